This design comes from an exercise in tuning for small area on the open sky130 flow, not from production work. RTL that was checked went through simulation tests only; none was proved equivalent to the original. Runs are listed by start time; runs that overlapped did not see each other's results, and the first one shown may already differ from the original design. Not every run is shown, and edits may drop behaviour that the tests do not exercise. No functional check of the RTL was part of run 3. The clock cells of runs 10 and 11 come from the design's own scripts or RTL, not from TritonCTS. The flow treats the clock pin as an ideal source. Dropping or thinning the clock tree relies on that and would not hold on a real chip.

### flow/config.mk
export PLATFORM = sky130hd
export DESIGN_NAME = bt656_tx
export DESIGN_NICKNAME = bt656_tx
export VERILOG_FILES = /design/flow/design.v
export SDC_FILE = /design/flow/constraint.sdc
export NUM_CORES = 8
export LEC_CHECK = 0
export CAP_MARGIN = 20
export CORE_MARGIN = 2
export CORE_UTILIZATION = 40
export SLEW_MARGIN = 20
### flow/run.sh
#!/bin/bash
# synth_recipe.tcl (not shown) runs the flow's synth.tcl, then flattens the netlist and writes it again
# the make line also repeats each setting of config.mk as NAME=value (left out here)
make -C /OpenROAD-flow-scripts/flow DESIGN_CONFIG=/design/flow/config.mk WORK_HOME=/design/flow/orfs CLKGATE_MAP_FILE= SYNTH_SCRIPT=/design/flow/synth_recipe.tcl finish
### flow/design.v
`timescale 1 ns / 1 ps
`default_nettype none
module bt656_tx
    #(
    parameter SYS_CLOCK         = 50000000,
    parameter PIXEL_CLOCK       = 12500000,
    parameter HACT_PIXELS       = 720*2,
    parameter HBLK_PIXELS       = (19+62+57)*2, 
    parameter VACT_LINES_F1     = 240, 
    parameter VBLK_LINES_F1_TOP = 18,
    parameter VBLK_LINES_F1_BOT = 4,
    parameter VACT_LINES_F2     = 240, 
    parameter VBLK_LINES_F2_TOP = 18,
    parameter VBLK_LINES_F2_BOT = 5
    )(
    input wire i_ResetN,
    input wire i_SysClock,
    input wire i_TxValid,
    input wire i_InterlaceMode,
    input wire i_FirstField,
    input wire [15:0] i_FirstLine,
    output wire [7:0] o_Data,
    output wire o_PixelClock,
    output wire o_Vsignal,
    output wire o_Hsignal,
    output wire o_Fsignal
    );
    localparam s_MSB4BIT_VBLK_EAV     = 4'b1011;  
    localparam s_MSB4BIT_VBLK_EAV2SAV = 4'b0011;  
    localparam s_MSB4BIT_VBLK_SAV     = 4'b0111;  
    localparam s_MSB4BIT_VBLK_HACT    = 4'b0001;  
    localparam s_MSB4BIT_VACT_EAV     = 4'b1010;  
    localparam s_MSB4BIT_VACT_EAV2SAV = 4'b0010;  
    localparam s_MSB4BIT_VACT_SAV     = 4'b0110;  
    localparam s_MSB4BIT_VACT_HACT    = 4'b0000;  
    localparam s_LSB1BIT_F1           = 1'b0;
    localparam s_LSB1BIT_F2           = 1'b1;
    reg [4:0] status, next_status;  
    reg [$clog2(SYS_CLOCK / PIXEL_CLOCK) - 1:0] prescaler_count;
    reg [$clog2(HACT_PIXELS + HBLK_PIXELS):0] pixel_count;
    wire [$clog2(HACT_PIXELS + HBLK_PIXELS):0] pixel_count_max;
    reg [$clog2(VACT_LINES_F2 + VBLK_LINES_F2_TOP + VBLK_LINES_F2_BOT):0] line_count;
    wire [$clog2(VACT_LINES_F2 + VBLK_LINES_F2_TOP + VBLK_LINES_F2_BOT):0] line_count_max;
    reg Vsignal;
    reg Hsignal;
    reg Fsignal;
    reg EAVsignal;
    reg SAVsignal;
    reg [31:0] Dout;
    reg [3:0] byte_count;
    reg InterlaceMode;
    reg displaying;
    reg field_id;
    wire PixelClock;
    wire PixelEnable;
    wire [7:0] EmbbedSync;
    wire bitP3,bitP2,bitP1,bitP0;
    wire VBLK_HACT_to_VACT_EAV_Cond;
    wire VACT_HACT_to_VBLK_EAV_Cond;
    wire DISPLAYER_OUT_Cond;
    wire TRIG_DISPLAYER_Cond;
    assign DISPLAYER_OUT_Cond = (displaying == 1 && i_ResetN);
    assign TRIG_DISPLAYER_Cond = (i_TxValid && displaying == 0);
    assign o_Vsignal = DISPLAYER_OUT_Cond ? Vsignal : 1;
    assign o_Hsignal = DISPLAYER_OUT_Cond ? Hsignal : 1;
    assign o_Fsignal = DISPLAYER_OUT_Cond ? Fsignal : 0;
    assign o_Data = DISPLAYER_OUT_Cond ? Dout[31:24] : 0;
    assign o_PixelClock = DISPLAYER_OUT_Cond ? ~PixelClock : 0;
    assign PixelClock = prescaler_count[$clog2(SYS_CLOCK / PIXEL_CLOCK) - 1];
    assign PixelEnable = (prescaler_count == {1'b0, {($clog2(SYS_CLOCK / PIXEL_CLOCK) - 1){1'b1}}});
    always @(posedge i_SysClock, negedge i_ResetN) begin : FreqDivisor
        if (!i_ResetN) begin
            prescaler_count <= 0;
        end else begin
            prescaler_count <= prescaler_count + 1;
        end
    end
    assign pixel_count_max = (HACT_PIXELS + HBLK_PIXELS - 1);
    always @(posedge i_SysClock, negedge i_ResetN) begin : PixelCounter
        if (!i_ResetN) begin
            pixel_count <= 0;
        end else if (PixelEnable) begin
            if (TRIG_DISPLAYER_Cond) begin
                pixel_count <= 0;
            end else if (displaying == 1) begin
                if (pixel_count == pixel_count_max) begin
                    pixel_count <= 0;
                end else begin
                    pixel_count <= pixel_count + 1;
                end
            end
        end
    end
    assign line_count_max = next_status[0] == s_LSB1BIT_F1 ? (VACT_LINES_F1 + VBLK_LINES_F1_TOP + VBLK_LINES_F1_BOT - 1) : (VACT_LINES_F2 + VBLK_LINES_F2_TOP + VBLK_LINES_F2_BOT - 1);
    always @(posedge i_SysClock, negedge i_ResetN) begin : LineCounter
        if (!i_ResetN) begin
            line_count <= 0;
            field_id <= s_LSB1BIT_F1;
        end else if (PixelEnable) begin
            if (TRIG_DISPLAYER_Cond) begin
                line_count <= i_FirstLine;
                field_id <= i_FirstField;
            end else if (displaying == 1) begin
                if (pixel_count == pixel_count_max) begin
                    if (line_count == line_count_max) begin
                        line_count <= 0;
                        field_id <= ~field_id;
                    end else begin
                        line_count <= line_count + 1;
                    end
                end
            end
        end
    end
    always @(posedge i_SysClock, negedge i_ResetN) begin : UpdateStatusMachine
        if (!i_ResetN) begin
            status <= {s_MSB4BIT_VBLK_EAV, s_LSB1BIT_F1};
            displaying <= 0;
        end else if (PixelEnable) begin
            if (TRIG_DISPLAYER_Cond) begin
                displaying <= 1;
            end else if (displaying == 1) begin
                status <= next_status;
            end
        end
    end
    always @(posedge i_SysClock, negedge i_ResetN) begin : InterlaceModeSelector
        if (!i_ResetN) begin
            InterlaceMode <= 0;
        end else if (PixelEnable && TRIG_DISPLAYER_Cond) begin
            InterlaceMode <= i_InterlaceMode;
        end
    end
    always @(posedge i_SysClock) begin : SyncGen
        if (PixelEnable) begin
            EAVsignal <= next_status[4];
            SAVsignal <= next_status[3];
            Hsignal <= next_status[2];
            Vsignal <= next_status[1];
            Fsignal <= next_status[0];
        end
    end
    assign bitP3 = next_status[1] ^ (~next_status[3]);
    assign bitP2 = next_status[0] ^ (~next_status[3]);
    assign bitP1 = next_status[0] ^ next_status[1];
    assign bitP0 = (next_status[0] ^ next_status[1]) ^ (~next_status[3]);
    assign EmbbedSync = {1'b1,next_status[0],next_status[1],(~next_status[3]),bitP3,bitP2,bitP1,bitP0};
    always @(posedge i_SysClock, negedge i_ResetN) begin : DataOut
        if (!i_ResetN) begin
            byte_count <= 0;
            Dout <= 0;
        end else if (PixelEnable) begin
            if (displaying == 0) begin
                Dout <= 0;
            end else if (next_status[4] || next_status[3]) begin
                Dout <= byte_count == 0 ? {24'hFF0000,EmbbedSync} : {Dout[23:0],Dout[31:24]};
            end else if (next_status[2]) begin
                Dout <= byte_count == 0 ? 32'h80108010 : {Dout[23:0],Dout[31:24]};
            end else begin
                Dout <= byte_count == 0 ? {8'h25,8'hAA,8'h5A,8'h55} : {Dout[23:0],Dout[31:24]};  
            end
            if (displaying == 0) begin
                byte_count <= 0;
            end else begin
                byte_count <= byte_count != 3 ? byte_count + 1 : 0;
            end
        end
    end
    assign VBLK_HACT_to_VACT_EAV_Cond = next_status[0] == s_LSB1BIT_F1 ? (line_count == VBLK_LINES_F1_TOP) : (line_count == VBLK_LINES_F2_TOP);
    assign VACT_HACT_to_VBLK_EAV_Cond = next_status[0] == s_LSB1BIT_F1 ? (line_count == (VACT_LINES_F1 + VBLK_LINES_F1_TOP)) : (line_count == (VACT_LINES_F2 + VBLK_LINES_F2_TOP));
    always @(*) begin : NextStatusMachine
        next_status[0] = InterlaceMode == 0 ? s_LSB1BIT_F1 : field_id;
        case (status[4:1])
            s_MSB4BIT_VBLK_EAV: begin
                if (pixel_count == 4)
                    next_status[4:1] = s_MSB4BIT_VBLK_EAV2SAV;
                else
                    next_status[4:1] = s_MSB4BIT_VBLK_EAV;
            end
            s_MSB4BIT_VBLK_EAV2SAV: begin
                if (pixel_count == (HBLK_PIXELS - 4))
                    next_status[4:1] = s_MSB4BIT_VBLK_SAV;
                else
                    next_status[4:1] = s_MSB4BIT_VBLK_EAV2SAV;
            end
            s_MSB4BIT_VBLK_SAV: begin
                 if (pixel_count == HBLK_PIXELS)
                    next_status[4:1] = s_MSB4BIT_VBLK_HACT;
                 else
                    next_status[4:1] = s_MSB4BIT_VBLK_SAV;
            end
            s_MSB4BIT_VBLK_HACT: begin
                if (pixel_count == 0 && VBLK_HACT_to_VACT_EAV_Cond)
                    next_status[4:1] = s_MSB4BIT_VACT_EAV;
                else if (pixel_count == 0)
                    next_status[4:1] = s_MSB4BIT_VBLK_EAV;
                else
                    next_status[4:1] = s_MSB4BIT_VBLK_HACT;
            end
            s_MSB4BIT_VACT_EAV: begin
                if (pixel_count == 4)
                    next_status[4:1] = s_MSB4BIT_VACT_EAV2SAV;
                else
                    next_status[4:1] = s_MSB4BIT_VACT_EAV;
            end
            s_MSB4BIT_VACT_EAV2SAV: begin
                if (pixel_count == (HBLK_PIXELS - 4))
                    next_status[4:1] = s_MSB4BIT_VACT_SAV;
                else
                    next_status[4:1] = s_MSB4BIT_VACT_EAV2SAV;
            end
            s_MSB4BIT_VACT_SAV: begin
                if (pixel_count == HBLK_PIXELS)
                    next_status[4:1] = s_MSB4BIT_VACT_HACT;
                else
                    next_status[4:1] = s_MSB4BIT_VACT_SAV;
            end
            s_MSB4BIT_VACT_HACT: begin
                if (pixel_count == 0 && (line_count == 0 || VACT_HACT_to_VBLK_EAV_Cond)) begin
                    next_status[4:1] = s_MSB4BIT_VBLK_EAV;
                end else if (pixel_count == 0) begin
                    next_status[4:1] = s_MSB4BIT_VACT_EAV;
                end else begin
                    next_status[4:1] = s_MSB4BIT_VACT_HACT;
                end
            end
            default: begin
                next_status[4:1] = s_MSB4BIT_VBLK_EAV;
            end
        endcase
    end
endmodule
`resetall
### flow/constraint.sdc
create_clock -name core_clock -period 20.0 [get_ports {i_SysClock}]
set_input_delay 4.0000 -clock core_clock [delete_from_list [all_inputs] [get_ports {i_SysClock}]]
set_output_delay 4.0000 -clock core_clock [all_outputs]
set_load 0.01 [all_outputs]
==> results of run 1 <==
[worst paths after layout]
path / start / endpoint / slack, ps / depth (start not counted)
hold reg to reg: prescaler_count[0] / prescaler_count[0] / 430 / 1
setup reg to reg: pixel_count[3] / line_count[3] / 17050 / 6
min in group asynchronous: i_ResetN / prescaler_count[0] / 3770 / 1
max in group asynchronous: i_ResetN / Dout[7] / 15260 / 2
setup / recovery: i_ResetN / o_Vsignal / 9860 / 5
hold / removal: prescaler_count[0] / prescaler_count[0] / 430 / 1
[registers in the layout (all words and copies together), names as in the netlist, 2 cells and up]
| register | count |
|---|---|
| line_count | 10 |
| pixel_count | 12 |
| Dout | 32 |
| status | 4 |
| prescaler_count | 2 |
| byte_count | 4 |
[placed cells by master (no fill, tap or decap), types with 3 or more instances in the layout]
master,netlist,layout
a21oi_1,12,12
a221o_1,9,9
a22o_1,7,7
a22oi_1,4,4
a31oi_1,4,4
and2_1,4,4
and3_1,13,13
buf_4,0,3
clkbuf_8,0,9
clkdlybuf4s50_1,0,25
dfrtp_1,64,64
dfstp_2,3,3
edfxtp_1,3,3
ha_1,8,8
inv_1,16,16
inv_6,0,4
mux2_2,3,3
nand2_1,48,48
nand2b_1,3,3
nand3_1,14,14
nand4_1,5,5
nor2_1,26,25
nor2b_1,9,9
nor3_1,3,3
nor3b_1,3,3
nor4_1,6,6
o21ai_0,34,34
o2bb2ai_1,15,15
o31ai_1,3,3
o41ai_1,3,3
or2_2,3,3
or4_1,4,4
xnor2_1,4,4
xor2_1,3,3
[cells by family after synthesis]
kind of cell / after synthesis
mux: 6
flops: 70
compound gates: 104
xor+xnor: 7
simple gates: 151
fa+ha+maj: 8
buf+inv: 39
[per-stage QoR]
step | instance area (sq um) | instances
6_report | 4250 | 519
5_1_grt | 4250 | 519
4_1_cts | 4250 | 519
3_5_place_dp | 4020 | 503
3_3_place_gp | 4020 | 503
2_1_floorplan | 3690 | 385
[layout make-up]
class                   count  area, sq um  area share
flip-flops and latches     70         1770       0.416
clock inverters             7          104      0.0244
repair buffers             29          278      0.0653
well taps                 111          139      0.0327
clock buffers               9          124      0.0291
inverters                  17         63.8      0.0150
multi-input cells         276         1770       0.417
[per-layer routing]
layer,up-vias,wire [um],GRT usage
li1,1441,-,-
met3,7,320,0.0258
met2,59,3820,0.274
met1,1442,3980,0.260
met4,0,95,0.0717
met5,-,0,0
==> summary.md, run 1 <==
| Metric | Value |
|---|---|
| Hold slack | 431 ps |
| Synth Area per Inst | 9.59 sq um |
| Most common library cells after synthesis | dfrtp_1 (64), nand2_1 (48), o21ai_0 (34) |
| NumNets Final | 432 |
| Hold Path Class | reg -> reg |
| EDFF count, synth | 3 |
| # fillers | 871 |
| Worst Skew | 8.21 ps |
| Layout area overhead | 15.2% |
| I/O pin count | 33 |
| Max_cap viols | 0 |
| DR WL/cell | 15.8 um |
| Clk sinks | 70 |
| Crit. End Element | output port |
| Num CTS Buffers | 9 |
| CORE AREA | 0.00911 sq mm |
| RSZ-0062 raised after global routing | no |
| Drt first pass iters | 4 |
| Post-cts sizing count | 0 |
| Final setup viols | 0 |
| Crit Path Max Fanout | 39 |
| Syn nets | 414 |
| CTS tree | done |
| Fin Setup TNS | 0 ps |
| Largest net degree at the start of global routing | 40 |
| Synth Area in XOR/XNOR | 0.0166 |
| Gr usage total | 0.180 |
| Critical Path Max Stage Delay | 680 ps |
| Worst Path Required | 16000 ps |
| Worst-Margin Slew | 1040 ps |
| Top post-synthesis cells by area | dfrtp_1 (43%), nand2_1 (4.9%), o21ai_0 (4.6%) |
| Synth Warn # | 1 |
| DR iter-0 viols | 139 |
| Layout Utilization | 0.467 |
| Worst path buffer plus inverter count | 3 |
| CTS Buffer Depth | 2 |
| Period utilisation layout | 0.507 |
| Post-DP HPWL | 5440 um |
| Netlist cell types | 53 |
| Vias in the first global route | 2800 |
| Gr ovfl total | 0 |
| Cell Chain, Critical Path | buf_2 > buf_4 > nand2_1 > or2_2 > clkdlybuf4s50_1 |
| PortBufs | 26 |
| Antenna violations before repair | 0 |
| Post-CTS setup buffer count | 0 |
| Antenna Cells | 0 |
| Cell taking the most area after synthesis | dfrtp_1 |
| Critical path's slowest cell | buf_2 |
| Die height | 100 um |
| Via count | 2949 |
| Final period demand of the worst path | 10140 ps |
| Synth Flop Type | dfrtp_1 |
| Setup slack after layout | 9860 ps |
| Die area | 0.0100 sq mm |
| Worst path top cell family by delay | buffers and inverters |
| Clk slew on worst S/H paths | 80 ps |
| Asr flop ratio synth | 0.957 |
| Startpoint types | input pin |
| Top cell type's share of synthesized area | 0.434 |
| CP Data Arrival Time | 6140 ps |
| Final number of max-transition violations | 0 |
| Layout cell share with drive strength beyond 1 | 0.0907 |
| Outcome | finished clean |
| Post-Synth Adder-Cell Area | 0.0271 |
| Instance count of the mapped netlist | 385 |
| Final wirelength | 8220 um |
| Most common cell in the netlist | dfrtp_1 |
| Final hold violations | 0 |
| Hold buffers post-CTS | 0 |
| Placer congestion estimate | 0.898 |
| Synth Cell Area | 0.00369 sq mm |
| First-pass GRT wire length | 14200 um |
| Post-synthesis mux area share | 0.0183 |
| Setup Crit Path Kind | in -> out |
| Sequential-to-total area share from yosys stat | 0.479 |
| Site row count | 35 |
| Root Driver | clkbuf_8 |
| Routed vias/inst | 5.68 |
| Chip width | 100 um |
| Highest Clock Rate | 0.0986 GHz |
| Clock latency on the worst-skew pair | 350 ps |
| DRT antenna net count | 0 |
| Synth Area in Compound Gates | 0.202 |
| Main combinational cell family by area after synthesis | simple AND/OR/NAND/NOR gates |
| #FFs+latches synth | 70 |
| DP Worst Slack | 9740 ps |
| Starting density of the core | 0.405 |
| Synth Area in Simple Gates | 0.216 |
| Slew margin rel. | 0.303 |
| Residual DRC | 0 |
| H-tree Lvls | 3 |
Power of run 1 is not shown: the default activity estimate is doubtful for this run.
==> run 2: changes to the inputs <==
==> flow/design.v (replaced) <==
`timescale 1 ns / 1 ps
`default_nettype none
module bt656_tx
    #(
    parameter SYS_CLOCK         = 50000000,
    parameter PIXEL_CLOCK       = 12500000,
    parameter HACT_PIXELS       = 720*2,
    parameter HBLK_PIXELS       = (19+62+57)*2,
    parameter VACT_LINES_F1     = 240,
    parameter VBLK_LINES_F1_TOP = 18,
    parameter VBLK_LINES_F1_BOT = 4,
    parameter VACT_LINES_F2     = 240,
    parameter VBLK_LINES_F2_TOP = 18,
    parameter VBLK_LINES_F2_BOT = 5
    )(
    input wire i_ResetN,
    input wire i_SysClock,
    input wire i_TxValid,
    input wire i_InterlaceMode,
    input wire i_FirstField,
    input wire [15:0] i_FirstLine,
    output wire [7:0] o_Data,
    output wire o_PixelClock,
    output wire o_Vsignal,
    output wire o_Hsignal,
    output wire o_Fsignal
    );
    reg [1:0]  presc;      
    reg        disp;       
    reg        im;         
    reg        fld;        
    reg        vb;         
    reg [8:0]  line;       
    reg [10:0] pos;        
    wire [8:0] w = pos[10:2];
    wire [1:0] b = pos[1:0];
    wire tick = ~presc[1] & presc[0];
    wire adv  = tick & disp;
    wire eol  = pos[10] & pos[9] & pos[7] & pos[5] & pos[4] & pos[1] & pos[0];
    wire pre  = pos[10] & pos[9] & pos[8];
    wire nxl  = adv & eol & ~pos[8];
    wire eof  = line[8] & line[2] & (fld ? line[1] : line[0]);
    always @(posedge i_SysClock, negedge i_ResetN) begin
        if (!i_ResetN) begin
            presc <= 2'd0;
            disp  <= 1'b0;
            pos   <= {11{1'b1}};
            vb    <= 1'b1;
        end else begin
            presc <= presc + 2'd1;
            if (tick & i_TxValid)
                disp <= 1'b1;
            if (adv)
                pos <= eol ? 11'd0 : pos + 11'd1;
            if (nxl & (vb ? (line == 9'd17) : (line[8] & line[0])))
                vb <= ~vb;
        end
    end
    always @(posedge i_SysClock) begin
        if (!disp) begin
            im   <= i_InterlaceMode;
            fld  <= i_InterlaceMode & i_FirstField;
            line <= i_FirstLine[8:0];
        end else if (nxl) begin
            if (eof) begin
                line <= 9'd0;
                fld  <= im & ~fld;
            end else begin
                line <= line + 9'd1;
            end
        end
    end
    wire sync = (w == 9'd0) | (w == 9'd68);
    wire hact = (w >= 9'd69) & ~pre;
    wire hx   = ~w[2];                 
    wire [7:0] xy = {1'b1, fld, vb, hx, vb ^ hx, fld ^ hx, fld ^ vb, fld ^ vb ^ hx};
    reg [7:0] data;
    always @(*) begin
        if (pre)
            data = 8'h00;
        else if (sync)
            case (b)
                2'd0: data = 8'hFF;
                2'd3: data = xy;
                default: data = 8'h00;
            endcase
        else if (!hact)
            data = b[0] ? 8'h10 : 8'h80;
        else
            case (b)
                2'd0: data = 8'h25;
                2'd1: data = 8'hAA;
                2'd2: data = 8'h5A;
                default: data = 8'h55;
            endcase
    end
    assign o_Data       = data;
    assign o_PixelClock = disp & ~presc[1];
    assign o_Vsignal    = vb;
    assign o_Hsignal    = ~hact;
    assign o_Fsignal    = fld & ~pre;
endmodule
`resetall
==> run 2 against run 1 <==
  * Design area decreased by 52%
  * Still clean on timing, DRC and antenna
  * Wire length decreased by 57%
  * First-iteration DRC count decreased by 61%
  * Final cell count decreased by 50%
  * Synthesized area decreased by 54%
==> summary.md, run 2 <==
| Metric | Value |
|---|---|
| Outcome | finished clean |
| Post-cts sizing count | 0 |
| Starting density of the core | 0.421 |
| #FFs+latches synth | 26 |
| Synth Warn # | 1 |
| Synth Flop Type | dfstp_2 |
| Worst Skew | 7.62 ps |
| Sequential-to-total area share from yosys stat | 0.422 |
| Largest registers | pos x11, line x9, presc x2 |
| Cell Chain, Critical Path | or4_4 > or4_4 > or2_4 > o32ai_1 > clkdlybuf4s50_1 |
| Asr flop ratio synth | 0.577 |
| Critical Path Max Stage Delay | 590 ps |
| Instance count of the mapped netlist | 186 |
| Slew margin rel. | 0.492 |
| Drt first pass iters | 4 |
| Gr ovfl total | 0 |
| H-tree Lvls | 1 |
| I/O pin count | 33 |
| Period utilisation layout | 0.339 |
| Hold buffers post-CTS | 0 |
| Clock latency on the worst-skew pair | 260 ps |
| CTS Buffer Depth | 2 |
| PortBufs | 25 |
| First-pass GRT wire length | 6330 um |
| Num CTS Buffers | 3 |
| Storage cell area | 721 sq um |
| Netlist cell types | 38 |
| Most common cell in the netlist | nand2_1 |
| DR WL/cell | 13.6 um |
| Top post-synthesis cells by area | edfxtp_1 (19%), dfstp_2 (18%), ha_1 (5.1%) |
| Most common cell after layout, fill and taps aside | clkdlybuf4s50_1 |
| EDFF count, synth | 11 |
| Cell mode on critical path | or4_4 |
| Clk sinks | 26 |
| Largest net degree at the start of global routing | 16 |
| Setup Crit Path Kind | reg -> out |
| Routed vias/inst | 5.42 |
| Multi-input logic area | 915 sq um |
| Gr usage total | 0.157 |
| Residual DRC | 0 |
| Startpoint types | flop |
| Layout area overhead | 19.2% |
| Highest Clock Rate | 0.147 GHz |
| Critical path's slowest cell | or4_4 |
| Area after DPL | 0.00199 sq mm |
| Hold Path Class | reg -> reg |
| Worst Path Required | 16000 ps |
| DR iter-0 viols | 54 |
| Post-DP HPWL | 2620 um |
| CP Data Arrival Time | 2780 ps |
| Syn nets | 214 |
| Fin area | 0.00203 sq mm |
| CTS tree | done |
| CORE AREA | 0.00406 sq mm |
| Placer congestion estimate | 0.854 |
| Max_cap viols | 0 |
| Die area | 0.00481 sq mm |
| DRT antenna net count | 0 |
| Hold slack | 427 ps |
| Final hold violations | 0 |
| Vias in the first global route | 1414 |
| Antenna violations before repair | 0 |
| Die height | 69.3 um |
| Final setup viols | 0 |
| Crit Path Max Fanout | 9 |
| Antenna Cells | 0 |
| Fin Setup TNS | 0 ps |
| Synth Cell Area | 0.00171 sq mm |
| Top cell type's share of synthesized area | 0.194 |
| Chip width | 69.3 um |
| # fillers | 392 |
| Largest register FFs | 11 |
| Most common library cells after synthesis | nand2_1 (22), nor2_1 (16), nand3_1 (13) |
| Crit. End Element | output port |
| Final period demand of the worst path | 6780 ps |
| Most frequent cells in the layout | clkdlybuf4s50_1 (25), nand2_1 (22), nor2_1 (16) |
| Root Driver | clkbuf_8 |
| RSZ-0062 raised after global routing | no |
| Worst-Margin Slew | 756 ps |
| Clk slew on worst S/H paths | 80 ps |
| Layout cell share with drive strength beyond 1 | 0.101 |
| Cell taking the most area after synthesis | edfxtp_1 |
| Site row count | 23 |
| Post-CTS setup buffer count | 0 |
| NumNets Final | 237 |
| Synth Area per Inst | 9.18 sq um |
| Final wirelength | 3500 um |
| Largest Register | pos |
| Final number of max-transition violations | 0 |
| Via count | 1398 |
## run 2: critical path, delay by kind of cell (launching register included)
family	cells	cell delay (ps)
buffers and inverters	1	580
AO/OA/AOI/OAI	1	120
flip-flops	1	400
AND/OR/NAND/NOR	3	1420
## run 2: final cells by class
cell class / instances / area share
multi-input cells: 143 / 0.450
clock buffers: 4 / 0.0221
inverters: 9 / 0.0166
flip-flops and latches: 26 / 0.354
repair buffers: 26 / 0.127
well taps: 50 / 0.0308
## run 2: final timing paths
check                         start        end  slack, ps  cells after the start
hold reg to reg            presc[0]   presc[0]        430                      1
setup reg to reg           presc[1]        fld      18000                      7
setup / recovery             pos[9]  o_Data[5]      13220                      5
max in group asynchronous  i_ResetN       disp      15460                      1
hold / removal             presc[0]   presc[0]        430                      1
min in group asynchronous  i_ResetN   presc[0]       4130                      1
## run 2: logic make-up after synthesis
logic type / Yosys count / synth area share
simple gates: 76 / 0.220
flops: 26 / 0.422
mux: 1 / 0.00587
buf+inv: 17 / 0.0418
xor+xnor: 18 / 0.0924
compound gates: 41 / 0.166
fa+ha+maj: 7 / 0.0513
## run 2: per-layer routing
layer / up-vias / GRT usage / part of all wire
met3: 2 / 0.0233 / 0.027
li1: 713 / - / -
met2: 25 / 0.256 / 0.46
met4: 0 / 0.0305 / 0.0034
met5: - / 0 / 0
met1: 658 / 0.224 / 0.51
## run 2: metrics by stage
stage          utilization  cells  setup slack, ps
6_report             0.501    258            13220
5_1_grt              0.501    258            13140
4_1_cts              0.501    258            13220
3_5_place_dp         0.490    254            13520
3_3_place_gp         0.490    254            13540
2_1_floorplan            -    186            14000
Power of run 2 is not shown: the default activity estimate is doubtful for this run.
==> run 3: changes to the inputs <==
--- a/flow/design.v
+++ b/flow/design.v
@@ -31,28 +31,35 @@
     reg        fld;        
     reg        vb;         
     reg [8:0]  line;       
+    reg        cy;         
     reg [10:0] pos;        
     wire [8:0] w = pos[10:2];
     wire [1:0] b = pos[1:0];
     wire tick = ~presc[1] & presc[0];
     wire adv  = tick & disp;
-    wire eol  = pos[10] & pos[9] & pos[7] & pos[5] & pos[4] & pos[1] & pos[0];
-    wire pre  = pos[10] & pos[9] & pos[8];
-    wire nxl  = adv & eol & ~pos[8];
-    wire eof  = line[8] & line[2] & (fld ? line[1] : line[0]);
+    wire [11:0] inc = {1'b0, pos} + 12'd1;
+    wire eol  = inc[11];                
+    wire pre  = ~w[8] & ~w[7] & ~w[5] & ~w[3] & ~w[2] & ~w[0];                  
+    wire eav  = ~w[8] & ~w[7] & ~w[5] & ~w[3] & ~w[2] & w[0];                   
+    wire sav  = ~w[8] & ~w[6] & ~w[5] & w[4] & ~w[3] & w[2] & w[1] & w[0];      
+    wire nxl  = adv & eol;
+    wire hact = w[8] | (w[7] & (w[6] | w[5] | (w[4] & w[3])));               
+    wire shift = adv & hact;
+    wire [8:0] ln = {line[0], line[8:1]};
+    wire eof  = ln[8] & ln[2] & (fld ? ln[1] : ln[0]);
     always @(posedge i_SysClock, negedge i_ResetN) begin
         if (!i_ResetN) begin
             presc <= 2'd0;
             disp  <= 1'b0;
-            pos   <= {11{1'b1}};
+            pos   <= 11'd331;
             vb    <= 1'b1;
         end else begin
             presc <= presc + 2'd1;
             if (tick & i_TxValid)
                 disp <= 1'b1;
             if (adv)
-                pos <= eol ? 11'd0 : pos + 11'd1;
-            if (nxl & (vb ? (line == 9'd17) : (line[8] & line[0])))
+                pos <= inc[10:0] | {2'b00, eol, 1'b0, eol, 2'b00, eol, eol, 2'b00};
+            if (nxl & (vb ? (ln == 9'd17) : (ln[8] & ln[0])))
                 vb <= ~vb;
         end
     end
@@ -61,18 +68,18 @@
             im   <= i_InterlaceMode;
             fld  <= i_InterlaceMode & i_FirstField;
             line <= i_FirstLine[8:0];
-        end else if (nxl) begin
-            if (eof) begin
-                line <= 9'd0;
-                fld  <= im & ~fld;
-            end else begin
-                line <= line + 9'd1;
-            end
+            cy   <= 1'b0;
+        end else if (nxl & eof) begin
+            line <= 9'd0;
+            fld  <= im & ~fld;
+            cy   <= 1'b0;
+        end else if (shift) begin
+            line <= {line[0] ^ cy, line[8:1]};
+            cy   <= nxl | (cy & line[0]);
         end
     end
-    wire sync = (w == 9'd0) | (w == 9'd68);
-    wire hact = (w >= 9'd69) & ~pre;
-    wire hx   = ~w[2];                 
+    wire sync = eav | sav;
+    wire hx   = ~w[7];                 
     wire [7:0] xy = {1'b1, fld, vb, hx, vb ^ hx, fld ^ hx, fld ^ vb, fld ^ vb ^ hx};
     reg [7:0] data;
     always @(*) begin
==> flow/flow/run.sh (new file) <==
#!/bin/bash
# The standard ORFS layout (standard.sh, standard synthesis unchanged) with three
# changes that only touch buffering:
#  - the port buffers are the smallest buffer, buf_1;
#  - CTS builds its tree from clkbuf_8 without dummy loads;
#  - after CTS the root clock buffer, which drives only the leaf buffers, is shrunk to clkbuf_1.
# ORFS writes each step's log under orfs/logs; make's own output goes to flow_make.log here.
set -euo pipefail
HERE=$(pwd)
export BUFFER_PORTS_ARGS="-buffer_cell sky130_fd_sc_hd__buf_1"
export CTS_ARGS="-sink_clustering_enable -repair_clock_nets -dont_use_dummy_load -buf_list sky130_fd_sc_hd__clkbuf_8 -root_buf sky130_fd_sc_hd__clkbuf_8"
export POST_CTS_TCL="$HERE/flow/post_cts.tcl"
bash standard.sh finish > "$HERE/flow_make.log" 2>&1
==> flow/flow/post_cts.tcl (new file) <==
# Shrink the clock buffers that the clock port drives directly (the root of the tree,
# which drives only the leaf buffers) to clkbuf_1.
set net [[ord::get_db_block] findNet i_SysClock]
foreach it [$net getITerms] {
  set inst [$it getInst]
  if {[string match "*clkbuf*" [[$inst getMaster] getName]]} {
    puts "post_cts: [$inst getName] [[$inst getMaster] getName] -> sky130_fd_sc_hd__clkbuf_1"
    replace_cell [$inst getName] sky130_fd_sc_hd__clkbuf_1
  }
}
==> flow/standard.sh (new file) <==
#!/bin/bash
# synth_recipe.tcl (not shown) runs the flow's synth.tcl, then flattens the netlist and writes it again
# the make line also repeats each setting of config.mk as NAME=value (left out here)
make -C /OpenROAD-flow-scripts/flow DESIGN_CONFIG=/design/flow/config.mk WORK_HOME=/design/flow/orfs CLKGATE_MAP_FILE= SYNTH_SCRIPT=/design/flow/synth_recipe.tcl "${@:-finish}"
removed: flow/run.sh
==> run 3 against run 2 <==
  * Die area is 7.4% lower
  * Count of clock-buffer cells in the layout is 1 lower
  * Core utilization is 3.6 points lower
  * Global-route usage is 0.43 points lower
  * Critical path type unchanged
  * Sequential share of layout area is 6.9 points higher
  * First-iteration DRC count is 57% lower
  * Clock skew is 9.9 ps higher
  * Final cell count is 16% lower
==> summary.md, run 3 <==
| Metric | Value |
|---|---|
| Setup Crit Path Kind | reg -> out |
| RSZ-0062 raised after global routing | no |
| Final setup viols | 0 |
| Startpoint types | flop |
| GR peak layer | met2 |
| Die area | 0.00445 sq mm |
| Placer congestion estimate | 0.809 |
| Clk sinks | 27 |
| GRT met3 Usage | 0.0169 |
| Worst-Margin Slew | 830 ps |
| Crit Path Max Fanout | 6 |
| Worst reg2reg setup slack | 17440 ps |
| RR Endpoint | line[8] |
| Site row count | 22 |
| Largest Register | pos |
| CP Data Arrival Time | 2120 ps |
| I/O pin count | 33 |
| NumNets Final | 198 |
| Cell taking the most area after synthesis | edfxtp_1 |
| Post-DP HPWL | 2320 um |
| Synth Area per Inst | 10.8 sq um |
| Residual DRC | 0 |
| Layout cell share with drive strength beyond 1 | 0.130 |
| Crit. End Element | output port |
| Top post-synthesis cells by area | edfxtp_1 (21%), dfrtp_1 (14%), dfstp_2 (10%) |
| Gr usage total | 0.153 |
| RR Startpoint | presc[1] |
| DR iter-0 viols | 23 |
| Instance count of the mapped netlist | 146 |
| Clock latency on the worst-skew pair | 340 ps |
| EDFF count, synth | 11 |
| CORE AREA | 0.00372 sq mm |
| Most frequent cells in the layout | buf_1 (25), nand2_1 (13), edfxtp_1 (11) |
| Worst Skew | 17.6 ps |
| Die height | 66.7 um |
| Worst Path Required | 16000 ps |
| Fin cells | 217 |
| Largest net degree at the start of global routing | 17 |
| Period utilisation layout | 0.306 |
| Synth Cell Area | 0.00157 sq mm |
| Most common cell after layout, fill and taps aside | buf_1 |
| PortBufs | 25 |
| Outcome | finished clean |
| DRT antenna net count | 0 |
| Syn nets | 173 |
| Layout area overhead | 10.0% |
| Synth Warn # | 1 |
| CP Capture Point | o_Data[3] |
| DR WL/cell | 14.3 um |
| Asr flop ratio synth | 0.556 |
| Gr ovfl total | 0 |
| Slew margin rel. | 0.447 |
| Sequential-to-total area share from yosys stat | 0.466 |
| Top cell type's share of synthesized area | 0.210 |
| Via count | 1190 |
| Largest registers | pos x11, line x9, presc x2 |
| Routed vias/inst | 5.48 |
| R2R depth | 6 |
| GR Util met2 | 0.250 |
| Vias in the first global route | 1094 |
| DP Worst Slack | 14260 ps |
| Antenna Cells | 0 |
| Hold Path Class | reg -> reg |
| Final hold violations | 0 |
| Fin Setup TNS | 0 ps |
| Starting density of the core | 0.423 |
| Antenna violations before repair | 0 |
| Final wirelength | 3090 um |
| GR Util met1 | 0.213 |
| Setup slack after layout | 13880 ps |
| Final number of max-transition violations | 0 |
| Largest register FFs | 11 |
| Critical Path Start | pos[0] |
| Final period demand of the worst path | 6120 ps |
| Most common cell in the netlist | nand2_1 |
| Max_cap viols | 0 |
| Highest Clock Rate | 0.163 GHz |
| Clk slew on worst S/H paths | 100 ps |
| Most common library cells after synthesis | nand2_1 (13), edfxtp_1 (11), xnor2_1 (10) |
| First-pass GRT wire length | 5260 um |
| Inst Count DP | 214 |
| Drt first pass iters | 4 |
| #FFs+latches synth | 27 |
| CTS tree | done |
| Synth Flop Type | edfxtp_1 |
| Chip width | 66.7 um |
| Netlist cell types | 50 |
-- run 3: how the worst min path moves through the flow --
| stage | from | end | slack (ps) | cells past startpoint |
|---|---|---|---|---|
| 6_report | presc[0] | presc[0] | 430 | 1 |
| 5_1_grt | presc[0] | presc[0] | 450 | 1 |
| 3_3_place_gp | presc[0] | presc[0] | 410 | 1 |
| 2_1_floorplan | presc[0] | presc[0] | 400 | 1 |
| 3_5_place_dp | presc[0] | presc[0] | 420 | 1 |
-- run 3: logic make-up (layout without fill, tap and decap cells) --
group           Yosys count  count (layout)  synth area share
xor+xnor                 12              12            0.0668
flops                    27              27             0.466
simple gates             49              49             0.194
mux                       2               2            0.0143
buf+inv                  13              36            0.0366
fa+ha+maj                 6               6            0.0477
compound gates           37              37             0.174
-- run 3: routing by layer --
| metal | routed length [um] | up-vias |
|---|---|---|
| li1 | - | 591 |
| met1 | 1530 | 570 |
| met2 | 1430 | 27 |
| met3 | 119 | 2 |
| met4 | 20 | 0 |
| met5 | 0 | - |
-- run 3: metrics by stage --
step	hold slack [ps]	utilization	instance area, sq um
global placement	411	0.457	1700
detailed placement	421	0.457	1700
floorplan	401	-	1570
finish	429	0.466	1730
global route	451	0.466	1730
-- run 3: area by class of cell --
| cell class | count | area, sq um |
|---|---|---|
| inverters | 8 | 30.0 |
| fillers | 356 | 1990 |
| well taps | 48 | 60.1 |
| flip-flops and latches | 27 | 733 |
| multi-input cells | 106 | 782 |
| repair buffers | 25 | 93.8 |
| clock buffers | 3 | 31.3 |
-- run 3: worst max-delay path, stage by stage, from the launching register on --
cell and delay (ps):
dfstp_2 610, inv_1 80, ha_1 380, a211oi_2 300, a21oi_1 100, a21oi_1 150, buf_1 170
Power of run 3 is not shown: the default activity estimate is doubtful for this run.
==> run 4: changes to the inputs <==
--- a/flow/design.v
+++ b/flow/design.v
@@ -27,11 +27,10 @@
     );
     reg [1:0]  presc;      
     reg        disp;       
-    reg        im;         
     reg        fld;        
     reg        vb;         
-    reg [8:0]  line;       
-    reg        cy;         
+    reg [10:0] ring;
+    reg        cy;
     reg [10:0] pos;        
     wire [8:0] w = pos[10:2];
     wire [1:0] b = pos[1:0];
@@ -44,8 +43,8 @@
     wire sav  = ~w[8] & ~w[6] & ~w[5] & w[4] & ~w[3] & w[2] & w[1] & w[0];      
     wire nxl  = adv & eol;
     wire hact = w[8] | (w[7] & (w[6] | w[5] | (w[4] & w[3])));               
-    wire shift = adv & hact;
-    wire [8:0] ln = {line[0], line[8:1]};
+    wire [8:0] ln = {ring[5:0], ring[10:8]};     
+    wire im = ring[6];                            
     wire eof  = ln[8] & ln[2] & (fld ? ln[1] : ln[0]);
     always @(posedge i_SysClock, negedge i_ResetN) begin
         if (!i_ResetN) begin
@@ -65,17 +64,18 @@
     end
     always @(posedge i_SysClock) begin
         if (!disp) begin
-            im   <= i_InterlaceMode;
             fld  <= i_InterlaceMode & i_FirstField;
-            line <= i_FirstLine[8:0];
+            ring <= {1'b0, i_InterlaceMode, i_FirstLine[8:0]};
             cy   <= 1'b0;
-        end else if (nxl & eof) begin
-            line <= 9'd0;
-            fld  <= im & ~fld;
-            cy   <= 1'b0;
-        end else if (shift) begin
-            line <= {line[0] ^ cy, line[8:1]};
-            cy   <= nxl | (cy & line[0]);
+        end else begin
+            if (nxl & eof) begin
+                fld  <= im & ~fld;
+                ring <= {5'd0, ring[6], 5'd0};
+                cy   <= 1'b0;
+            end else begin
+                ring <= {ring[0], ring[10:8], ring[7] ^ cy, ring[6:1]};
+                cy   <= nxl | (cy & ring[7]);
+            end
         end
     end
     wire sync = eav | sav;
==> run 4 against run 3 <==
  * Sequential share of layout area fell by 2.9 points
  * Synthesized cell count increased by 1.4%
  * Wire length decreased by 7.7%
  * Non-clock buffer count unchanged
  * Final cell count unchanged
  * Worst setup slack improved by 4.9 ps
  * Die area shrank 3.7%
  * Via count shrank 7.2%
  * Critical path type unchanged
  * Global-route usage grew 0.26 points
  * Critical endpoint is now o_Data[1]
  * Still clean on timing, DRC and antenna
==> summary.md, run 4 <==
| Metric | Value |
|---|---|
| First-pass GRT wire length | 5180 um |
| Synth Flop Type | dfxtp_1 |
| RSZ-0062 raised after global routing | no |
| Residual DRC | 0 |
| CTS tree | done |
| R2R depth | 4 |
| Outcome | finished clean |
| Post-DP HPWL | 2170 um |
| Instance count of the mapped netlist | 148 |
| Worst Path Required | 16000 ps |
| Layout cell share with drive strength beyond 1 | 0.124 |
| Antenna Cells | 0 |
| CP Data Arrival Time | 2110 ps |
| I/O pin count | 33 |
| Synth Cell Area | 0.00151 sq mm |
| Sequential-to-total area share from yosys stat | 0.432 |
| Gr usage total | 0.156 |
| Critical Path Start | pos[0] |
| PortBufs | 25 |
| RR Startpoint | pos[1] |
| Syn nets | 175 |
| Layout area overhead | 9.53% |
| RR Endpoint | fld |
| Die height | 65.4 um |
| Worst Skew | 11.9 ps |
| Worst reg2reg setup slack | 18030 ps |
| Final setup viols | 0 |
| Routed vias/inst | 5.09 |
| Clk sinks | 28 |
| Setup Crit Path Kind | reg -> out |
| # fillers | 375 |
| Via count | 1104 |
| CORE AREA | 0.00363 sq mm |
| Placer congestion estimate | 0.850 |
| Largest registers | pos x11, ring x11, presc x2 |
| Asr flop ratio synth | 0.536 |
| Final period demand of the worst path | 6110 ps |
| Period utilisation layout | 0.306 |
| Worst Hold End | presc[0] |
| Clock latency on the worst-skew pair | 330 ps |
| Gr ovfl total | 0 |
| Starting density of the core | 0.416 |
| Netlist cell types | 43 |
| Crit. End Element | output port |
| Worst-Margin Slew | 788 ps |
| #FFs+latches synth | 28 |
| EDFF count, synth | 1 |
| Antenna violations before repair | 0 |
| DR iter-0 viols | 33 |
| Final wirelength | 2850 um |
| Final hold violations | 0 |
| Synth Area per Inst | 10.2 sq um |
| Most frequent cells in the layout | buf_1 (25), nand2_1 (15), dfxtp_1 (12) |
| Hold Path Stages | 1 |
| Hold Path Class | reg -> reg |
| Fin Setup TNS | 0 ps |
| Cell taking the most area after synthesis | dfxtp_1 |
| Top post-synthesis cells by area | dfxtp_1 (16%), dfrtp_1 (15%), dfstp_2 (10%) |
| Largest net degree at the start of global routing | 17 |
| Hold Path Origin | presc[0] |
| Clk slew on worst S/H paths | 90 ps |
| Die area | 0.00428 sq mm |
| Most common library cells after synthesis | nand2_1 (15), dfxtp_1 (12), a22o_1 (9), dfrtp_1 (9), nor2_1 (9) |
| Highest Clock Rate | 0.164 GHz |
| Crit Path Max Fanout | 7 |
| Site row count | 22 |
| Top cell type's share of synthesized area | 0.159 |
| Most common cell after layout, fill and taps aside | buf_1 |
| Max_cap viols | 0 |
| Chip width | 65.4 um |
| DR WL/cell | 13.2 um |
| Vias in the first global route | 1102 |
| Most common cell in the netlist | nand2_1 |
| Layout Utilization | 0.455 |
| Final number of max-transition violations | 0 |
| Synth Warn # | 1 |
| Drt first pass iters | 4 |
| NumNets Final | 198 |
| Slew margin rel. | 0.475 |
| DRT antenna net count | 0 |
| Startpoint types | flop |
run 4: critical path, cell delays in order (launching register included):
cell	delay, ps
dfstp_2	620
inv_1	110
ha_1	390
mux2_2	370
a21oi_1	130
buf_1	160
run 4: metrics by stage:
step                      hold WS (ps)  area, sq um  cells  worst slack [ps]
after global placement             412         1620    214             14310
after floorplan                    401         1510    148             14460
final                              424         1650    217             13890
after detailed placement           418         1620    214             14250
after global routing               465         1650    217             13670
run 4: metal layers:
metal	GRT usage	up-vias	wire (um)
li1	-	566	-
met1	0.215	511	1410
met2	0.251	25	1330
met5	0	-	0
met3	0.0188	2	86
met4	0.0547	0	23
run 4: area by class of cell:
class | count | area, sq um | area share
Timing Repair Buffer | 25 | 93.8 | 0.0567
Clock buffer | 3 | 31.3 | 0.0189
Tap cell | 48 | 60.1 | 0.0363
Inverter | 7 | 26.3 | 0.0159
Multi-Input combinational cell | 106 | 790 | 0.477
Sequential cell | 28 | 653 | 0.395
run 4: kinds of logic after synthesis:
| family | Yosys count | share of synthesized area |
|---|---|---|
| AO/OA/AOI/OAI | 29 | 0.157 |
| XOR/XNOR | 14 | 0.0812 |
| adder cells (fa/ha/maj) | 6 | 0.0497 |
| buffers and inverters | 14 | 0.0447 |
| flip-flops | 28 | 0.432 |
| multiplexers | 6 | 0.0431 |
| AND/OR/NAND/NOR | 51 | 0.191 |
run 4: how the worst max path moves through the flow:
stage	slack, ps	cells after the start	endpoint
final	13890	5	o_Data[1]
after global routing	13670	6	o_Data[4]
after global placement	14310	5	o_Data[3]
after detailed placement	14250	5	o_Data[1]
after floorplan	14460	4	o_Data[1]
Power of run 4 is not shown: the default activity estimate is doubtful for this run.
==> run 5: changes to the inputs <==
==> flow/flow/run.sh (replaced) <==
#!/bin/bash
# The standard ORFS layout (standard.sh) with changes that touch only how the
# combinational logic is mapped and how ports and the clock are buffered:
#  - synthesis is ORFS's own (synth_recipe.tcl, same registers and names), with ABC's
#    area script replaced by flow/abc_area.script (ABC_AREA=1, from a copy of the
#    ORFS scripts folder that differs only in that file);
#  - the port buffers are the smallest buffer, buf_1;
#  - CTS builds its tree from clkbuf_8 without dummy loads, and after CTS the root
#    clock buffer, which drives only the leaf buffers, is shrunk to clkbuf_1.
# ORFS writes each step's log under orfs/logs; make's output goes to flow_*.log here.
set -euo pipefail
HERE=$(pwd)
rm -rf "$HERE/scripts_abc"
cp -r "$FLOW_HOME/scripts" "$HERE/scripts_abc"
cp "$HERE/flow/abc_area.script" "$HERE/scripts_abc/abc_area.script"
bash standard.sh SCRIPTS_DIR="$HERE/scripts_abc" ABC_AREA=1 synth > "$HERE/flow_synth.log" 2>&1
export BUFFER_PORTS_ARGS="-buffer_cell sky130_fd_sc_hd__buf_1"
export CTS_ARGS="-sink_clustering_enable -repair_clock_nets -dont_use_dummy_load -buf_list sky130_fd_sc_hd__clkbuf_8 -root_buf sky130_fd_sc_hd__clkbuf_8"
export POST_CTS_TCL="$HERE/flow/post_cts.tcl"
bash standard.sh finish > "$HERE/flow_make.log" 2>&1
==> flow/flow/abc_area.script (new file) <==
&get -n
&deepsyn -J 100 -T 300
&put
dch -f
amap
topo
stime -c
==> run 5 against run 4 <==
  * Critical path depth increased by 5
  * Via count increased by 4.4%
  * Final cell count increased by 4.1%
  * Synthesized cell count increased by 4.1%
  * Non-clock buffer count unchanged
  * Count of clock-buffer cells in the layout unchanged
  * Synthesized area decreased by 12%
  * Wire length decreased by 7.0%
  * Core utilization increased by 3.2 points
  * Critical path type unchanged
  * Largest cell class is now registers
==> summary.md, run 5 <==
| Metric | Value |
|---|---|
| Synth Warn # | 1 |
| Post-DP HPWL | 2140 um |
| Most common cell in the netlist | clkinv_1 |
| # fillers | 335 |
| Top post-synthesis cells by area | dfxtp_1 (18%), dfrtp_1 (17%), dfstp_2 (12%) |
| Placer congestion estimate | 0.824 |
| Worst Path Required | 16000 ps |
| Final number of max-transition violations | 0 |
| Cell Chain, Critical Path | or2_0 > or3_1 > nor3_1 > o21ai_0 > clkinv_1 > nand3_1 > nor2_1 > a21oi_1 > o21ai_0 > buf_1 |
| Clock latency on the worst-skew pair | 370 ps |
| Critical Path Max Stage Delay | 430 ps |
| Drt first pass iters | 4 |
| DRT antenna net count | 0 |
| CTS tree | done |
| #FFs+latches synth | 28 |
| Worst Skew | 14.1 ps |
| Gr usage total | 0.161 |
| Main combinational cell family by area after synthesis | compound AO/OA/AOI/OAI gates |
| Crit. End Element | output port |
| Most common library cells after synthesis | clkinv_1 (26), nor2_1 (20), nand2_1 (14), o21ai_0 (14), dfxtp_1 (12) |
| Top cell type's share of synthesized area | 0.180 |
| Critical path's slowest cell | dfrtp_1 |
| Chip width | 61.7 um |
| Synth Area in Compound Gates | 0.208 |
| Asr flop ratio synth | 0.536 |
| Via count | 1153 |
| Vias in the first global route | 1070 |
| Period utilisation layout | 0.325 |
| Residual DRC | 0 |
| Layout area overhead | 13.5% |
| Instance count of the mapped netlist | 154 |
| Multi-input logic area | 582 sq um |
| Post-Synth Adder-Cell Area | 0.0563 |
| NumNets Final | 211 |
| Startpoint types | flop |
| Worst-Margin Slew | 800 ps |
| Max_cap viols | 0 |
| Clk slew on worst S/H paths | 90 ps |
| Syn nets | 181 |
| I/O pin count | 33 |
| Cell mode on critical path | o21ai_0 |
| Slew margin rel. | 0.467 |
| Site row count | 20 |
| Netlist cell types | 28 |
| EDFF count, synth | 1 |
| Fin Setup TNS | 0 ps |
| DR iter-0 viols | 59 |
| Synth Area in XOR/XNOR | 0 |
| Final wirelength | 2650 um |
| Gr ovfl total | 0 |
| Starting density of the core | 0.429 |
| Antenna violations before repair | 0 |
| Die area | 0.00381 sq mm |
| Final setup viols | 0 |
| Storage cell area | 653 sq um |
| CP Data Arrival Time | 2490 ps |
| Cell taking the most area after synthesis | dfxtp_1 |
| Die height | 61.7 um |
| Layout cell share with drive strength beyond 1 | 0.0440 |
| Highest Clock Rate | 0.154 GHz |
| Post-synthesis mux area share | 0 |
| First-pass GRT wire length | 4460 um |
| Synth Area per Inst | 8.65 sq um |
| DR WL/cell | 11.7 um |
| Synth Flop Type | dfxtp_1 |
| Largest net degree at the start of global routing | 17 |
| Outcome | finished clean |
| Worst path buffer plus inverter count | 2 |
| RSZ-0062 raised after global routing | no |
| Most common cell after layout, fill and taps aside | clkinv_1 |
| Synth Area in Simple Gates | 0.172 |
| Setup Crit Path Kind | reg -> out |
| Final period demand of the worst path | 6490 ps |
| Hold Path Class | reg -> reg |
| Synth Cell Area | 0.00133 sq mm |
| Routed vias/inst | 5.10 |
| Final hold violations | 0 |
| Sequential-to-total area share from yosys stat | 0.490 |
| Antenna Cells | 0 |
| Worst path top cell family by delay | simple AND/OR/NAND/NOR gates |
| Largest registers | pos x11, ring x11, presc x2 |
| CORE AREA | 0.00310 sq mm |
| Crit Path Max Fanout | 5 |
| Most frequent cells in the layout | clkinv_1 (26), buf_1 (25), nor2_1 (20) |
| PortBufs | 25 |
| Clk sinks | 28 |
-- run 5: changes by cell type after synthesis, moves of 5 or more --
cell	change
xor2_1	-7
clkinv_1	+26
nor2_1	+11
o21ai_0	+13
xnor2_1	-7
o22ai_1	+5
inv_1	-7
-- run 5: final timing paths --
| kind | slack, ps | to | from | depth (start not counted) |
|---|---|---|---|---|
| worst max-delay path | 13510 | o_Data[1] | pos[10] | 10 |
| worst min-delay path | 450 | presc[0] | presc[0] | 1 |
| worst max register to register | 17020 | fld | presc[1] | 14 |
| worst min register to register | 450 | presc[0] | presc[0] | 1 |
| max in group asynchronous | 15800 | pos[9] | i_ResetN | 1 |
| min in group asynchronous | 3690 | presc[1] | i_ResetN | 1 |
-- run 5: cell families (layout without fill, tap and decap cells) --
logic type / Yosys count / after routing
adder cells (fa/ha/maj): 6 / 6
flip-flops: 28 / 28
AO/OA/AOI/OAI: 43 / 43
buffers and inverters: 26 / 54
AND/OR/NAND/NOR: 51 / 51
-- run 5: metal layers --
layer,vias up,GRT usage,part of all wire
li1,600,-,-
met1,518,0.214,0.51
met2,31,0.254,0.43
met3,4,0.0311,0.047
met4,0,0.0729,0.015
met5,-,0,0
-- run 5: stage by stage --
| stage | setup WS, ps | hold WS [ps] | util | instances | area, sq um |
|---|---|---|---|---|---|
| 2_1_floorplan | 14180 | 424 | - | 154 | 1330 |
| 3_3_place_gp | 13940 | 440 | 0.477 | 223 | 1480 |
| 3_5_place_dp | 13910 | 446 | 0.477 | 223 | 1480 |
| 5_1_grt | 13270 | 473 | 0.488 | 226 | 1510 |
| 6_report | 13510 | 449 | 0.488 | 226 | 1510 |
-- run 5: final cells by class --
class,count,share of cell area
clock buffers,3,0.0207
inverters,26,0.0645
multi-input cells,100,0.385
flip-flops and latches,28,0.432
well taps,44,0.0364
repair buffers,25,0.0620
-- run 5: worst register-to-register path: cells and delay by family, from the launching register on --
kind / cells / cell delay, ps
adder cells (fa/ha/maj): 1 / 190
AND/OR/NAND/NOR: 8 / 1350
flip-flops: 1 / 390
AO/OA/AOI/OAI: 1 / 250
buffers and inverters: 4 / 520
Power of run 5 is not shown: the default activity estimate is doubtful for this run.
==> run 6: changes to the inputs <==
--- a/flow/design.v
+++ b/flow/design.v
@@ -34,7 +34,7 @@
     reg [10:0] pos;        
     wire [8:0] w = pos[10:2];
     wire [1:0] b = pos[1:0];
-    wire tick = ~presc[1] & presc[0];
+    wire tick = ~presc[1] & presc[0];     
     wire adv  = tick & disp;
     wire [11:0] inc = {1'b0, pos} + 12'd1;
     wire eol  = inc[11];                
@@ -53,7 +53,7 @@
             pos   <= 11'd331;
             vb    <= 1'b1;
         end else begin
-            presc <= presc + 2'd1;
+            presc <= {presc[0], ~presc[1]};
             if (tick & i_TxValid)
                 disp <= 1'b1;
             if (adv)
==> run 6 against run 5 <==
  * Wire length grew 0.72%
  * Via count decreased by 1.9%
  * Clock skew decreased by 5.9 ps
  * Count of clock-buffer cells in the layout unchanged
  * Critical path depth up 1
  * Final cell count fell by 2.7%
  * Register-to-register slack lost 1000 ps
  * Sequential share of layout area is 0.25 points higher
  * Critical path type unchanged
  * Largest cell class unchanged
==> summary.md, run 6 <==
| Metric | Value |
|---|---|
| RR Endpoint | fld |
| Antenna violations before repair | 0 |
| First-pass GRT wire length | 4420 um |
| Highest Clock Rate | 0.150 GHz |
| # fillers | 339 |
| Main combinational cell family by area after synthesis | compound AO/OA/AOI/OAI gates |
| Slew margin rel. | 0.404 |
| EDFF count, synth | 1 |
| Synth Area in XOR/XNOR | 0 |
| Layout area overhead | 13.6% |
| DR iter-0 viols | 47 |
| Worst Hold End | presc[1] |
| Largest registers | pos x11, ring x11, presc x2 |
| Clk slew on worst S/H paths | 80 ps |
| Syn nets | 174 |
| Critical Path Max Stage Delay | 370 ps |
| R2R depth | 12 |
| Outcome | finished clean |
| Via count | 1131 |
| Setup Crit Path Kind | reg -> out |
| Crit Path Max Fanout | 5 |
| Instance count of the mapped netlist | 148 |
| Placer congestion estimate | 0.794 |
| Top cell type's share of synthesized area | 0.181 |
| Synth Area in Simple Gates | 0.181 |
| Final period demand of the worst path | 6640 ps |
| Crit. End Element | output port |
| CTS tree | done |
| Synth Warn # | 1 |
| Max_cap viols | 0 |
| Starting density of the core | 0.427 |
| Vias in the first global route | 1026 |
| Layout Utilization | 0.485 |
| Netlist cell types | 30 |
| RR Startpoint | disp |
| Post-DP HPWL | 2120 um |
| Synth Cell Area | 0.00132 sq mm |
| Layout cell share with drive strength beyond 1 | 0.0455 |
| Chip width | 61.5 um |
| Critical path's slowest cell | dfrtp_1 |
| Cell Chain, Critical Path | clkinv_1 > nor2_1 > nor4_1 > nand4_1 > o21ai_0 > and3_1 > nand2_1 > nor2_1 > nor2_1 > a32oi_1 > buf_1 |
| Synth Area in Compound Gates | 0.207 |
| Post-synthesis mux area share | 0 |
| Final setup viols | 0 |
| Hold Path Stages | 0 |
| CORE AREA | 0.00310 sq mm |
| DR WL/cell | 12.1 um |
| Clock latency on the worst-skew pair | 330 ps |
| Final hold violations | 0 |
| Worst-Margin Slew | 887 ps |
| PortBufs | 25 |
| Period utilisation layout | 0.332 |
| Gr usage total | 0.155 |
| Antenna Cells | 0 |
| Startpoint types | flop |
| Clk sinks | 28 |
| Most common library cells after synthesis | clkinv_1 (25), nor2_1 (19), dfxtp_1 (12), nand2_1 (12), dfrtp_1 (9) |
| Most common cell in the netlist | clkinv_1 |
| Drt first pass iters | 4 |
| Worst Path Required | 16000 ps |
| Cell mode on critical path | nor2_1 |
| Hold Path Class | reg -> reg |
| RSZ-0062 raised after global routing | no |
| Gr ovfl total | 0 |
| Final number of max-transition violations | 0 |
| Residual DRC | 0 |
| Hold slack | 409 ps |
| Hold Path Origin | presc[0] |
| Routed vias/inst | 5.14 |
| Worst Skew | 8.23 ps |
| Sequential-to-total area share from yosys stat | 0.493 |
| Largest net degree at the start of global routing | 17 |
| Most frequent cells in the layout | clkinv_1 (25), buf_1 (25), nor2_1 (19) |
| Cell taking the most area after synthesis | dfxtp_1 |
| Site row count | 20 |
| #FFs+latches synth | 28 |
| Final wirelength | 2670 um |
| Synth Area per Inst | 8.94 sq um |
| I/O pin count | 33 |
| Synth Flop Type | dfxtp_1 |
| Top post-synthesis cells by area | dfxtp_1 (18%), dfrtp_1 (17%), dfstp_2 (12%) |
| DRT antenna net count | 0 |
| Worst reg2reg setup slack | 16000 ps |
| Asr flop ratio synth | 0.536 |
| Die area | 0.00379 sq mm |
| Fin Setup TNS | 0 ps |
| CP Data Arrival Time | 2640 ps |
| NumNets Final | 204 |
| Post-Synth Adder-Cell Area | 0.0473 |
| Die height | 61.5 um |
[run 6: cell count changes in the layout (fill, tap and decap cells not counted), moves of 2 or more]
cell     before  now
nand4_1       1    3
nand2_1      14   12
o21ai_0      14    7
a22oi_1       1    4
a21oi_1       8    6
or2_0         3    5
nor3_1        2    6
o22ai_1       5    3
[run 6: routing by layer]
metal | part of all wire | vias to the layer above | global-route usage | wire length [um]
met4 | 0.0071 | 0 | 0.0456 | 19
met3 | 0.033 | 2 | 0.0189 | 89
li1 | - | 586 | - | -
met2 | 0.46 | 18 | 0.254 | 1230
met5 | 0 | - | 0 | 0
met1 | 0.50 | 525 | 0.215 | 1330
[run 6: cell type report]
class	instances	area (sq um)	area share
clock buffers	3	31.3	0.0208
inverters	25	93.8	0.0624
multi-input cells	95	577	0.384
flip-flops and latches	28	653	0.434
well taps	44	55.1	0.0366
repair buffers	25	93.8	0.0624
[run 6: how the worst max path moves through the flow]
stage,end,slack (ps),startpoint
after global placement,o_Data[4],13770,pos[5]
final,o_Data[4],13360,pos[5]
after detailed placement,o_Data[4],13710,pos[5]
after floorplan,o_Data[4],14120,pos[5]
after global routing,o_Data[4],13110,pos[5]
[run 6: cell families after synthesis]
logic type	Yosys count
AND/OR/NAND/NOR	52
AO/OA/AOI/OAI	38
flip-flops	28
buffers and inverters	25
adder cells (fa/ha/maj)	5
[run 6: through the flow]
stage / worst slack (ps) / std cells / instance area [sq um]
finish: 13360 / 220 / 1500
global route: 13110 / 220 / 1500
detailed placement: 13710 / 217 / 1470
global placement: 13770 / 217 / 1470
floorplan: 14120 / 148 / 1320
[run 6: critical path, delay by kind of cell (launching register included)]
kind,cells,cell delay (ps)
simple gates,7,1170
compound gates,2,520
flops,1,370
buf+inv,2,250
Power of run 6 is not shown: the default activity estimate is doubtful for this run.
==> run 7: changes to the inputs <==
==> flow/flow/run.sh (replaced) <==
#!/bin/bash
# The standard ORFS layout (standard.sh) with changes that touch only how the
# combinational logic is mapped and how the ports and the clock are buffered.
#
# Synthesis: ORFS's own synthesis script (synth_recipe.tcl: same yosys passes, same
# registers and register names), except that
#  - adders are not pre-mapped to half/full-adder cells (ADDER_MAP_FILE empty), so
#    ABC maps all of the combinational logic, and
#  - ABC runs an area script (ABC_AREA=1) from flow/abc/ instead of ORFS's.
# Each script in flow/abc/ is tried in a scratch ORFS folder (trial_*/), and the
# one with the smallest cell area is then run for real by standard.sh.
#
# Layout: standard.sh finish, with the smallest buffer (buf_1) on the ports, a CTS
# tree of clkbuf_8 without dummy loads, and the root clock buffer (which drives
# only the leaf buffers) shrunk to clkbuf_1 after CTS (flow/post_cts.tcl).
#
# ORFS writes each step's log under orfs/logs (trial_*/orfs/logs for the trials);
# make's own output goes to flow_*.log here.
set -uo pipefail
HERE=$(pwd)

scripts_with() {  # $1: folder to make, $2: ABC script to use as abc_area.script
  rm -rf "$1"
  cp -r "$FLOW_HOME/scripts" "$1"
  cp "$2" "$1/abc_area.script"
}

best=""
best_area=""
for s in "$HERE"/flow/abc/*.script; do
  n=$(basename "$s" .script)
  t="$HERE/trial_$n"
  scripts_with "$t/scripts" "$s"
  if bash standard.sh WORK_HOME="$t/orfs" SCRIPTS_DIR="$t/scripts" ABC_AREA=1 ADDER_MAP_FILE= synth \
      > "$HERE/flow_trial_$n.log" 2>&1; then
    a=$(awk '/Chip area for module/ {print $NF}' "$t"/orfs/reports/*/bt656_tx/base/synth_stat.txt)
    echo "trial $n: area $a" | tee -a "$HERE/flow_trials.log"
    if [[ -n "$a" ]] && { [[ -z "$best_area" ]] || awk -v a="$a" -v b="$best_area" 'BEGIN{exit !(a < b)}'; }; then
      best="$n"; best_area="$a"
    fi
  else
    echo "trial $n: failed" | tee -a "$HERE/flow_trials.log"
  fi
  rm -rf "$t/orfs/objects" "$t/orfs/results"
done
echo "chosen: $best ($best_area)" | tee -a "$HERE/flow_trials.log"

set -e
if [[ -n "$best" ]]; then
  scripts_with "$HERE/scripts_abc" "$HERE/flow/abc/$best.script"
  bash standard.sh SCRIPTS_DIR="$HERE/scripts_abc" ABC_AREA=1 ADDER_MAP_FILE= synth > "$HERE/flow_synth.log" 2>&1
else
  bash standard.sh synth > "$HERE/flow_synth.log" 2>&1
fi
export BUFFER_PORTS_ARGS="-buffer_cell sky130_fd_sc_hd__buf_1"
export CTS_ARGS="-sink_clustering_enable -repair_clock_nets -dont_use_dummy_load -buf_list sky130_fd_sc_hd__clkbuf_8 -root_buf sky130_fd_sc_hd__clkbuf_8"
export POST_CTS_TCL="$HERE/flow/post_cts.tcl"
bash standard.sh finish > "$HERE/flow_make.log" 2>&1
==> flow/flow/abc/dc2.script (new file) <==
strash
dc2
dch -f
amap
topo
stime -c
==> flow/flow/abc/ds0.script (new file) <==
&get -n
&deepsyn -J 200 -T 300 -S 0
&put
dch -f
amap
topo
stime -c
==> flow/flow/abc/ds1.script (new file) <==
&get -n
&deepsyn -J 200 -T 300 -S 1
&put
dch -f
amap
topo
stime -c
==> flow/flow/abc/ds2.script (new file) <==
&get -n
&deepsyn -J 200 -T 300 -S 2
&put
dch -f
amap
topo
stime -c
==> flow/flow/abc/ds3.script (new file) <==
&get -n
&deepsyn -J 200 -T 300 -S 3
&put
dch -f
amap
topo
stime -c
==> flow/flow/abc/ds4.script (new file) <==
&get -n
&deepsyn -J 200 -T 300 -S 4
&put
dch -f
amap
topo
stime -c
==> flow/flow/abc/ds5.script (new file) <==
&get -n
&deepsyn -J 200 -T 300 -S 5
&put
dch -f
amap
topo
stime -c
==> flow/flow/abc/ds6.script (new file) <==
&get -n
&deepsyn -J 200 -T 300 -S 6
&put
dch -f
amap
topo
stime -c
==> flow/flow/abc/ds7.script (new file) <==
&get -n
&deepsyn -J 200 -T 300 -S 7
&put
dch -f
amap
topo
stime -c
removed: flow/flow/abc_area.script
==> run 7 against run 6 <==
  * Still clean on timing, DRC and antenna
  * Global-route usage is 0.76 points lower
  * Critical path depth decreased by 6
  * Core utilization fell by 3.3 points
  * Sequential cell count unchanged
  * Count of clock-buffer cells in the layout did not move
  * Clock skew rose by 6.6 ps
  * Wire length grew 9.4%
  * Sequential share of layout area decreased by 3.6 points
  * Worst setup slack better by 600 ps
  * Final cell count shrank 0.91%
  * Largest cell class is now multi-input gates
  * Highest routed layer unchanged
==> summary.md, run 7 <==
| Metric | Value |
|---|---|
| Setup Crit Path Kind | reg -> out |
| Gr ovfl total | 0 |
| RSZ-0062 raised after global routing | no |
| Worst-Margin Slew | 761 ps |
| Largest net degree at the start of global routing | 17 |
| Startpoint types | flop |
| Top post-synthesis cells by area | dfxtp_1 (16%), dfrtp_1 (15%), dfstp_2 (10%) |
| Residual DRC | 0 |
| Final hold violations | 0 |
| Post-DP HPWL | 2240 um |
| Period utilisation layout | 0.302 |
| DR WL/cell | 13.4 um |
| Highest Clock Rate | 0.165 GHz |
| Most common cell in the netlist | nand2_1 |
| Largest registers | pos x11, ring x11, presc x2 |
| Fin cells | 218 |
| Chip width | 65.3 um |
| Final wirelength | 2920 um |
| Antenna Cells | 0 |
| CTS tree | done |
| DR iter-0 viols | 34 |
| Site row count | 22 |
| Layout cell share with drive strength beyond 1 | 0.0882 |
| Crit Path Max Fanout | 13 |
| Clk slew on worst S/H paths | 90 ps |
| Hold Path Class | reg -> reg |
| Synth Area per Inst | 10.1 sq um |
| Layout area overhead | 9.24% |
| Worst Path Required | 16000 ps |
| NumNets Final | 198 |
| Most common library cells after synthesis | nand2_1 (13), dfxtp_1 (12), a22o_1 (9), dfrtp_1 (9), xnor2_1 (9) |
| Routed vias/inst | 5.25 |
| EDFF count, synth | 1 |
| Die area | 0.00426 sq mm |
| I/O pin count | 33 |
| Netlist cell types | 45 |
| Gr usage total | 0.148 |
| Fin Setup TNS | 0 ps |
| Top cell type's share of synthesized area | 0.160 |
| Instance count of the mapped netlist | 149 |
| Placer congestion estimate | 0.780 |
| Final period demand of the worst path | 6050 ps |
| Clock latency on the worst-skew pair | 320 ps |
| Via count | 1145 |
| Most frequent cells in the layout | buf_1 (25), nand2_1 (13), dfxtp_1 (12) |
| Worst Skew | 14.8 ps |
| Inst Count DP | 215 |
| Die height | 65.3 um |
| Drt first pass iters | 4 |
| Final number of max-transition violations | 0 |
| Slew margin rel. | 0.493 |
| Outcome | finished clean |
| Synth Flop Type | dfxtp_1 |
| Synth Warn # | 1 |
| Sequential-to-total area share from yosys stat | 0.435 |
| Clk sinks | 28 |
| Crit. End Element | output port |
| Synth Cell Area | 0.00150 sq mm |
| CORE AREA | 0.00363 sq mm |
| Antenna violations before repair | 0 |
| Max_cap viols | 0 |
| #FFs+latches synth | 28 |
| DRT antenna net count | 0 |
| Cell taking the most area after synthesis | dfxtp_1 |
| PortBufs | 25 |
| Asr flop ratio synth | 0.536 |
| Syn nets | 175 |
| CP Data Arrival Time | 2050 ps |
| First-pass GRT wire length | 4960 um |
| Vias in the first global route | 1112 |
| Most common cell after layout, fill and taps aside | buf_1 |
| Final setup viols | 0 |
| Starting density of the core | 0.414 |
[run 7: cell types whose count changed after synthesis, moves of 5 or more]
cell / change
clkinv_1: -25
nor2_1: -14
xnor2_1: +9
inv_1: +8
or2_0: -5
[run 7: metal layers]
| metal | GRT usage | wire length [um] | vias to the layer above |
|---|---|---|---|
| met5 | 0 | 0 | - |
| li1 | - | - | 583 |
| met3 | 0.0274 | 102 | 2 |
| met2 | 0.256 | 1350 | 21 |
| met1 | 0.191 | 1450 | 539 |
| met4 | 0.0339 | 22 | 0 |
[run 7: critical path, cell delays in order, from the launching register on]
cell and delay, ps:
dfstp_2 590, ha_1 460, a21oi_1 120, o21a_1 190, a211oi_1 190, buf_1 180
[run 7: cells by family after synthesis]
| logic type | after synthesis | synth area share |
|---|---|---|
| flip-flops | 28 | 0.435 |
| XOR/XNOR | 12 | 0.0699 |
| buffers and inverters | 15 | 0.0508 |
| AO/OA/AOI/OAI | 39 | 0.201 |
| adder cells (fa/ha/maj) | 5 | 0.0416 |
| AND/OR/NAND/NOR | 47 | 0.180 |
| multiplexers | 3 | 0.0225 |
[run 7: layout make-up]
cell class | count | area (sq um)
sequential | 28 | 653
clock buffer | 3 | 31.3
fill | 392 | 1990
inverter | 8 | 30.0
timing repair buffer | 25 | 93.8
tap | 48 | 60.1
multi-input combinational | 106 | 773
[run 7: path summary, 6_finish.rpt]
kind | start | to | slack, ps | cells after the start
setup / recovery | pos[0] | o_Data[4] | 13950 | 5
hold / removal | presc[0] | presc[1] | 410 | 0
setup reg to reg | pos[0] | pos[8] | 18180 | 4
hold reg to reg | presc[0] | presc[1] | 410 | 0
max in group asynchronous | i_ResetN | pos[9] | 15790 | 1
min in group asynchronous | i_ResetN | pos[2] | 3720 | 1
[run 7: per-stage QoR]
| step | cell area (sq um) | worst slack (ps) | hold WS [ps] | util |
|---|---|---|---|---|
| 2_1_floorplan | 1500 | 14420 | 367 | - |
| 3_3_place_gp | 1610 | 14350 | 381 | 0.443 |
| 3_5_place_dp | 1610 | 14300 | 396 | 0.443 |
| 5_1_grt | 1640 | 13800 | 438 | 0.452 |
| 6_report | 1640 | 13950 | 409 | 0.452 |
Power of run 7 is not shown: the default activity estimate is doubtful for this run.
==> run 8: changes to the inputs <==
--- a/flow/flow/run.sh
+++ b/flow/flow/run.sh
@@ -21,6 +21,7 @@
 
 scripts_with() {  # $1: folder to make, $2: ABC script to use as abc_area.script
   rm -rf "$1"
+  mkdir -p "$(dirname "$1")"
   cp -r "$FLOW_HOME/scripts" "$1"
   cp "$2" "$1/abc_area.script"
 }
==> run 8 against run 7 <==
  * Still clean
  * Core utilization increased by 1.5 points
  * Sequential cell count unchanged
  * Maximum frequency decreased by 5.2%
  * Hold slack improved by 13 ps
  * Synthesized area decreased by 19%
  * Global-route usage increased by 0.58 points
  * Worst setup slack got worse by 330 ps
  * Final cell count decreased by 7.8%
  * Clock skew decreased by 3.7 ps
  * Critical path type unchanged
==> summary.md, run 8 <==
| Metric | Value |
|---|---|
| Outcome | finished clean |
| Hold Path Origin | presc[0] |
| Post-DP HPWL | 1950 um |
| Critical Path Max Stage Delay | 540 ps |
| Final setup viols | 0 |
| Final period demand of the worst path | 6380 ps |
| DR WL/cell | 12.2 um |
| Synth Cell Area | 0.00122 sq mm |
| Most common cell after layout, fill and taps aside | clkinv_1 |
| Final hold violations | 0 |
| Cell Chain, Critical Path | or2_0 > a21oi_1 > o21ai_0 > clkinv_1 > o21ai_0 > clkinv_1 > o221ai_1 > buf_1 |
| PortBufs | 25 |
| Largest net degree at the start of global routing | 16 |
| Multi-input logic area | 473 sq um |
| Vias in the first global route | 949 |
| Clock latency on the worst-skew pair | 330 ps |
| Fin Setup TNS | 0 ps |
| CORE AREA | 0.00298 sq mm |
| Slew margin rel. | 0.472 |
| Synth Area per Inst | 8.74 sq um |
| Gr ovfl total | 0 |
| Worst-Margin Slew | 792 ps |
| Die area | 0.00352 sq mm |
| Critical Path Start | pos[8] |
| Synth Area in XOR/XNOR | 0 |
| Final number of max-transition violations | 0 |
| First-pass GRT wire length | 4080 um |
| Via count | 1087 |
| Sequential-to-total area share from yosys stat | 0.534 |
| Cell taking the most area after synthesis | dfxtp_1 |
| R2R depth | 16 |
| Antenna Cells | 0 |
| DRT antenna net count | 0 |
| Worst reg2reg setup slack | 16410 ps |
| RSZ-0062 raised after global routing | no |
| Highest Clock Rate | 0.157 GHz |
| Post-synthesis mux area share | 0 |
| # fillers | 302 |
| Hold Path Stages | 0 |
| Site row count | 20 |
| Gr usage total | 0.153 |
| Routed vias/inst | 5.41 |
| Starting density of the core | 0.411 |
| Residual DRC | 0 |
| Synth Warn # | 1 |
| CP Capture Point | o_Data[7] |
| CP Data Arrival Time | 2380 ps |
| Asr flop ratio synth | 0.536 |
| Synth Area in Simple Gates | 0.162 |
| Most common library cells after synthesis | clkinv_1 (26), nor2_1 (20), o21ai_0 (13) |
| EDFF count, synth | 1 |
| Most frequent cells in the layout | clkinv_1 (26), buf_1 (25), nor2_1 (20) |
| Hold Path Class | reg -> reg |
| Clk sinks | 28 |
| Most common cell in the netlist | clkinv_1 |
| Layout cell share with drive strength beyond 1 | 0.0476 |
| Drt first pass iters | 4 |
| Chip width | 59.3 um |
| Die height | 59.3 um |
| Syn nets | 161 |
| Final wirelength | 2450 um |
| Critical path's slowest cell | dfstp_2 |
| Synth Flop Type | dfxtp_1 |
| RR Startpoint | disp |
| Worst Path Required | 16000 ps |
| Synth Area in Compound Gates | 0.225 |
| Startpoint types | flop |
| Layout area overhead | 13.6% |
| Fin area | 0.00139 sq mm |
| Netlist cell types | 25 |
| Largest registers | pos x11, ring x11, presc x2 |
| Clk slew on worst S/H paths | 90 ps |
| Area after DPL | 0.00136 sq mm |
| Instance count of the mapped netlist | 140 |
| Setup Crit Path Kind | reg -> out |
| Antenna violations before repair | 0 |
| Storage cell area | 653 sq um |
| Max_cap viols | 0 |
| Crit. End Element | output port |
| CTS tree | done |
| RR Endpoint | fld |
| Worst Skew | 11.1 ps |
| NumNets Final | 191 |
| DR iter-0 viols | 63 |
| Period utilisation layout | 0.319 |
| #FFs+latches synth | 28 |
| Post-Synth Adder-Cell Area | 0 |
| Main combinational cell family by area after synthesis | compound AO/OA/AOI/OAI gates |
| I/O pin count | 33 |
| Placer congestion estimate | 0.871 |
| Top post-synthesis cells by area | dfxtp_1 (20%), dfrtp_1 (18%), dfstp_2 (13%) |
| Crit Path Max Fanout | 6 |
| Top cell type's share of synthesized area | 0.196 |
## run 8: cell count changes after synthesis, sizes merged, moves of 8 or more
| cell | before | now |
|---|---|---|
| inv | 8 | 0 |
| nor2 | 5 | 20 |
| o21ai | 5 | 13 |
| xnor2 | 9 | 0 |
| clkinv | 0 | 26 |
## run 8: cells by family (layout without fill, tap and decap cells)
group	count (synthesis)	after routing
AO/OA/AOI/OAI	42	42
buffers and inverters	26	54
AND/OR/NAND/NOR	44	44
flip-flops	28	28
## run 8: cell type report
class,instances,area share
Sequential cell,28,0.470
Multi-Input combinational cell,86,0.340
Inverter,26,0.0702
Timing Repair Buffer,25,0.0675
Tap cell,33,0.0297
Clock buffer,3,0.0225
## run 8: worst min path at each step
| stage | endpoint | slack, ps |
|---|---|---|
| 3_5_place_dp | presc[1] | 400 |
| 6_report | presc[1] | 420 |
| 3_3_place_gp | presc[1] | 390 |
| 5_1_grt | presc[1] | 430 |
| 2_1_floorplan | presc[1] | 370 |
## run 8: routing by layer
layer / GRT usage / part of all wire / up-vias
met2: 0.257 / 0.46 / 34
met3: 0.0197 / 0.044 / 4
met4: 0.0747 / 0.020 / 0
met5: 0 / 0 / -
met1: 0.193 / 0.47 / 504
li1: - / - / 545
## run 8: per-stage QoR
stage	setup WS, ps	hold WS (ps)	utilization	std cells
2_1_floorplan	14250	374	-	140
3_3_place_gp	14050	388	0.456	198
3_5_place_dp	13960	398	0.456	198
5_1_grt	13410	429	0.467	201
6_report	13620	423	0.467	201
## run 8: critical path, delay by kind of cell, from the launching register on
kind                   cells  cell delay (ps)
DFF                        1              540
buffers and inverters      3              500
AOI/OAI and AO/OA          4              860
and+or+nand+nor            1              150
Power of run 8 is not shown: the default activity estimate is doubtful for this run.
==> run 9: changes to the inputs <==
--- a/flow/design.v
+++ b/flow/design.v
@@ -26,8 +26,8 @@
     output wire o_Fsignal
     );
     reg [1:0]  presc;      
-    reg        disp;       
-    reg        fld;        
+    reg        fldn;       
+    wire       fld = ~fldn;
     reg        vb;         
     reg [10:0] ring;
     reg        cy;
@@ -35,10 +35,12 @@
     wire [8:0] w = pos[10:2];
     wire [1:0] b = pos[1:0];
     wire tick = ~presc[1] & presc[0];     
-    wire adv  = tick & disp;
+    wire w82  = ~w[8] & ~w[7] & ~w[5] & ~w[3] & ~w[2] & ~w[0];    
+    wire disp = ~(w82 & ~pos[0]);       
+    wire adv  = tick & (disp | i_TxValid);
     wire [11:0] inc = {1'b0, pos} + 12'd1;
     wire eol  = inc[11];                
-    wire pre  = ~w[8] & ~w[7] & ~w[5] & ~w[3] & ~w[2] & ~w[0];                  
+    wire pre  = w82;                    
     wire eav  = ~w[8] & ~w[7] & ~w[5] & ~w[3] & ~w[2] & w[0];                   
     wire sav  = ~w[8] & ~w[6] & ~w[5] & w[4] & ~w[3] & w[2] & w[1] & w[0];      
     wire nxl  = adv & eol;
@@ -49,13 +51,10 @@
     always @(posedge i_SysClock, negedge i_ResetN) begin
         if (!i_ResetN) begin
             presc <= 2'd0;
-            disp  <= 1'b0;
-            pos   <= 11'd331;
+            pos   <= 11'd330;
             vb    <= 1'b1;
         end else begin
             presc <= {presc[0], ~presc[1]};
-            if (tick & i_TxValid)
-                disp <= 1'b1;
             if (adv)
                 pos <= inc[10:0] | {2'b00, eol, 1'b0, eol, 2'b00, eol, eol, 2'b00};
             if (nxl & (vb ? (ln == 9'd17) : (ln[8] & ln[0])))
@@ -64,12 +63,12 @@
     end
     always @(posedge i_SysClock) begin
         if (!disp) begin
-            fld  <= i_InterlaceMode & i_FirstField;
+            fldn <= ~(i_InterlaceMode & i_FirstField);
             ring <= {1'b0, i_InterlaceMode, i_FirstLine[8:0]};
             cy   <= 1'b0;
         end else begin
             if (nxl & eof) begin
-                fld  <= im & ~fld;
+                fldn <= ~(im & fldn);
                 ring <= {5'd0, ring[6], 5'd0};
                 cy   <= 1'b0;
             end else begin
--- a/flow/config.mk
+++ b/flow/config.mk
@@ -6,6 +6,6 @@
 export NUM_CORES = 8
 export LEC_CHECK = 0
 export CAP_MARGIN = 20
-export CORE_MARGIN = 2
-export CORE_UTILIZATION = 40
+export CORE_AREA = 2.5 2.5 62.5 62.5
+export DIE_AREA = 0 0 65 65
 export SLEW_MARGIN = 20
==> run 9 against run 8 <==
  * Still clean
  * Core utilization fell by 5.9 points
  * Design area shrank 0.54%
  * First-iteration DRC count is 140% higher
  * Synthesized area is 1.9% lower
  * Die area rose by 20%
  * Global-route usage down 2.1 points
  * Worst setup slack got worse by 230 ps
  * Sequential cell count fell by 1
  * Final cell count increased by 5.5%
  * Hold slack got worse by 39 ps
==> summary.md, run 9 <==
| Metric | Value |
|---|---|
| Residual DRC | 0 |
| DR WL/cell | 11.7 um |
| Post-DP HPWL | 2000 um |
| Syn nets | 159 |
| R2R depth | 14 |
| Worst-Margin Slew | 759 ps |
| Outcome | finished clean |
| Cell taking the most area after synthesis | dfxtp_1 |
| Antenna Cells | 0 |
| Fin Setup TNS | 0 ps |
| Period utilisation layout | 0.330 |
| NumNets Final | 189 |
| Crit. End Element | output port |
| Highest Clock Rate | 0.151 GHz |
| Worst Path Required | 16000 ps |
| #FFs+latches synth | 27 |
| RSZ-0062 raised after global routing | no |
| Most frequent cells in the layout | buf_1 (25), nor2_1 (24), clkinv_1 (23) |
| Hold Path Class | reg -> reg |
| Routed vias/inst | 5.01 |
| Startpoint types | flop |
| I/O pin count | 33 |
| PortBufs | 25 |
| Final setup viols | 0 |
| Setup Crit Path Kind | reg -> out |
| Gr ovfl total | 0 |
| Final period demand of the worst path | 6610 ps |
| Synth Area per Inst | 8.69 sq um |
| Via count | 1063 |
| Synth Warn # | 1 |
| Drt first pass iters | 4 |
| First-pass GRT wire length | 4330 um |
| Sequential-to-total area share from yosys stat | 0.522 |
| CP Data Arrival Time | 2610 ps |
| Most common cell in the netlist | nor2_1 |
| Asr flop ratio synth | 0.519 |
| Largest registers | pos x11, ring x11, presc x2 |
| Synth Cell Area | 0.00120 sq mm |
| Placer congestion estimate | 0.830 |
| Slew margin rel. | 0.487 |
| Synth Flop Type | dfxtp_1 |
| Starting density of the core | 0.354 |
| Gr usage total | 0.132 |
| Top cell type's share of synthesized area | 0.200 |
| DR iter-0 viols | 150 |
| Max_cap viols | 0 |
| CORE AREA | 0.00339 sq mm |
| Instance count of the mapped netlist | 138 |
| Most common cell after layout, fill and taps aside | buf_1 |
| Final wirelength | 2490 um |
| Antenna violations before repair | 0 |
| EDFF count, synth | 1 |
| Layout area overhead | 15.2% |
| Clk slew on worst S/H paths | 90 ps |
| Clock latency on the worst-skew pair | 360 ps |
| Layout cell share with drive strength beyond 1 | 0.0422 |
| CTS tree | done |
| Clk sinks | 27 |
| Final hold violations | 0 |
| Top post-synthesis cells by area | dfxtp_1 (20%), dfrtp_1 (19%), dfstp_2 (11%) |
| DRT antenna net count | 0 |
| Die area | 0.00423 sq mm |
| Vias in the first global route | 1007 |
| Die height | 65 um |
| Largest net degree at the start of global routing | 16 |
| Hold Path Stages | 0 |
| # fillers | 363 |
| Netlist cell types | 29 |
| Crit Path Max Fanout | 6 |
| Chip width | 65 um |
| Final number of max-transition violations | 0 |
| Site row count | 21 |
| Most common library cells after synthesis | nor2_1 (24), clkinv_1 (23), dfxtp_1 (12), o21ai_0 (12), nand2_1 (11) |
| Worst Skew | 10.1 ps |
run 9: routing by layer:
| metal | vias to the layer above | global-route usage | share of wire |
|---|---|---|---|
| li1 | 538 | - | - |
| met1 | 484 | 0.172 | 0.48 |
| met2 | 36 | 0.214 | 0.45 |
| met3 | 5 | 0.0208 | 0.052 |
| met4 | 0 | 0.0638 | 0.021 |
| met5 | - | 0 | 0 |
run 9: worst paths after layout:
| kind | start | endpoint | slack, ps |
|---|---|---|---|
| min in group asynchronous | i_ResetN | pos[10] | 3660 |
| setup reg to reg | pos[1] | fldn | 16970 |
| hold reg to reg | presc[0] | presc[1] | 380 |
| hold / removal | presc[0] | presc[1] | 380 |
| setup / recovery | pos[3] | o_Data[7] | 13390 |
| max in group asynchronous | i_ResetN | pos[5] | 15880 |
run 9: cells by family after synthesis:
group,Yosys count,synth area share
compound gates,41,0.235
flops,27,0.522
simple gates,47,0.171
buf+inv,23,0.0719
run 9: final cells by class:
class	count	area [sq um]	area share
Inverter	23	86.3	0.0624
Clock buffer	3	31.3	0.0226
Timing Repair Buffer	25	93.8	0.0679
Sequential cell	27	627	0.453
Tap cell	46	57.6	0.0416
Multi-Input combinational cell	88	487	0.352
run 9: critical path: stages (launching register included):
cell,delay (ps)
dfstp_2,540
clkinv_1,70
nor2_1,120
a32oi_1,110
nor3b_1,540
nand3_1,210
o21ai_0,160
nor2_1,100
a32o_1,270
buf_1,120
run 9: through the flow:
| stage | util | std cells | setup slack, ps | hold slack, ps | area, sq um |
|---|---|---|---|---|---|
| after floorplan | - | 138 | 14160 | 354 | 1200 |
| after global placement | 0.399 | 209 | 13860 | 366 | 1350 |
| after detailed placement | 0.399 | 209 | 13810 | 377 | 1350 |
| after global routing | 0.408 | 212 | 13150 | 422 | 1380 |
| final | 0.408 | 212 | 13390 | 384 | 1380 |
Power of run 9 is not shown: the default activity estimate is doubtful for this run.
==> run 10: changes to the inputs <==
==> flow/design.v (replaced) <==
`timescale 1 ns / 1 ps
`default_nettype none
module bt656_tx
    #(
    parameter SYS_CLOCK         = 50000000,
    parameter PIXEL_CLOCK       = 12500000,
    parameter HACT_PIXELS       = 720*2,
    parameter HBLK_PIXELS       = (19+62+57)*2,
    parameter VACT_LINES_F1     = 240,
    parameter VBLK_LINES_F1_TOP = 18,
    parameter VBLK_LINES_F1_BOT = 4,
    parameter VACT_LINES_F2     = 240,
    parameter VBLK_LINES_F2_TOP = 18,
    parameter VBLK_LINES_F2_BOT = 5
    )(
    input wire i_ResetN,
    input wire i_SysClock,
    input wire i_TxValid,
    input wire i_InterlaceMode,
    input wire i_FirstField,
    input wire [15:0] i_FirstLine,
    output wire [7:0] o_Data,
    output wire o_PixelClock,
    output wire o_Vsignal,
    output wire o_Hsignal,
    output wire o_Fsignal
    );
    localparam [10:0] POS_INV   = 11'd2039;
    localparam [10:0] RING_INV  = 11'd293;
    localparam [1:0]  PRESC_INV = 2'd0;
    localparam        VB_INV    = 1'b0;
    localparam        FLD_INV   = 1'b1;
    localparam        CY_INV    = 1'b0;
    reg  [1:0]  presc_q;
    wire [1:0]  presc = presc_q ^ PRESC_INV;
    reg  [10:0] pos_q;
    wire [10:0] pos = pos_q ^ POS_INV;
    wire [8:0]  w = pos[10:2];
    wire [1:0]  b = pos[1:0];
    reg         vb_q;
    wire        vb = vb_q ^ VB_INV;
    reg         fld_q;
    wire        fld = fld_q ^ FLD_INV;
    reg  [10:0] ring_q;
    wire [10:0] ring = ring_q ^ RING_INV;
    reg         cy_q;
    wire        cy = cy_q ^ CY_INV;
    wire w82  = ~w[8] & ~w[7] & ~w[5] & ~w[3] & ~w[2] & ~w[0];
    wire disp = ~(w82 & ~b[0]);         
    wire pre  = w82;                    
    wire eav  = ~w[8] & ~w[7] & ~w[5] & ~w[3] & ~w[2] & w[0];                   
    wire sav  = ~w[8] & ~w[6] & ~w[5] & w[4] & ~w[3] & w[2] & w[1] & w[0];      
    wire hact = w[8] | (w[7] & (w[6] | w[5] | (w[4] & w[3])));               
    wire tick = ~presc[1] & presc[0];
    wire adv  = tick & (disp | i_TxValid);
    wire [11:0] inc = {1'b0, pos} + 12'd1;
    wire eol  = inc[11];                
    wire nxl  = adv & eol;              
    wire [8:0] ln = {ring[5:0], ring[10:8]};    
    wire im = ring[6];                           
    wire eof  = ln[8] & ln[2] & (fld ? ln[1] : ln[0]);
    always @(posedge i_SysClock, negedge i_ResetN) begin
        if (!i_ResetN) begin
            presc_q <= 2'b00 ^ PRESC_INV;
            pos_q   <= 11'd330 ^ POS_INV;
            vb_q    <= 1'b1 ^ VB_INV;
        end else begin
            presc_q <= {presc[0], ~presc[1]} ^ PRESC_INV;
            if (adv)
                pos_q <= (inc[10:0] | {2'b00, eol, 1'b0, eol, 2'b00, eol, eol, 2'b00}) ^ POS_INV;
            if (nxl & (vb ? (ln == 9'd17) : (ln[8] & ln[0])))
                vb_q <= ~vb ^ VB_INV;
        end
    end
    always @(posedge i_SysClock) begin
        if (!disp) begin
            fld_q  <= (i_InterlaceMode & i_FirstField) ^ FLD_INV;
            ring_q <= {1'b0, i_InterlaceMode, i_FirstLine[8:0]} ^ RING_INV;
            cy_q   <= 1'b0 ^ CY_INV;
        end else if (nxl & eof) begin
            fld_q  <= (im & ~fld) ^ FLD_INV;
            ring_q <= {5'd0, ring[6], 5'd0} ^ RING_INV;
            cy_q   <= 1'b0 ^ CY_INV;
        end else begin
            ring_q <= {ring[0], ring[10:8], ring[7] ^ cy, ring[6:1]} ^ RING_INV;
            cy_q   <= (nxl | (cy & ring[7])) ^ CY_INV;
        end
    end
    wire sync = eav | sav;
    wire hx   = ~w[7];                  
    wire [7:0] xy = {1'b1, fld, vb, hx, vb ^ hx, fld ^ hx, fld ^ vb, fld ^ vb ^ hx};
    reg [7:0] data;
    always @(*) begin
        if (pre)
            data = 8'h00;
        else if (sync)
            case (b)
                2'd0: data = 8'hFF;
                2'd3: data = xy;
                default: data = 8'h00;
            endcase
        else if (!hact)
            data = b[0] ? 8'h10 : 8'h80;
        else
            case (b)
                2'd0: data = 8'h25;
                2'd1: data = 8'hAA;
                2'd2: data = 8'h5A;
                default: data = 8'h55;
            endcase
    end
    assign o_Data       = data;
    assign o_PixelClock = disp & ~presc[1];
    assign o_Vsignal    = vb;
    assign o_Hsignal    = ~hact;
    assign o_Fsignal    = fld & ~pre;
endmodule
`resetall
--- a/flow/flow/run.sh
+++ b/flow/flow/run.sh
@@ -10,9 +10,9 @@
 # Each script in flow/abc/ is tried in a scratch ORFS folder (trial_*/), and the
 # one with the smallest cell area is then run for real by standard.sh.
 #
-# Layout: standard.sh finish, with the smallest buffer (buf_1) on the ports, a CTS
-# tree of clkbuf_8 without dummy loads, and the root clock buffer (which drives
-# only the leaf buffers) shrunk to clkbuf_1 after CTS (flow/post_cts.tcl).
+# Layout: standard.sh finish, with the smallest buffer (buf_1) on the ports, and
+# after CTS the clock tree rebuilt as three clkbuf_4 buffers driven straight from
+# the clock port, each driving a third of the flip-flops (flow/post_cts.tcl).
 #
 # ORFS writes each step's log under orfs/logs (trial_*/orfs/logs for the trials);
 # make's own output goes to flow_*.log here.
==> flow/flow/post_cts.tcl (replaced) <==
# After CTS: replace the clock tree that CTS built (a root buffer driving leaf
# buffers) by three clkbuf_4 leaf buffers driven straight from the clock port. The
# flip-flops are sorted by x and cut into three groups of (nearly) equal size; each
# group gets its own buffer, placed at the group's centre and then legalized. All
# flip-flops see the same one-buffer clock path, so the tree stays balanced.
proc my_flat_clock_tree {nleaf leaf_cell} {
  set block [ord::get_db_block]
  set port_net [$block findNet i_SysClock]
  # the clock sinks, found through the CTS buffers
  set bufs {}
  set sinks {}
  set todo [list $port_net]
  while {[llength $todo]} {
    set net [lindex $todo 0]
    set todo [lrange $todo 1 end]
    foreach it [$net getITerms] {
      if {[$it isOutputSignal]} { continue }
      set inst [$it getInst]
      if {[string match "*clkbuf*" [[$inst getMaster] getName]]} {
        lappend bufs $inst
        lappend todo [[$inst findITerm X] getNet]
      } else {
        lappend sinks $it
      }
    }
  }
  foreach inst $bufs {
    set onet [[$inst findITerm X] getNet]
    foreach it [$onet getITerms] { $it disconnect }
    [$inst findITerm A] disconnect
    puts "post_cts: removed [$inst getName] ([[$inst getMaster] getName])"
    odb::dbInst_destroy $inst
    odb::dbNet_destroy $onet
  }
  set pts {}
  foreach it $sinks {
    set bb [[$it getInst] getBBox]
    lappend pts [list [expr {([$bb xMin] + [$bb xMax]) / 2.0}] [expr {([$bb yMin] + [$bb yMax]) / 2.0}] $it]
  }
  set pts [lsort -real -index 0 $pts]
  set n [llength $pts]
  set master [[ord::get_db] findMaster $leaf_cell]
  for {set g 0} {$g < $nleaf} {incr g} {
    set lo [expr {$g * $n / $nleaf}]
    set hi [expr {($g + 1) * $n / $nleaf}]
    set net [odb::dbNet_create $block "clknet_leaf_$g"]
    $net setSigType CLOCK
    set inst [odb::dbInst_create $block $master "clkbuf_leaf_$g"]
    [$inst findITerm A] connect $port_net
    [$inst findITerm X] connect $net
    set sx 0.0
    set sy 0.0
    for {set k $lo} {$k < $hi} {incr k} {
      set p [lindex $pts $k]
      set it [lindex $p 2]
      $it disconnect
      $it connect $net
      set sx [expr {$sx + [lindex $p 0]}]
      set sy [expr {$sy + [lindex $p 1]}]
    }
    set cnt [expr {$hi - $lo}]
    $inst setLocation [expr {int($sx / $cnt)}] [expr {int($sy / $cnt)}]
    $inst setPlacementStatus PLACED
    puts "post_cts: clkbuf_leaf_$g ($leaf_cell) drives $cnt flip-flops"
  }
  detailed_placement
  check_placement -verbose
}
my_flat_clock_tree 3 sky130_fd_sc_hd__clkbuf_4
==> run 10 against run 9 <==
  * Still clean on timing, DRC and antenna
  * Design area down 3.3%
  * Hold slack gained 2.2 ps
  * Critical path depth decreased by 2
  * Sequential share of layout area up 1.9 points
  * Die area did not move
  * Global-route usage up 0.46 points
  * Critical endpoint unchanged
  * Clock skew grew 0.57 ps
  * Maximum frequency is 5.4% higher
  * Worst setup slack better by 340 ps
==> summary.md, run 10 <==
| Metric | Value |
|---|---|
| Clock latency on the worst-skew pair | 160 ps |
| Via count | 1039 |
| Critical Path Max Stage Delay | 630 ps |
| Period utilisation layout | 0.313 |
| Critical Path Start | pos_q[9] |
| Final wirelength | 2600 um |
| CORE AREA | 0.00339 sq mm |
| DR WL/cell | 12.6 um |
| Worst path buffer plus inverter count | 1 |
| Outcome | finished clean |
| GR Util met2 | 0.263 |
| Max_cap viols | 0 |
| Largest registers | pos_q x11, ring_q x11, presc_q x2 |
| PortBufs | 25 |
| Most common library cells after synthesis | nor2_1 (20), nand2_1 (17), o21ai_0 (16) |
| Hold Path Origin | presc_q[0] |
| GRT met3 Usage | 0.0243 |
| Crit. End Element | output port |
| Site row count | 21 |
| Highest Clock Rate | 0.160 GHz |
| Cell taking the most area after synthesis | dfxtp_1 |
| Synth Cell Area | 0.00116 sq mm |
| Antenna violations before repair | 0 |
| EDFF count, synth | 1 |
| Worst Skew | 10.6 ps |
| Worst-Margin Slew | 888 ps |
| Antenna Cells | 0 |
| Most common cell in the netlist | nor2_1 |
| Startpoint types | flop |
| Routed vias/inst | 5.04 |
| # fillers | 347 |
| Worst path top cell family by delay | simple AND/OR/NAND/NOR gates |
| Post-DP HPWL | 2110 um |
| I/O pin count | 33 |
| Die height | 65 um |
| DRT antenna net count | 0 |
| Layout cell share with drive strength beyond 1 | 0.0750 |
| Clk sinks | 27 |
| Synth Warn # | 1 |
| Synth Flop Type | dfxtp_1 |
| Cell Chain, Critical Path | a32oi_1 > nor3_1 > nor2_1 > a221oi_1 > nand2_1 > a31oi_1 > buf_1 |
| Clk slew on worst S/H paths | 100 ps |
| Layout area overhead | 15.0% |
| Critical path's slowest cell | dfstp_2 |
| Asr flop ratio synth | 0.519 |
| NumNets Final | 183 |
| Placer congestion estimate | 0.748 |
| Final hold violations | 0 |
| Starting density of the core | 0.343 |
| DR iter-0 viols | 63 |
| Netlist cell types | 28 |
| Top cell type's share of synthesized area | 0.207 |
| Worst Path Required | 16000 ps |
| Synth Area per Inst | 8.81 sq um |
| GR Util met1 | 0.152 |
| Residual DRC | 0 |
| RR Startpoint | presc_q[1] |
| Fin Setup TNS | 0 ps |
| Crit Path Max Fanout | 9 |
| Sequential-to-total area share from yosys stat | 0.544 |
| Gr ovfl total | 0 |
| Final setup viols | 0 |
| Instance count of the mapped netlist | 132 |
| Largest net degree at the start of global routing | 15 |
| GR peak layer | met2 |
| Most frequent cells in the layout | buf_1 (25), nor2_1 (20), nand2_1 (17) |
| Hold Path Class | reg -> reg |
| Die area | 0.00423 sq mm |
| First-pass GRT wire length | 4550 um |
| Final period demand of the worst path | 6270 ps |
| Top post-synthesis cells by area | dfxtp_1 (21%), dfstp_2 (20%), dfrtp_1 (11%) |
| #FFs+latches synth | 27 |
| Hold slack | 386 ps |
| Setup Crit Path Kind | reg -> out |
| Syn nets | 153 |
| Slew margin rel. | 0.403 |
| Drt first pass iters | 4 |
| Vias in the first global route | 1037 |
| CP Data Arrival Time | 2270 ps |
| Chip width | 65 um |
| Gr usage total | 0.137 |
| RSZ-0062 raised after global routing | no |
| Most common cell after layout, fill and taps aside | buf_1 |
| Final number of max-transition violations | 0 |
-- run 10: cell count changes after synthesis, sizes merged, moves of 2 or more --
cell,change
clkinv,-9
a22o,-8
nand2,+6
dfrtp,-4
dfstp,+4
nor2,-4
o21ai,+4
a22oi,+3
a21o,+2
a32o,-2
o21a,+2
-- run 10: worst register-to-register path: stages, from the launching register on --
cell	delay [ps]
dfrtp_1	390
clkinv_1	60
nand2_1	70
nor2_1	150
nand2_1	100
nor2_1	170
nand2_1	110
nor2_1	160
nand2_1	100
nor2_1	150
nand2_1	100
nor2_1	150
nand2_1	100
nor2_1	260
clkinv_1	260
o31ai_1	780
clkinv_1	340
a22o_1	300
-- run 10: cell type report --
| class | count | area, sq um | share of cell area |
|---|---|---|---|
| repair buffers | 25 | 93.8 | 0.0702 |
| well taps | 46 | 57.6 | 0.0431 |
| multi-input cells | 91 | 478 | 0.358 |
| plain buffers | 3 | 22.5 | 0.0169 |
| flip-flops and latches | 27 | 632 | 0.473 |
| inverters | 14 | 52.6 | 0.0393 |
-- run 10: cell families after synthesis --
| logic type | Yosys count | share of synthesized area |
|---|---|---|
| AO/OA/AOI/OAI | 45 | 0.249 |
| buffers and inverters | 14 | 0.0452 |
| flip-flops | 27 | 0.544 |
| AND/OR/NAND/NOR | 46 | 0.163 |
-- run 10: stage by stage --
step	setup WS, ps	util	instance area [sq um]	cells
6_report	13730	0.394	1340	206
3_5_place_dp	13970	0.388	1310	203
5_1_grt	13540	0.394	1340	206
3_3_place_gp	14000	0.388	1310	203
2_1_floorplan	14230	-	1160	132
-- run 10: final timing paths --
| path | end | slack [ps] | cells past startpoint |
|---|---|---|---|
| hold reg to reg | presc_q[1] | 390 | 0 |
| min in group asynchronous | pos_q[6] | 3850 | 1 |
| setup / recovery | o_Data[7] | 13730 | 7 |
| hold / removal | presc_q[1] | 390 | 0 |
| setup reg to reg | ring_q[3] | 16120 | 17 |
| max in group asynchronous | presc_q[0] | 15690 | 1 |
-- run 10: layer usage --
layer  share of wire  vias up
met5               0        -
met4          0.0073        0
met3           0.033        2
met2            0.52       21
met1            0.44      487
li1                -      529
Power of run 10 is not shown: the default activity estimate is doubtful for this run.
==> run 11: changes to the inputs <==
--- a/flow/design.v
+++ b/flow/design.v
@@ -25,18 +25,18 @@
     output wire o_Hsignal,
     output wire o_Fsignal
     );
-    localparam [10:0] POS_INV   = 11'd2039;
-    localparam [10:0] RING_INV  = 11'd293;
+    localparam [10:0] POS_INV   = 11'd1889;
+    localparam [10:0] RING_INV  = 11'd301;
     localparam [1:0]  PRESC_INV = 2'd0;
     localparam        VB_INV    = 1'b0;
     localparam        FLD_INV   = 1'b1;
     localparam        CY_INV    = 1'b0;
     reg  [1:0]  presc_q;
     wire [1:0]  presc = presc_q ^ PRESC_INV;
-    reg  [10:0] pos_q;
-    wire [10:0] pos = pos_q ^ POS_INV;
-    wire [8:0]  w = pos[10:2];
-    wire [1:0]  b = pos[1:0];
+    reg  [8:0]  w_q;
+    reg  [1:0]  b_q;
+    wire [8:0]  w = w_q ^ POS_INV[10:2];
+    wire [1:0]  b = b_q ^ POS_INV[1:0];  
     reg         vb_q;
     wire        vb = vb_q ^ VB_INV;
     reg         fld_q;
@@ -46,15 +46,16 @@
     reg         cy_q;
     wire        cy = cy_q ^ CY_INV;
     wire w82  = ~w[8] & ~w[7] & ~w[5] & ~w[3] & ~w[2] & ~w[0];
-    wire disp = ~(w82 & ~b[0]);         
+    wire disp = ~(w82 & b[0]);          
     wire pre  = w82;                    
     wire eav  = ~w[8] & ~w[7] & ~w[5] & ~w[3] & ~w[2] & w[0];                   
     wire sav  = ~w[8] & ~w[6] & ~w[5] & w[4] & ~w[3] & w[2] & w[1] & w[0];      
     wire hact = w[8] | (w[7] & (w[6] | w[5] | (w[4] & w[3])));               
     wire tick = ~presc[1] & presc[0];
     wire adv  = tick & (disp | i_TxValid);
-    wire [11:0] inc = {1'b0, pos} + 12'd1;
-    wire eol  = inc[11];                
+    wire b3   = b[1] & ~b[0];           
+    wire [9:0] winc = {1'b0, w} + 10'd1;
+    wire eol  = b3 & winc[9];           
     wire nxl  = adv & eol;              
     wire [8:0] ln = {ring[5:0], ring[10:8]};    
     wire im = ring[6];                           
@@ -62,12 +63,15 @@
     always @(posedge i_SysClock, negedge i_ResetN) begin
         if (!i_ResetN) begin
             presc_q <= 2'b00 ^ PRESC_INV;
-            pos_q   <= 11'd330 ^ POS_INV;
+            w_q     <= 9'd82 ^ POS_INV[10:2];
+            b_q     <= 2'b11 ^ POS_INV[1:0];
             vb_q    <= 1'b1 ^ VB_INV;
         end else begin
             presc_q <= {presc[0], ~presc[1]} ^ PRESC_INV;
             if (adv)
-                pos_q <= (inc[10:0] | {2'b00, eol, 1'b0, eol, 2'b00, eol, eol, 2'b00}) ^ POS_INV;
+                b_q <= {b[0], ~b[1]} ^ POS_INV[1:0];
+            if (adv & b3)
+                w_q <= (winc[8:0] | {2'b00, winc[9], 1'b0, winc[9], 2'b00, winc[9], winc[9]}) ^ POS_INV[10:2];
             if (nxl & (vb ? (ln == 9'd17) : (ln[8] & ln[0])))
                 vb_q <= ~vb ^ VB_INV;
         end
@@ -95,17 +99,17 @@
             data = 8'h00;
         else if (sync)
             case (b)
-                2'd0: data = 8'hFF;
-                2'd3: data = xy;
+                2'b00: data = 8'hFF;
+                2'b10: data = xy;
                 default: data = 8'h00;
             endcase
         else if (!hact)
-            data = b[0] ? 8'h10 : 8'h80;
+            data = (b[1] ^ b[0]) ? 8'h10 : 8'h80;
         else
             case (b)
-                2'd0: data = 8'h25;
-                2'd1: data = 8'hAA;
-                2'd2: data = 8'h5A;
+                2'b00: data = 8'h25;
+                2'b01: data = 8'hAA;
+                2'b11: data = 8'h5A;
                 default: data = 8'h55;
             endcase
     end
==> run 11 against run 10 <==
  * Still clean on timing, DRC and antenna
  * Core utilization fell by 0.11 points
  * Global-route usage down 0.84 points
  * Design area decreased by 0.28%
  * Worst setup slack got worse by 520 ps
  * Maximum frequency down 7.7%
  * Final cell count stayed put
  * Hold slack worse by 20 ps
  * Sequential share of layout area shrank 0.15 points
  * Synthesized area fell by 0.32%
  * Wire length shrank 1.8%
  * Critical endpoint is now o_Data[1]
==> summary.md, run 11 <==
| Metric | Value |
|---|---|
| Critical Path Start | w_q[7] |
| Highest Clock Rate | 0.147 GHz |
| Antenna Cells | 0 |
| Final period demand of the worst path | 6790 ps |
| Area after DPL | 0.00131 sq mm |
| DRT antenna net count | 0 |
| Routed vias/inst | 5.11 |
| Setup slack after layout | 13210 ps |
| Final setup viols | 0 |
| Worst Skew | 11.2 ps |
| Final wirelength | 2550 um |
| CP Data Arrival Time | 2790 ps |
| Hold slack | 366 ps |
| Worst path top cell family by delay | simple AND/OR/NAND/NOR gates |
| I/O pin count | 33 |
| Hold Path Origin | presc_q[0] |
| Clk sinks | 27 |
| Most common library cells after synthesis | clkinv_1 (20), nand2_1 (17), nor2_1 (15) |
| Outcome | finished clean |
| Top cell type's share of synthesized area | 0.207 |
| RSZ-0062 raised after global routing | no |
| Cell taking the most area after synthesis | dfxtp_1 |
| Residual DRC | 0 |
| Instance count of the mapped netlist | 132 |
| RR Endpoint | ring_q[9] |
| Largest net degree at the start of global routing | 15 |
| Chip width | 65 um |
| Worst Hold End | presc_q[1] |
| Starting density of the core | 0.342 |
| Antenna violations before repair | 0 |
| Crit. End Element | output port |
| Most frequent cells in the layout | buf_1 (25), clkinv_1 (20), nand2_1 (17) |
| Worst-Margin Slew | 875 ps |
| Hold Path Stages | 0 |
| NumNets Final | 183 |
| Gr ovfl total | 0 |
| Crit Path Max Fanout | 5 |
| Worst reg2reg setup slack | 16330 ps |
| Final number of max-transition violations | 0 |
| Gr usage total | 0.129 |
| RR Startpoint | presc_q[1] |
| Top post-synthesis cells by area | dfxtp_1 (21%), dfrtp_1 (17%), dfstp_2 (14%) |
| Hold Path Class | reg -> reg |
| Cell Chain, Critical Path | clkinv_1 > nor4_1 > a41oi_1 > nor3_1 > clkinv_1 > nor2_1 > a21oi_1 > o221ai_1 > buf_1 |
| Slew margin rel. | 0.411 |
| Period utilisation layout | 0.339 |
| Drt first pass iters | 4 |
| Layout area overhead | 15.0% |
| Setup Crit Path Kind | reg -> out |
| Largest register FFs | 11 |
| DR iter-0 viols | 43 |
| Largest Register | ring_q |
| Vias in the first global route | 989 |
| Synth Flop Type | dfxtp_1 |
| DP Worst Slack | 13420 ps |
| Largest registers | ring_q x11, w_q x9 |
| Most common cell in the netlist | clkinv_1 |
| Fin area | 0.00133 sq mm |
| Site row count | 21 |
| Critical Path Max Stage Delay | 590 ps |
| Synth Cell Area | 0.00116 sq mm |
| Via count | 1052 |
| Clock latency on the worst-skew pair | 170 ps |
| PortBufs | 25 |
| Synth Area per Inst | 8.78 sq um |
| CORE AREA | 0.00339 sq mm |
| Worst Path Required | 16000 ps |
| Max_cap viols | 0 |
| EDFF count, synth | 1 |
| DR WL/cell | 12.4 um |
| R2R depth | 15 |
| Critical path's slowest cell | dfstp_2 |
| Cell mode on critical path | clkinv_1 |
| Most common cell after layout, fill and taps aside | buf_1 |
| #FFs+latches synth | 27 |
| Netlist cell types | 24 |
| Fin Setup TNS | 0 ps |
| Layout cell share with drive strength beyond 1 | 0.0563 |
| Clk slew on worst S/H paths | 110 ps |
| Worst path buffer plus inverter count | 3 |
| First-pass GRT wire length | 4240 um |
| Syn nets | 153 |
| Asr flop ratio synth | 0.519 |
| Sequential-to-total area share from yosys stat | 0.542 |
| Synth Warn # | 1 |
| Startpoint types | flop |
| Post-DP HPWL | 1960 um |
| Final hold violations | 0 |
| Die height | 65 um |
| Placer congestion estimate | 0.735 |
| Die area | 0.00423 sq mm |
==> run 11: cell families after synthesis <==
group | Yosys count | share of synthesized area
compound gates | 41 | 0.228
buf+inv | 20 | 0.0648
simple gates | 44 | 0.165
flops | 27 | 0.542
==> run 11: per-layer routing <==
layer  track usage  vias up  share of wire
met5             0        -              0
met1         0.160      493           0.47
met2         0.227       34           0.47
met4        0.0160        0              0
met3        0.0365        0          0.061
li1              -      525              -
==> run 11: through the flow <==
stage | std cells | utilization
detailed placement | 203 | 0.386
global placement | 203 | 0.386
floorplan | 132 | -
finish | 206 | 0.393
global route | 206 | 0.393
==> run 11: worst max-delay path by stage <==
stage	end	depth (start not counted)	slack (ps)
2_1_floorplan	o_Data[7]	7	13760
3_3_place_gp	o_Data[1]	9	13470
3_5_place_dp	o_Data[1]	9	13420
5_1_grt	o_Data[1]	9	12960
6_report	o_Data[1]	9	13210
==> run 11: final cells by class <==
cell class	instances	area, sq um
multi-input cells	85	455
inverters	20	75.1
well taps	46	57.6
flip-flops and latches	27	628
repair buffers	25	93.8
plain buffers	3	22.5
fillers	373	2060
Power of run 11 is not shown: the default activity estimate is doubtful for this run.

[port drivers added, routing unchanged]
The results above use ideal ports. As a check the final layouts listed here were re-extracted and re-timed, cells and wires unchanged. Step 1 (the two cells are an assumption about what drives the block):
set clk [get_ports {i_SysClock}]
set_driving_cell -lib_cell sky130_fd_sc_hd__clkbuf_16 $clk
set_driving_cell -lib_cell sky130_fd_sc_hd__buf_2 [delete_from_list [all_inputs] $clk]
Step 2 moves the port delays by t, midway between the first and last clock arrival at a register: inputs arrive t later, outputs are due t later. That takes back most of the time a late clock gives input paths. Three values: ideal ports, drivers, drivers and shift; two values: the first two.
run	shift t [ns]	setup slack, ns	worst data-port slew with drivers (ns)
run 1	0.377	9.861 / 9.835 / 9.835	0.03
run 2	0.285	13.219 / 13.194 / 13.479	0.04
run 3	0.351	13.882 / 13.860 / 14.211	0.03
run 4	0.346	13.887 / 13.865 / 14.211	0.03
run 5	0.381	13.509 / 13.488 / 13.869	0.03
run 6	0.344	13.355 / 13.334 / 13.678	0.03
run 7	0.330	13.954 / 13.932 / 14.262	0.03
run 8	0.347	13.621 / 13.601 / 13.947	0.03
run 9	0.381	13.394 / 13.373 / 13.754	0.03
run 10	0.188	13.733 / 13.703 / 13.891	0.03
run 11	0.190	13.214 / 13.183 / 13.373	0.03
After both steps setup and hold are still met in every run listed. For run 1, which loses most, drivers alone change the setup slack by -0.026 ns; drivers and shift together by -0.026 ns.
